Background: an optimization exercise with open tools, aiming at small area, a short achievable clock period and few clock cycles per item. Do not read the settings as production practice. RTL that was checked went through simulation tests only; none was proved equivalent to the original. Runs are listed by start time; runs that overlapped did not see each other's results, and the first one shown may already differ from the original design. The series may have gaps, and a smaller design here may also do less where the tests do not look. No functional check of the RTL was part of runs 3 to 8. Power and IR drop assume default switching activity.

==> flow/design.v <==
module cordicp(
  x,
  clk,
  rst,
  en,
  lookup,
  y,
  valid);
input [31:0] x;
input clk;
input en;
input rst;
input [2047:0] lookup;
wire [63:0] tab [31:0];
output reg [63:0] y;
output reg valid;
reg [63:0] x_reg;
reg [4:0] counter;
reg [1:0] state;
  parameter E_IDLE  = 2'd0;
  parameter E_CALC  = 2'd1;
always @ (posedge clk) begin
  if (rst == 1'b1) begin
    x_reg <= {16'h00, x, 16'h00};
    y <= 64'h0000_0001_0000_0000;  
    counter <= 4'b0;
    valid <= 1'b0;
    state <= E_IDLE;
  end else begin
  case (state)
    E_IDLE: begin
      x_reg <= {16'h00, x, 16'h00};
      valid <= 1'b0;
      if (en == 1'b1) begin
        state <= E_CALC;
        y <= 64'h0000_0001_0000_0000;  
      end
    end
    E_CALC: begin
      counter <= counter+1;
      if (x_reg > tab[counter]) begin
        x_reg <= x_reg - tab[counter];
        if (counter < 5'd16)
          y <= y << (5'd16 - counter);
        else
          y <= y + (y >> (counter - 5'd15));
      end
      if (counter == 5'd31) begin
        state <= E_IDLE;
        valid <= 1'b1;
      end
    end
  endcase
  end
end
genvar i;
generate
  for (i=0; i<32; i=i+1) begin : U
    assign tab[31-i] = lookup[(i*64+63):i*64];
  end
endgenerate
endmodule
module cordicn(
  x,
  clk,
  rst,
  en,
  lookup,
  y,
  valid);
input [31:0] x;
input clk;
input en;
input rst;
input [2047:0] lookup;
wire [63:0] tab [31:0];
output reg [63:0] y;
output reg valid;
reg [63:0] x_reg;
reg [4:0] counter;
reg [1:0] state;
  parameter E_IDLE  = 2'd0;
  parameter E_CALC  = 2'd1;
always @ (posedge clk) begin
  if (rst == 1'b1) begin
    x_reg <= {16'h00, x, 16'h00};
    y <= 64'h0000_0001_0000_0000;  
    counter <= 4'b0;
    valid <= 1'b0;
    state <= E_IDLE;
  end else begin
  case (state)
    E_IDLE: begin
      x_reg <= {16'h00, x, 16'h00};
      valid <= 1'b0;
      if (en == 1'b1) begin
        state <= E_CALC;
        y <= 64'h0000_0001_0000_0000;  
      end
    end
    E_CALC: begin
      counter <= counter+1;
      if (x_reg > tab[counter]) begin
        x_reg <= x_reg - tab[counter];
        if (counter < 5'd16)
          y <= y >> (5'd16 - counter);
        else
          y <= y - (y >> (counter - 5'd14));
      end
      if (counter == 5'd31) begin
        state <= E_IDLE;
        valid <= 1'b1;
      end 
    end
  endcase
  end
end
genvar i;
generate
  for (i=0; i<32; i=i+1) begin : U
    assign tab[31-i] = lookup[(i*64+63):i*64];
  end
endgenerate
endmodule
module top
(
  clk,
  rst,
  x,
  en,
  epx,
  sinhx,
  coshx,
  valid
);
input             clk;
input             rst;
input      [31:0] x;
input             en;
output reg [31:0] epx;
       reg [31:0] enx;
output reg [31:0] sinhx;
output reg [31:0] coshx;
output reg        valid;
wire [2047:0] lookupp;
wire [2047:0] lookupn;
wire   [31:0] w_sinhx;
wire   [31:0] w_coshx;
wire   [63:0] w_epx;
wire   [63:0] w_enx;
wire          w_valid;
wire          validp;
wire          validn;
cordicp epos (
  .x      (x),
  .clk    (clk),
  .rst    (rst),
  .en     (en),
  .lookup (lookupp),
  .y      (w_epx),
  .valid  (validp)
);
cordicn eneg (
  .x      (x),
  .clk    (clk),
  .rst    (rst),
  .en     (en),
  .lookup (lookupn),
  .y      (w_enx),
  .valid  (validn)
);
always @ (posedge clk) begin
  if (rst == 1'b1) begin
    epx   <= 32'b0;
    enx   <= 32'b0;
    sinhx <= 32'b0;
    coshx <= 32'b0;
    valid <=  1'b0;
  end else begin
  if (validp == 1'b1)
    epx <= w_epx[47:16];
  if (validn == 1'b1)
    enx <= w_enx[47:16];
  sinhx <= w_sinhx;
  coshx <= w_coshx;
  valid <= w_valid;
  end
end
assign w_sinhx = (w_epx [47:16] - w_enx [47:16]) >> 1;
assign w_coshx = (w_epx [47:16] + w_enx [47:16]) >> 1;
assign w_valid = validn & validp;
assign lookupp = { 
  64'h0000_000B_1721_7F7D,    
  64'h0000_000A_65AF_6785,    
  64'h0000_0009_B43D_4F8D,    
  64'h0000_0009_02CB_3795,    
  64'h0000_0008_5159_1F9D,    
  64'h0000_0007_9FE7_07A6,    
  64'h0000_0006_EE74_EFAE,    
  64'h0000_0006_3D02_D7B6,    
  64'h0000_0005_8B90_BFBE,    
  64'h0000_0004_DA1E_A7C6,    
  64'h0000_0004_28AC_8FCE,    
  64'h0000_0003_773A_77D7,    
  64'h0000_0002_C5C8_5FDF,   
  64'h0000_0002_1456_47E7,   
  64'h0000_0001_62E4_2FEF,   
  64'h0000_0000_B172_17F7,   
  64'h0000_0000_67CC_8FB2,   
  64'h0000_0000_391F_EF8F,   
  64'h0000_0000_1E27_076E,  
  64'h0000_0000_0F85_1860, 
  64'h0000_0000_07E0_A6C3, 
  64'h0000_0000_03F8_1516, 
  64'h0000_0000_01FE_02A6, 
  64'h0000_0000_00FF_8055, 
  64'h0000_0000_007F_E00A,
  64'h0000_0000_003F_F801,
  64'h0000_0000_001F_FE00,
  64'h0000_0000_000F_FF80,
  64'h0000_0000_0007_FFE0,
  64'h0000_0000_0003_FFF8,
  64'h0000_0000_0001_FFFE,
  64'h0000_0000_0000_FFFF
  };
assign lookupn = {
    64'h0000_000B_1721_7F7D,      
    64'h0000_000A_65AF_6785,      
    64'h0000_0009_B43D_4F8D,      
    64'h0000_0009_02CB_3795,      
    64'h0000_0008_5159_1F9D,      
    64'h0000_0007_9FE7_07A6,      
    64'h0000_0006_EE74_EFAE,      
    64'h0000_0006_3D02_D7B6,      
    64'h0000_0005_8B90_BFBE,      
    64'h0000_0004_DA1E_A7C6,      
    64'h0000_0004_28AC_8FCE,      
    64'h0000_0003_773A_77D7,      
    64'h0000_0002_C5C8_5FDF,     
    64'h0000_0002_1456_47E7,     
    64'h0000_0001_62E4_2FEF,     
    64'h0000_0000_B172_17F7, 
    64'h0000_0000_49A5_8844, 
    64'h0000_0000_222F_1D04, 
    64'h0000_0000_1085_98B5, 
    64'h0000_0000_0820_AEC4, 
    64'h0000_0000_0408_1596,
    64'h0000_0000_0202_02AE,
    64'h0000_0000_0100_8055,
    64'h0000_0000_0080_200A,
    64'h0000_0000_0040_0801,
    64'h0000_0000_0020_0200,
    64'h0000_0000_0010_0080,
    64'h0000_0000_0008_0020,
    64'h0000_0000_0004_0008,
    64'h0000_0000_0002_0002,
    64'h0000_0000_0001_0000,
    64'h0000_0000_0000_8000
    };
endmodule
==> flow/run.sh <==
#!/bin/bash
# synth_recipe.tcl (not shown) runs the flow's synth.tcl, then flattens the netlist and writes it again
# the make line also repeats each setting of config.mk as NAME=value (left out here)
make -C /OpenROAD-flow-scripts/flow DESIGN_CONFIG=/design/flow/config.mk WORK_HOME=/design/flow/orfs CLKGATE_MAP_FILE= SYNTH_SCRIPT=/design/flow/synth_recipe.tcl finish
==> flow/config.mk <==
export PLATFORM = sky130hd
export DESIGN_NAME = top
export DESIGN_NICKNAME = top
export VERILOG_FILES = /design/flow/design.v
export SDC_FILE = /design/flow/constraint.sdc
export NUM_CORES = 4
export LEC_CHECK = 0
export CAP_MARGIN = 20
export CORE_MARGIN = 2
export CORE_UTILIZATION = 40
export PLACE_DENSITY = 0.6
export SLEW_MARGIN = 20
==> flow/constraint.sdc <==
create_clock -name core_clock -period 8.0 [get_ports {clk}]
set_input_delay 1.6000 -clock core_clock [delete_from_list [all_inputs] [get_ports {clk}]]
set_output_delay 1.6000 -clock core_clock [all_outputs]
set_load 0.01 [all_outputs]
==> results of run 1 <==
[worst max-delay path, stage by stage, from the launching register on]
cell,delay [ns]
dfxtp_4,0.36
buf_4,0.38
ha_1,0.72
buf_4,0.26
nor2_1,0.12
o31ai_1,0.58
o21ai_0,0.19
a311oi_1,0.54
ha_1,0.36
nand4_1,0.25
a2111oi_0,0.71
o311ai_0,0.24
buf_4,0.20
a2111oi_0,0.91
o211ai_1,0.45
nand2_1,0.58
xor2_1,0.18
o21ai_0,0.09
[power groups by stage]
stage | Combinational [W] | Clock (W) | Sequential [W]
5_1_grt | 0.00654 | 0.00255 | 0.00231
2_1_floorplan | 0.00406 | 0 | 0.00227
6_report | 0.00609 | 0.00245 | 0.00230
3_5_place_dp | 0.00589 | 0 | 0.00233
3_3_place_gp | 0.00591 | 0 | 0.00232
4_1_cts | 0.00593 | 0.00249 | 0.00229
[cells by family after synthesis]
group	after synthesis
buf+inv	592
flops	365
xor+xnor	263
mux	432
fa+ha+maj	284
simple gates	2138
compound gates	1952
other cells	1
[path summary, 6_finish.rpt]
kind                                 from                         end  slack [ns]  cells past startpoint
max          eneg.counter[1]$_SDFFE_PP0P_    eneg.x_reg[37]$_DFFE_PP_        0.57                     17
min            eneg.x_reg[5]$_SDFFE_PP0P_  eneg.x_reg[5]$_SDFFE_PP0P_        0.46                      2
max reg2reg  eneg.counter[1]$_SDFFE_PP0P_    eneg.x_reg[37]$_DFFE_PP_        0.57                     17
min reg2reg    eneg.x_reg[5]$_SDFFE_PP0P_  eneg.x_reg[5]$_SDFFE_PP0P_        0.46                      2
[layout by cell type, fill, tap and decap left out, types with 116 or more instances in the layout]
master             n
nand2_1          712
clkdlybuf4s50_1  128
nor2_1           798
inv_1            133
buf_4            116
dfxtp_1          294
ha_1             273
o21ai_0          510
a21oi_1          576
xnor2_1          161
a21o_1           154
mux2i_1          270
[cell type report]
type | instances | share of cell area [%]
antenna | 1 | 0.005218
clock buffer | 67 | 3.110
clock inverter | 22 | 0.6079
inverter | 140 | 1.096
multi-input combinational | 5071 | 70.23
sequential | 365 | 16.61
tap | 1414 | 3.689
timing repair buffer | 248 | 4.655
[through the flow]
| step | power (W) | area (um2) | std cells |
|---|---|---|---|
| detailed placement | 0.008218 | 46160 | 7238 |
| CTS | 0.01071 | 47950 | 7327 |
| finish | 0.01084 | 47950 | 7328 |
| floorplan | 0.006331 | 43590 | 6028 |
| global placement | 0.008231 | 46160 | 7238 |
| global route | 0.01140 | 47950 | 7328 |
[metal layers]
layer / routed length [um] / share of wire [%] / GRT usage, % / vias to the layer above
li1: - / - / - / 21780
met1: 78280 / 43 / 43.57 / 22320
met2: 77680 / 43 / 47.36 / 2583
met3: 18230 / 10 / 6.483 / 367
met4: 6527 / 3.6 / 9.718 / 0
met5: 0 / 0 / 0 / -
==> metrics.yaml, run 1 <==
rsz0062_at_grt: "false"
drv_cap: 0
p_clk_share_pct: 22.6
area_growth_pct: 10.07
core_area_um2: 108400
final_max_slew_viol_count: 0
synth_top_cell_area_share_pct: 13.83
antenna_found_initial: 2
multiInputGateArea_um2: 33680
hold_buffers: 0
grt_pass1_vias: 42860
numCtsBuffers: 50
fp.dieW_um: 334.0
crit_fanout: 38
synthTopCellsByArea: "dfxtp_1 14%, ha_1 8.0%, nor2_1 6.9%, a21oi_1 6.6%, mux2i_1 6.2%"
synth_seq_cells: 365
yosysUniqueCellTypes: 89
firstDrtPassIters: 8
grt_overflow: 0
p_leak_nw: 19.69
cts_tree: "yes"
worst_slew_pin_slew_ns: 1.283
area.sequential_um2: 7964
worst_ep_arrival_time_ns: 7.80
muxShareOfSynthArea_pct: 13.34
synth-edff-count: 64
hold_class: "flop to flop"
hpwl_um: 136400
status: "timing/DRC/antenna clean"
postLayoutCoreUtil_pct: 44.24
dp_slack_ns: 0.7794
via_count: 47050
grt_pass1_wl_um: 271700
critPathCaptureType: "flop"
layout.nets: 6195
port_buffers: 129
finalClockSkew_ns: 0.03738
fin_crit_sh_pct: 92.91
nFillCells: 11060
synth_top_area_cell: "dfxtp_1"
cts-root-buf: "clkbuf_16"
boundaryPins: 132
drt-total-wl_um: 180700
synth_commonest_cells: "798 x nor2_1, 715 x nand2_1, 578 x a21oi_1"
required_ns: 8.37
floorplan.initialDensity_pct: 40.19
worstSetupPathType: "flop to flop"
finalHoldViolCount: 0
fmaxAchievable_mhz: 134.5
drc: 0
grt_max_degree: 133
rows: 121
synth.most_common_cell: "nor2_1"
slew_headroom_pct: 13.58
drive_gt1_share_pct: 7.746
setup_viol: 0
clock_latency_ns: 0.66
postCtsSetupBuffers: 0
ir_drop_uv: 159.1
path_clk_slew_ns: 0.06
synth_warnings: 3
htree_levels: 2
place_congestion: 1.035
synth-xor-area-share_pct: 5.287
synth_compound_area_share_pct: 27.95
cellPowerDensity_nw_per_um2: 226.0
synth_top_family_by_area: "compound AO/OA/AOI/OAI gates"
ys.flop_type: "dfxtp_1"
synthCells: 6027
ys_seq_area_share_pct: 18.24
drtIter0Drc: 6281
p_sw_w: 0.005081
tns_ns: 0
fin_ws_ns: 0.5672
period_minus_slack_ns: 7.433
p_int_w: 0.005757
ys_async_sr_fraction_pct: 0
swShare_pct: 46.88
grt_usage_pct: 31.04
cts.sinks: 365
syn_avg_cell_area_um2: 7.229
pwr-share-comb_pct: 56.2
whs_ns: 0.4587
viasPerCell: 6.420
fp.dieArea_um2: 111600
routedWlPerCell_um: 24.66
yosys.area_share.simple_pct: 21.75
pwr-share-seq_pct: 21.2
synthAdderAreaFrac_pct: 8.259
cts_resized: 0
die_h_um: 334.0
cts_buffer_depth: 3
worst_setup_path_start_kind: "flop"
ant_nets: 0
syn_area_um2: 43570
Testbench counts, summed over its fixed seeds: cycles 69,640, items 2,048.
==> run 2, diff against run 1 <==
==> flow/design.v (replaced) <==
module cordicp (
  input             clk,
  input             ld,      
  input      [31:0] x,
  input             ph1,     
  input      [32:0] r0,
  input      [63:0] y0,
  input      [3:0]  cnt,     
  output reg [32:0] r,
  output reg [63:0] y
);
  reg [31:0] p;
  always @(*) begin
    case (cnt)
      4'd0: p = 32'h67CC8FB2;
      4'd1: p = 32'h391FEF8F;
      4'd2: p = 32'h1E27076E;
      4'd3: p = 32'hF851860;
      4'd4: p = 32'h7E0A6C3;
      4'd5: p = 32'h3F81516;
      4'd6: p = 32'h1FE02A6;
      4'd7: p = 32'hFF8055;
      4'd8: p = 32'h7FE00A;
      4'd9: p = 32'h3FF801;
      4'd10: p = 32'h1FFE00;
      4'd11: p = 32'hFFF80;
      4'd12: p = 32'h7FFE0;
      4'd13: p = 32'h3FFF8;
      4'd14: p = 32'h1FFFE;
      4'd15: p = 32'hFFFF;
    endcase
  end
  wire [32:0] diff = r - {1'b0, p};
  wire        d    = ~diff[32];
  wire [63:0] sh   = (y >> 1) >> cnt;
  always @(posedge clk) begin
    if (ld)       r <= {1'b0, x};
    else if (ph1) r <= r0;
    else if (d)   r <= diff;
    if (ph1)      y <= y0;
    else if (d)   y <= y + sh;
  end
endmodule
module cordicn (
  input             clk,
  input             ph1,
  input      [32:0] r0,
  input      [32:0] y0,
  input      [3:0]  cnt,
  output reg [32:0] y
);
  reg [32:0] r;
  reg [31:0] p;
  always @(*) begin
    case (cnt)
      4'd0: p = 32'h49A58844;
      4'd1: p = 32'h222F1D04;
      4'd2: p = 32'h108598B5;
      4'd3: p = 32'h820AEC4;
      4'd4: p = 32'h4081596;
      4'd5: p = 32'h20202AE;
      4'd6: p = 32'h1008055;
      4'd7: p = 32'h80200A;
      4'd8: p = 32'h400801;
      4'd9: p = 32'h200200;
      4'd10: p = 32'h100080;
      4'd11: p = 32'h80020;
      4'd12: p = 32'h40008;
      4'd13: p = 32'h20002;
      4'd14: p = 32'h10000;
      4'd15: p = 32'h8000;
    endcase
  end
  wire [32:0] diff = r - {1'b0, p};
  wire        d    = ~diff[32];
  wire [32:0] sh   = (y >> 2) >> cnt;
  always @(posedge clk) begin
    if (ph1)      r <= r0;
    else if (d)   r <= diff;
    if (ph1)      y <= y0;
    else if (d)   y <= y - sh;
  end
endmodule
module top (
  input             clk,
  input             rst,
  input      [31:0] x,
  input             en,
  output     [31:0] epx,
  output     [31:0] sinhx,
  output     [31:0] coshx,
  output reg        valid
);
  reg        ph1, busy;
  reg  [3:0] cnt;
  always @(posedge clk) begin
    if (rst) begin
      ph1   <= 1'b0;
      busy  <= 1'b0;
      valid <= 1'b0;
      cnt   <= 4'd0;
    end else begin
      ph1   <= en;
      valid <= busy & (cnt == 4'd15);
      if (ph1) begin
        busy <= 1'b1;
        cnt  <= 4'd0;
      end else if (busy) begin
        cnt <= cnt + 4'd1;
        if (cnt == 4'd15) busy <= 1'b0;
      end
    end
  end
  wire [32:0] xr;
  wire [31:0] xv = xr[31:0];
  wire [32:0] t;            
  assign t[0] = 1'b1;
  assign t[1] = xv[20:0] >= 21'hB173;
  assign t[2] = xv[20:0] >= 21'h162E5;
  assign t[3] = xv[20:0] >= 21'h21457;
  assign t[4] = xv[20:0] >= 21'h2C5C9;
  assign t[5] = xv[20:0] >= 21'h3773B;
  assign t[6] = xv[20:0] >= 21'h428AD;
  assign t[7] = xv[20:0] >= 21'h4DA1F;
  assign t[8] = xv[20:0] >= 21'h58B91;
  assign t[9] = xv[20:0] >= 21'h63D03;
  assign t[10] = xv[20:0] >= 21'h6EE75;
  assign t[11] = xv[20:0] >= 21'h79FE8;
  assign t[12] = xv[20:0] >= 21'h8515A;
  assign t[13] = xv[20:0] >= 21'h902CC;
  assign t[14] = xv[20:0] >= 21'h9B43E;
  assign t[15] = xv[20:0] >= 21'hA65B0;
  assign t[16] = xv[20:0] >= 21'hB1722;
  assign t[17] = xv[20:0] >= 21'hBC894;
  assign t[18] = xv[20:0] >= 21'hC7A06;
  assign t[19] = xv[20:0] >= 21'hD2B78;
  assign t[20] = xv[20:0] >= 21'hDDCEA;
  assign t[21] = xv[20:0] >= 21'hE8E5C;
  assign t[22] = xv[20:0] >= 21'hF3FCF;
  assign t[23] = xv[20:0] >= 21'hFF141;
  assign t[24] = xv[20:0] >= 21'h10A2B3;
  assign t[25] = xv[20:0] >= 21'h115425;
  assign t[26] = xv[20:0] >= 21'h120597;
  assign t[27] = xv[20:0] >= 21'h12B709;
  assign t[28] = xv[20:0] >= 21'h13687B;
  assign t[29] = xv[20:0] >= 21'h1419ED;
  assign t[30] = xv[20:0] >= 21'h14CB5F;
  assign t[31] = xv[20:0] >= 21'h157CD1;
  assign t[32] = xv[20:0] >= 21'h162E43;
  wire        z = (|xv[31:21]) | t[32];
  wire [31:0] hs;           
  genvar g;
  generate
    for (g = 0; g < 32; g = g + 1) begin : H
      assign hs[g] = t[g] & ~t[g+1] & ~z;
    end
  endgenerate
  reg [32:0] cs;            
  integer i;
  always @(*) begin
    cs = 33'd0;
    if (hs[0]) cs = cs | 33'h1;
    if (hs[1]) cs = cs | 33'hB17217F8;
    if (hs[2]) cs = cs | 33'h162E42FF0;
    if (hs[3]) cs = cs | 33'h145647E8;
    if (hs[4]) cs = cs | 33'hC5C85FE0;
    if (hs[5]) cs = cs | 33'h1773A77D8;
    if (hs[6]) cs = cs | 33'h28AC8FCF;
    if (hs[7]) cs = cs | 33'hDA1EA7C7;
    if (hs[8]) cs = cs | 33'h18B90BFBF;
    if (hs[9]) cs = cs | 33'h3D02D7B7;
    if (hs[10]) cs = cs | 33'hEE74EFAF;
    if (hs[11]) cs = cs | 33'h19FE707A7;
    if (hs[12]) cs = cs | 33'h51591F9E;
    if (hs[13]) cs = cs | 33'h102CB3796;
    if (hs[14]) cs = cs | 33'h1B43D4F8E;
    if (hs[15]) cs = cs | 33'h65AF6786;
    if (hs[16]) cs = cs | 33'h117217F7E;
    if (hs[17]) cs = cs | 33'h1C8939775;
    if (hs[18]) cs = cs | 33'h7A05AF6D;
    if (hs[19]) cs = cs | 33'h12B77C765;
    if (hs[20]) cs = cs | 33'h1DCE9DF5D;
    if (hs[21]) cs = cs | 33'h8E5BF755;
    if (hs[22]) cs = cs | 33'h13FCE0F4C;
    if (hs[23]) cs = cs | 33'h1F1402744;
    if (hs[24]) cs = cs | 33'hA2B23F3C;
    if (hs[25]) cs = cs | 33'h154245734;
    if (hs[26]) cs = cs | 33'h5966F2C;
    if (hs[27]) cs = cs | 33'hB7088724;
    if (hs[28]) cs = cs | 33'h1687A9F1B;
    if (hs[29]) cs = cs | 33'h19ECB713;
    if (hs[30]) cs = cs | 33'hCB5ECF0B;
    if (hs[31]) cs = cs | 33'h17CD0E703;
  end
  wire [32:0] r0  = {xv[16:0], 16'h0} - cs;
  wire [63:0] yp0 = {hs, 32'h0};
  wire [32:0] yn0;
  generate
    for (g = 0; g < 32; g = g + 1) begin : YN
      assign yn0[32-g] = hs[g];
    end
  endgenerate
  assign yn0[0] = 1'b0;
  wire [63:0] yp;
  wire [32:0] yn;
  cordicp epos (
    .clk (clk), .ld (en), .x (x), .ph1 (ph1), .r0 (r0), .y0 (yp0),
    .cnt (cnt), .r (xr), .y (yp)
  );
  cordicn eneg (
    .clk (clk), .ph1 (ph1), .r0 (r0), .y0 (yn0), .cnt (cnt), .y (yn)
  );
  wire [31:0] ep = yp[47:16];
  wire [31:0] en_ = {15'h0, yn[32:16]};
  wire [31:0] dif = ep - en_;
  wire [31:0] sum = ep + en_;
  assign epx   = ep;
  assign sinhx = {1'b0, dif[31:1]};
  assign coshx = {1'b0, sum[31:1]};
endmodule
==> run 2 against run 1 <==
  * Clock power fell by 44%
  * First-iteration DRC count fell by 56%
  * Cell area fell by 38%
  * Wire length fell by 47%
  * Cell count fell by 42%
  * Count of clock-buffer cells in the layout fell by 32
  * Core utilization rose by 0.13 points
  * Sequential share of layout area rose by 3.3 points
  * Worst hold slack improved by 0.0035 ns
  * Via count fell by 44%
  * Critical path type is now flop to output pin
  * Highest routed layer is now met5
==> metrics.yaml, run 2 <==
status: "timing/DRC/antenna clean"
synth_top_cell_area_share_pct: 14.42
syn_avg_cell_area_um2: 7.951
clock_latency_ns: 0.60
numCtsBuffers: 29
ys_seq_area_share_pct: 21.95
tns_ns: 0
grt_usage_pct: 26.71
syn_area_um2: 26860
final_max_slew_viol_count: 0
grt_overflow: 0
drv_cap: 0
worst_ep_arrival_time_ns: 5.64
drtIter0Drc: 2772
cts_resized: 0
slew_headroom_pct: 22.33
drive_gt1_share_pct: 8.075
boundaryPins: 132
hold_depth: 2
synth_seq_cells: 230
worstSetupPathType: "flop to output pin"
firstDrtPassIters: 6
hold_start: "epos.y[0]$_SDFFE_PP0P_"
cts.sinks: 230
hold_buffers: 0
floorplan.initialDensity_pct: 40.21
final_area_um2: 29640
ys.flop_type: "edfxtp_1"
ys_async_sr_fraction_pct: 0
antenna_found_initial: 1
finalClockSkew_ns: 0.01982
place_congestion: 1.013
grt_max_degree: 59
largest_register_ffs: 64
required_ns: 6.40
setup_viol: 0
final_common_cell: "nand2_1"
critPathCaptureType: "output pin"
period_minus_slack_ns: 7.237
ir_drop_uv: 255.3
synthTopCellsByArea: "edfxtp_1 14%, ha_1 10%, dfxtp_1 7.5%, mux4_2 5.7%, nand2_1 5.5%"
layout_common_cells: "396 x nand2_1, 253 x a21oi_1, 250 x nor2_1"
synth_commonest_cells: "396 x nand2_1, 253 x a21oi_1, 250 x nor2_1"
regMostFlops: "epos.y"
core_area_um2: 66800
drc: 0
drt-total-wl_um: 96010
fp.dieW_um: 263.1
hpwl_um: 73540
cts_buffer_depth: 3
reg2regPathDepth: 19
die_h_um: 263.1
area_growth_pct: 10.34
synthCells: 3378
via_count: 26340
yosysUniqueCellTypes: 100
path_clk_slew_ns: 0.06
postCtsSetupBuffers: 0
r2r_slack_ns: 1.19
routedWlPerCell_um: 22.49
cts-root-buf: "clkbuf_16"
synth_top_area_cell: "edfxtp_1"
cellPowerDensity_nw_per_um2: 459.5
cts_tree: "yes"
timing.rr.start: "cnt[0]$_SDFFE_PP0P_"
p_leak_nw: 12.42
fp.dieArea_um2: 69230
grt_pass1_vias: 24720
synth-edff-count: 129
fin_crit_sh_pct: 90.46
viasPerCell: 6.171
crit_fanout: 8
synth_warnings: 3
hold_class: "flop to flop"
rows: 95
htree_levels: 1
fmaxAchievable_mhz: 138.2
place_area_um2: 28660
layout.nets: 3628
synth.most_common_cell: "nand2_1"
hold_path_end: "epos.y[0]$_SDFFE_PP0P_"
rsz0062_at_grt: "false"
rr_endpoint: "epos.y[61]$_DFFE_PP_"
worst_setup_path_start_kind: "flop"
worst_slew_pin_slew_ns: 1.162
ant_nets: 0
grt_pass1_wl_um: 146500
port_buffers: 129
finalHoldViolCount: 0
==> run 2: cell count changes after synthesis, sizes merged, moves of 215 or more <==
cell    previous run  this run
nor2             801       251
mux2i            270        55
clkbuf           387       126
a21oi            578       253
nand2            715       396
o21ai            515       247
==> run 2: metal layers <==
| layer | track usage [%] | wire length [um] | vias to the layer above |
|---|---|---|---|
| met2 | 43.62 | 43970 | 1194 |
| met3 | 3.246 | 6626 | 244 |
| met5 | 0 | 9 | - |
| met4 | 11.80 | 4618 | 2 |
| li1 | - | - | 12420 |
| met1 | 35.46 | 40780 | 12480 |
==> run 2: cells by family (layout without fill, tap and decap cells) <==
group           after synthesis  count (layout)  synth area share [%]
simple gates               1172            1172                 21.56
compound gates              986             986                 23.53
buf+inv                     402             416                 6.433
flops                       230             230                 21.95
fa+ha+maj                   223             223                 10.56
xor+xnor                    204             204                 6.652
mux                         160             160                 9.303
other cells                   1               4               0.01396
==> run 2: layout make-up <==
class	instances	area (um2)
sequential	230	5912
inverter	176	660.6
multi-input combinational	2747	19280
timing repair buffer	186	1719
clock inverter	19	176.4
tap	873	1092
antenna	2	5.005
fill	6828	37170
clock buffer	35	790.8
==> run 2: worst max path at each step <==
stage                             from              endpoint  slack [ns]  cells after the start
2_1_floorplan      cnt[0]$_SDFFE_PP0P_  eneg.y[32]$_DFFE_PP_        1.72                     24
3_3_place_gp       cnt[0]$_SDFFE_PP0P_  epos.y[58]$_DFFE_PP_        1.33                     19
3_5_place_dp       cnt[0]$_SDFFE_PP0P_  epos.y[57]$_DFFE_PP_        1.35                     20
4_1_cts        epos.y[17]$_SDFFE_PP0P_             sinhx[27]        0.67                     18
5_1_grt        epos.y[17]$_SDFFE_PP0P_             sinhx[23]        0.18                     18
6_report       epos.y[17]$_SDFFE_PP0P_             sinhx[27]        0.76                     18
==> run 2: worst max-delay path: stages, from the launching register on <==
cell             delay [ns]
dfxtp_1                0.56
inv_1                  0.24
fa_1                   0.50
nor2b_1                0.14
o21ai_0                0.11
a21oi_1                0.22
o21ai_0                0.14
a21oi_1                0.24
o21ai_0                0.16
a21boi_0               0.28
o21ai_0                0.14
a21boi_0               0.26
o21ai_0                0.12
nand2b_1               0.16
a41oi_1                0.21
a31oi_1                0.68
nor4_1                 0.12
xor2_1                 0.20
clkdlybuf4s50_1        0.56
==> run 2: metrics by stage <==
stage / total power, W / utilization, % / std cells / hold slack [ns] / worst slack [ns]
6_report: 0.01362 / 44.36 / 4268 / 0.4622 / 0.7632
4_1_cts: 0.01351 / 44.35 / 4266 / 0.4722 / 0.6740
3_5_place_dp: 0.01208 / 42.90 / 4212 / 0.4641 / 1.347
2_1_floorplan: 0.009179 / - / 3379 / 0.4406 / 1.724
5_1_grt: 0.01462 / 44.36 / 4266 / 0.5015 / 0.1801
3_3_place_gp: 0.01207 / 42.90 / 4212 / 0.4551 / 1.333
==> run 2: report_power, final <==
| part | switching, W | internal (W) |
|---|---|---|
| Sequential | 0.000833 | 0.00198 |
| Combinational | 0.00536 | 0.00407 |
| Clock | 0.000592 | 0.000778 |
Testbench counts for the RTL of run 2, summed over its fixed seeds: cycles 36,872, items 2,048.
==> run 3, diff against run 2 <==
--- a/flow/design.v
+++ b/flow/design.v
@@ -4,4 +4,5 @@
   input      [31:0] x,
   input             ph1,     
+  input             run,     
   input      [32:0] r0,
   input      [63:0] y0,
@@ -31,18 +32,56 @@
     endcase
   end
-  wire [32:0] diff = r - {1'b0, p};
-  wire        d    = ~diff[32];
-  wire [63:0] sh   = (y >> 1) >> cnt;
-  always @(posedge clk) begin
-    if (ld)       r <= {1'b0, x};
-    else if (ph1) r <= r0;
-    else if (d)   r <= diff;
-    if (ph1)      y <= y0;
-    else if (d)   y <= y + sh;
-  end
+  wire [32:0] diff;
+  wire        dco;
+  padd #(.W(33)) sub (.a(r), .b({1'b1, ~p}), .ci(1'b1), .s(diff), .co(dco));
+  wire        d  = ~diff[32];
+  wire [63:0] sh = (y >> 1) >> cnt;
+  wire [63:0] sum;
+  wire        sco;
+  padd #(.W(64)) add (.a(y), .b(sh), .ci(1'b0), .s(sum), .co(sco));
+  always @(posedge clk) begin
+    if (ld)            r <= {1'b0, x};
+    else if (ph1)      r <= r0;
+    else if (d)        r <= diff;
+    if (ph1)           y <= y0;
+    else if (d & run)  y <= sum;
+  end
+endmodule
+module padd #(parameter integer W = 32) (
+  input  [W-1:0] a,
+  input  [W-1:0] b,
+  input          ci,
+  output [W-1:0] s,
+  output         co
+);
+  localparam integer L = $clog2(W);
+  wire [W-1:0] G [0:L];
+  wire [W-1:0] P [0:L];
+  wire [W-1:0] h = a ^ b;
+  assign G[0] = (a & b) | {{(W-1){1'b0}}, h[0] & ci};
+  assign P[0] = h;
+  genvar l, i;
+  generate
+    for (l = 0; l < L; l = l + 1) begin : A
+      for (i = 0; i < W; i = i + 1) begin : B
+        if ((i >> l) & 1) begin : C
+          localparam integer j = ((i >> l) << l) - 1;
+          assign G[l+1][i] = G[l][i] | (P[l][i] & G[l][j]);
+          assign P[l+1][i] = P[l][i] & P[l][j];
+        end else begin : D
+          assign G[l+1][i] = G[l][i];
+          assign P[l+1][i] = P[l][i];
+        end
+      end
+    end
+  endgenerate
+  wire [W:0] c = {G[L], ci};
+  assign s  = h ^ c[W-1:0];
+  assign co = c[W];
 endmodule
 module cordicn (
   input             clk,
   input             ph1,
+  input             run,
   input      [32:0] r0,
   input      [32:0] y0,
@@ -72,12 +111,17 @@
     endcase
   end
-  wire [32:0] diff = r - {1'b0, p};
-  wire        d    = ~diff[32];
-  wire [32:0] sh   = (y >> 2) >> cnt;
-  always @(posedge clk) begin
-    if (ph1)      r <= r0;
-    else if (d)   r <= diff;
-    if (ph1)      y <= y0;
-    else if (d)   y <= y - sh;
+  wire [32:0] diff;
+  wire        dco;
+  padd #(.W(33)) sub (.a(r), .b({1'b1, ~p}), .ci(1'b1), .s(diff), .co(dco));
+  wire        d  = ~diff[32];
+  wire [32:0] sh = (y >> 2) >> cnt;
+  wire [32:0] dif;
+  wire        yco;
+  padd #(.W(33)) sbt (.a(y), .b(~sh), .ci(1'b1), .s(dif), .co(yco));
+  always @(posedge clk) begin
+    if (ph1)           r <= r0;
+    else if (d)        r <= diff;
+    if (ph1)           y <= y0;
+    else if (d & run)  y <= dif;
   end
 endmodule
@@ -92,5 +136,5 @@
   output reg        valid
 );
-  reg        ph1, busy;
+  reg        ph1, busy, fin;
   reg  [3:0] cnt;
   always @(posedge clk) begin
@@ -98,9 +142,11 @@
       ph1   <= 1'b0;
       busy  <= 1'b0;
+      fin   <= 1'b0;
       valid <= 1'b0;
       cnt   <= 4'd0;
     end else begin
       ph1   <= en;
-      valid <= busy & (cnt == 4'd15);
+      fin   <= busy & (cnt == 4'd15);
+      valid <= fin;
       if (ph1) begin
         busy <= 1'b1;
@@ -157,5 +203,4 @@
   endgenerate
   reg [32:0] cs;            
-  integer i;
   always @(*) begin
     cs = 33'd0;
@@ -193,5 +238,7 @@
     if (hs[31]) cs = cs | 33'h17CD0E703;
   end
-  wire [32:0] r0  = {xv[16:0], 16'h0} - cs;
+  wire [32:0] r0;
+  wire        r0co;
+  padd #(.W(33)) sub0 (.a({xv[16:0], 16'h0}), .b(~cs), .ci(1'b1), .s(r0), .co(r0co));
   wire [63:0] yp0 = {hs, 32'h0};
   wire [32:0] yn0;
@@ -205,16 +252,23 @@
   wire [32:0] yn;
   cordicp epos (
-    .clk (clk), .ld (en), .x (x), .ph1 (ph1), .r0 (r0), .y0 (yp0),
+    .clk (clk), .ld (en), .x (x), .ph1 (ph1), .run (busy), .r0 (r0), .y0 (yp0),
     .cnt (cnt), .r (xr), .y (yp)
   );
   cordicn eneg (
-    .clk (clk), .ph1 (ph1), .r0 (r0), .y0 (yn0), .cnt (cnt), .y (yn)
+    .clk (clk), .ph1 (ph1), .run (busy), .r0 (r0), .y0 (yn0), .cnt (cnt), .y (yn)
   );
-  wire [31:0] ep = yp[47:16];
-  wire [31:0] en_ = {15'h0, yn[32:16]};
-  wire [31:0] dif = ep - en_;
-  wire [31:0] sum = ep + en_;
-  assign epx   = ep;
-  assign sinhx = {1'b0, dif[31:1]};
-  assign coshx = {1'b0, sum[31:1]};
-endmodule
+  wire [31:0] ep  = yp[47:16];
+  wire [16:0] en_ = yn[32:16];
+  wire [31:0] dif, sum;
+  wire        dco, sco;
+  padd #(.W(32)) osub (.a(ep), .b(~{15'h0, en_}), .ci(1'b1), .s(dif), .co(dco));
+  padd #(.W(32)) oadd (.a(ep), .b({15'h0, en_}), .ci(1'b0), .s(sum), .co(sco));
+  assign epx = ep;
+  reg  [30:0] sh_r, ch_r;
+  always @(posedge clk) begin
+    sh_r <= dif[31:1];
+    ch_r <= sum[31:1];
+  end
+  assign sinhx = {1'b0, sh_r};
+  assign coshx = {1'b0, ch_r};
+endmodule
--- a/flow/config.mk
+++ b/flow/config.mk
@@ -6,7 +6,9 @@
 export NUM_CORES = 4
 export LEC_CHECK = 0
+export ABC_AREA = 1
 export CAP_MARGIN = 20
 export CORE_MARGIN = 2
 export CORE_UTILIZATION = 40
 export PLACE_DENSITY = 0.6
+export SETUP_SLACK_MARGIN = 4.5
 export SLEW_MARGIN = 20
==> run 3 against run 2 <==
  * Sequential power fell by 17%
  * Maximum frequency rose by 53%
  * Register-to-register slack improved by 2.1 ns
  * Worst hold slack got worse by 0.0057 ns
  * Critical endpoint is now epos.r[31]$_DFFE_PP_
  * Largest cell class unchanged
  * Highest routed layer unchanged
==> metrics.yaml, run 3 <==
hold_start: "epos.y[0]$_SDFFE_PP0P_"
viasPerCell: 5.596
antenna_cells: 0
worst_setup_path_start_kind: "flop"
place_congestion: 1.019
grt_pass1_vias: 28960
finalHoldViolCount: 0
hold_buffers: 0
grt_pass1_wl_um: 172100
cts-root-buf: "clkbuf_16"
cellPowerDensity_nw_per_um2: 273.1
final_max_slew_viol_count: 0
ys.flop_type: "dfxtp_1"
stdcell_count: 5592
drtIter0Drc: 2997
hold_depth: 2
fmaxAchievable_mhz: 210.8
grt_overflow: 0
boundaryPins: 132
tns_ns: 0
rsz0062_at_grt: "true"
via_count: 31290
hpwl_um: 82610
path_clk_slew_ns: 0.06
regMostFlops: "epos.y"
htree_levels: 2
worst_slew_pin_slew_ns: 1.176
swShare_pct: 45.94
numCtsBuffers: 37
startpoint: "epos.r[18]$_DFFE_PP_"
synthCells: 4210
status: "timing/DRC/antenna clean"
worstSetupPathType: "flop to flop"
die_h_um: 268.5
drc: 0
crit_family: "simple AND/OR/NAND/NOR gates"
drive_gt1_share_pct: 27.05
core_area_um2: 68950
power.total_w: 0.01069
timing.rr.start: "epos.r[18]$_DFFE_PP_"
reg2regPathDepth: 27
synth-edff-count: 129
pwr-share-seq_pct: 21.8
fin_crit_sh_pct: 59.30
drt-total-wl_um: 121400
cts_tree: "yes"
p_leak_nw: 18.63
hold_path_end: "epos.y[0]$_SDFFE_PP0P_"
worst_ep_arrival_time_ns: 5.18
final_common_cell: "nand2_1"
finalClockSkew_ns: 0.02790
cts.sinks: 293
setup_viol: 0
floorplan.initialDensity_pct: 40.60
antenna_found_initial: 2
port_buffers: 129
largest_register_ffs: 64
yosysUniqueCellTypes: 66
ys_seq_area_share_pct: 25.57
dp.cells: 5117
ys_async_sr_fraction_pct: 0
pwr-share-comb_pct: 61.8
layout_common_cells: "944 x nand2_1, 456 x inv_1, 321 x nor2_1"
grt_usage_pct: 31.18
synth.most_common_cell: "nand2_1"
area_growth_pct: 39.89
critPathCaptureType: "flop"
slew_headroom_pct: 20.86
hold_class: "flop to flop"
grt_max_degree: 88
synth_top_cell_area_share_pct: 14.54
synth_commonest_cells: "1084 x nand2_1, 508 x inv_1, 401 x nor2_1"
syn_area_um2: 27990
synth_warnings: 6
p_sw_w: 0.004913
synth_seq_cells: 293
ant_nets: 0
drv_cap: 0
ir_drop_uv: 236.0
layout.nets: 4915
rows: 96
required_ns: 8.44
cts_buffer_depth: 3
routedWlPerCell_um: 21.70
firstDrtPassIters: 6
p_clk_share_pct: 16.4
crit_fanout: 4
r2r_slack_ns: 3.26
max_stage_delay_ns: 0.54
syn_avg_cell_area_um2: 6.649
clock_latency_ns: 0.58
fp.dieArea_um2: 72110
nFillCells: 6440
fp.dieW_um: 268.5
synthTopCellsByArea: "nand2_1 15%, edfxtp_1 14%, dfxtp_1 12%, ha_1 9.6%, inv_1 6.8%"
period_minus_slack_ns: 4.744
p_int_w: 0.005781
crit_slowest_cell: "edfxtp_1"
critical_path_buf_inv_count: 5
synth_top_area_cell: "nand2_1"
rr_endpoint: "epos.r[31]$_DFFE_PP_"
[run 3: cell families after synthesis]
group                      share of synthesized area (%)
and+or+nand+nor                                    32.33
DFF                                                25.57
muxes                                              1.967
buffers and inverters                              10.63
other                                            0.01340
AOI/OAI and AO/OA                                  14.50
adders and majority gates                          11.90
xor gates and xnor gates                           3.098
[run 3: final cells by class]
| class | count | area, um2 | share of cell area, % |
|---|---|---|---|
| multi-input combinational | 3206 | 21550 | 55.04 |
| timing repair buffer | 557 | 5846 | 14.93 |
| clock buffer | 53 | 1151 | 2.940 |
| inverter | 538 | 2161 | 5.518 |
| sequential | 293 | 7177 | 18.33 |
| tap | 931 | 1165 | 2.975 |
| clock inverter | 14 | 107.6 | 0.2748 |
[run 3: repair_timing]
item                       CTS  global route
setup buffers              241           137
cloned                      14            16
setup endpoints to repair  366           306
pin swaps                  193           192
gates resized for setup    660           446
[run 3: metal layers]
| layer | part of all wire [%] | track usage (%) | up-vias | routed length [um] |
|---|---|---|---|---|
| met5 | 0.0082 | 0 | - | 10 |
| met4 | 7.3 | 17.63 | 2 | 8918 |
| met3 | 7.1 | 4.521 | 453 | 8649 |
| met2 | 46 | 52.02 | 1491 | 56390 |
| met1 | 39 | 38.52 | 14570 | 47400 |
| li1 | - | - | 14770 | - |
[run 3: worst max-delay path by stage]
stage / endpoint / slack (ns) / cells past startpoint
2_1_floorplan: epos.y[33]$_DFFE_PP_ / 3.91 / 25
3_3_place_gp: epos.r[26]$_DFFE_PP_ / 2.25 / 23
3_5_place_dp: epos.r[26]$_DFFE_PP_ / 2.29 / 28
4_1_cts: epos.r[31]$_DFFE_PP_ / 3.46 / 30
5_1_grt: eneg.r[32]$_SDFFCE_PN0P_ / 3.14 / 23
6_report: epos.r[31]$_DFFE_PP_ / 3.26 / 27
[run 3: per-stage QoR]
step	hold slack (ns)	instance area, um2	util, %	worst slack, ns
after detailed placement	0.4464	30060	43.59	2.291
after CTS	0.4583	36030	52.26	3.457
after global routing	0.4710	39160	56.80	3.138
after global placement	0.4422	30060	43.59	2.249
final	0.4565	39160	56.80	3.256
after floorplan	0.3883	28490	-	3.909
[run 3: worst reg2reg max path: stages (launching register included)]
cell	delay, ns
edfxtp_1	0.54
buf_6	0.21
nor2_4	0.17
nand2_2	0.13
nor2_4	0.14
a21boi_1	0.17
and2_4	0.21
nor2_2	0.06
nand2_4	0.08
nand3_4	0.10
nor4_4	0.35
nand2_1	0.13
nor4b_2	0.25
ha_1	0.31
a21o_1	0.20
a21oi_2	0.15
inv_2	0.07
a21oi_2	0.13
inv_2	0.05
a21oi_2	0.15
inv_2	0.08
a21oi_4	0.14
inv_2	0.08
a211oi_4	0.31
nand2_1	0.08
nand2_1	0.08
nand3_2	0.09
a21oi_2	0.16
[run 3: power by group through the flow]
| stage | clock network, W | registers (W) | logic [W] |
|---|---|---|---|
| 2_1_floorplan | 0 | 0.00233 | 0.00317 |
| 3_3_place_gp | 0 | 0.00248 | 0.00441 |
| 3_5_place_dp | 0 | 0.00248 | 0.00440 |
| 4_1_cts | 0.00178 | 0.00232 | 0.00564 |
| 5_1_grt | 0.00184 | 0.00237 | 0.00714 |
| 6_report | 0.00176 | 0.00233 | 0.00660 |
==> run 4, diff against run 3 <==
--- a/flow/config.mk
+++ b/flow/config.mk
@@ -11,4 +11,3 @@
 export CORE_UTILIZATION = 40
 export PLACE_DENSITY = 0.6
-export SETUP_SLACK_MARGIN = 4.5
 export SLEW_MARGIN = 20
==> run 4 against run 3 <==
  * Via count decreased by 9.6%
  * Register-to-register slack got worse by 1.3 ns
  * Count of clock-buffer cells in the layout down 2
  * Critical path type unchanged
  * Non-clock buffer count fell by 400
  * Clock skew increased by 0.0025 ns
  * Combinational power fell by 33%
  * Still clean
  * Critical endpoint is now epos.r[26]$_DFFE_PP_
==> metrics.yaml, run 4 <==
status: "timing/DRC/antenna clean"
worst_setup_path_start_kind: "flop"
routedWlPerCell_um: 19.59
ant_nets: 0
antenna_found_initial: 1
synth_top_area_cell: "nand2_1"
port_buffers: 129
period_minus_slack_ns: 5.998
final_common_cell: "nand2_1"
synth-xor-area-share_pct: 3.098
timing.rr.start: "epos.r[20]$_DFFE_PP_"
syn_area_um2: 27990
antenna_cells: 0
crit_family: "simple AND/OR/NAND/NOR gates"
hold_start: "epos.y[0]$_SDFFE_PP0P_"
path_common_cell: "nor2_1"
area_growth_pct: 10.66
yosys.area_share.simple_pct: 32.33
muxShareOfSynthArea_pct: 1.967
regMostFlops: "epos.y"
drtIter0Drc: 2628
ir_drop_uv: 176.4
synth_compound_area_share_pct: 14.50
hpwl_um: 79930
place_area_um2: 29730
critical_path_buf_inv_count: 3
synth_seq_cells: 293
core_area_um2: 68950
tns_ns: 0
grt_overflow: 0
critPathCaptureType: "flop"
fin_ws_ns: 2.002
synth_commonest_cells: "1084 x nand2_1, 508 x inv_1, 401 x nor2_1"
slew_headroom_pct: 31.69
rows: 96
crit_fanout: 40
place_congestion: 1.026
yosysUniqueCellTypes: 66
largest_register_ffs: 64
synth_top_family_by_area: "simple AND/OR/NAND/NOR gates"
fp.dieW_um: 268.5
postCtsSetupBuffers: 0
layout.nets: 4507
numCtsBuffers: 37
crit_slowest_cell: "nor2_4"
synth.most_common_cell: "nand2_1"
htree_levels: 2
drive_gt1_share_pct: 5.784
viasPerCell: 5.456
synthTopCellsByArea: "nand2_1 15%, edfxtp_1 14%, dfxtp_1 12%, ha_1 9.6%, inv_1 6.8%"
worst_ep_arrival_time_ns: 6.32
synth_warnings: 6
final_max_slew_viol_count: 0
cellPowerDensity_nw_per_um2: 278.2
fmaxAchievable_mhz: 166.7
via_count: 28280
fp.dieArea_um2: 72110
floorplan.initialDensity_pct: 40.60
clock_latency_ns: 0.57
cts_tree: "yes"
drv_cap: 0
dp_slack_ns: 2.237
hold_buffers: 0
boundaryPins: 132
cts_buffer_depth: 3
synth-edff-count: 129
startpoint: "epos.r[20]$_DFFE_PP_"
worstSetupPathType: "flop to flop"
synth_top_cell_area_share_pct: 14.54
finalHoldViolCount: 0
drt-total-wl_um: 101500
p_leak_nw: 15.09
syn_avg_cell_area_um2: 6.649
grt_pass1_wl_um: 154600
whs_ns: 0.4569
synthCells: 4210
grt_usage_pct: 27.77
drc: 0
final_area_um2: 30970
max_stage_delay_ns: 0.74
required_ns: 8.32
ys.flop_type: "dfxtp_1"
fin_crit_sh_pct: 74.97
firstDrtPassIters: 7
die_h_um: 268.5
hold_class: "flop to flop"
cts.sinks: 293
cts-root-buf: "clkbuf_16"
synthAdderAreaFrac_pct: 11.90
rsz0062_at_grt: "false"
cts_resized: 0
ys_async_sr_fraction_pct: 0
grt_max_degree: 81
layout_common_cells: "1082 x nand2_1, 504 x inv_1, 399 x nor2_1"
finalClockSkew_ns: 0.03035
path_clk_slew_ns: 0.06
ys_seq_area_share_pct: 25.57
setup_viol: 0
grt_pass1_vias: 26460
worst_slew_pin_slew_ns: 1.022
## run 4: cell families after synthesis
group / after synthesis
buf+inv: 720
compound gates: 737
fa+ha+maj: 247
flops: 293
mux: 55
other cells: 1
xor+xnor: 99
simple gates: 2058
## run 4: through the flow
stage          cells  utilization, %  power [W]
2_1_floorplan   4211               -   0.005429
3_3_place_gp    5117           43.13   0.006816
3_5_place_dp    5117           43.13   0.006812
4_1_cts         5184           44.93   0.008604
5_1_grt         5184           44.93   0.009291
6_report        5184           44.93   0.008617
## run 4: tightest hold or removal path, cell delays in order, from the launching register on
cell,delay (ns)
dfxtp_1,0.31
nand2_1,0.06
nand2_1,0.04
## run 4: report_power, final
part | internal [W] | switching [W] | total (W) | leakage [nW]
Sequential | 0.00206 | 0.000394 | 0.00246 | 2.66
Clock | 0.00102 | 0.000728 | 0.00175 | 0.621
Combinational | 0.00157 | 0.00284 | 0.00441 | 11.8
Total | 0.00465 | 0.00397 | 0.00862 | 15.1
## run 4: per-layer routing
layer	track usage, %	wire [um]	vias to the layer above
met4	11.17	4488	0
met5	0	0	-
met1	35.48	42760	13030
met2	46.98	47620	1135
li1	-	-	13900
met3	4.027	6671	222
## run 4: cell type report
class | instances | area (um2)
clock buffers | 51 | 1086
clock inverters | 16 | 153.9
fillers | 7318 | 37970
inverters | 538 | 2023
multi-input cells | 3198 | 17880
flip-flops and latches | 293 | 7168
well taps | 931 | 1165
repair buffers | 157 | 1501
## run 4: path summary, 6_finish.rpt
path	endpoint	slack [ns]	cells after the start
worst min-delay path	epos.y[0]$_SDFFE_PP0P_	0.46	2
worst min register to register	epos.y[0]$_SDFFE_PP0P_	0.46	2
worst max register to register	epos.r[26]$_DFFE_PP_	2.00	27
worst max-delay path	epos.r[26]$_DFFE_PP_	2.00	27
==> run 5, diff against run 4 <==
--- a/flow/design.v
+++ b/flow/design.v
@@ -202,43 +202,46 @@
     end
   endgenerate
-  reg [32:0] cs;            
+  reg [15:0] rlo;
+  reg [16:0] rk;
   always @(*) begin
-    cs = 33'd0;
-    if (hs[0]) cs = cs | 33'h1;
-    if (hs[1]) cs = cs | 33'hB17217F8;
-    if (hs[2]) cs = cs | 33'h162E42FF0;
-    if (hs[3]) cs = cs | 33'h145647E8;
-    if (hs[4]) cs = cs | 33'hC5C85FE0;
-    if (hs[5]) cs = cs | 33'h1773A77D8;
-    if (hs[6]) cs = cs | 33'h28AC8FCF;
-    if (hs[7]) cs = cs | 33'hDA1EA7C7;
-    if (hs[8]) cs = cs | 33'h18B90BFBF;
-    if (hs[9]) cs = cs | 33'h3D02D7B7;
-    if (hs[10]) cs = cs | 33'hEE74EFAF;
-    if (hs[11]) cs = cs | 33'h19FE707A7;
-    if (hs[12]) cs = cs | 33'h51591F9E;
-    if (hs[13]) cs = cs | 33'h102CB3796;
-    if (hs[14]) cs = cs | 33'h1B43D4F8E;
-    if (hs[15]) cs = cs | 33'h65AF6786;
-    if (hs[16]) cs = cs | 33'h117217F7E;
-    if (hs[17]) cs = cs | 33'h1C8939775;
-    if (hs[18]) cs = cs | 33'h7A05AF6D;
-    if (hs[19]) cs = cs | 33'h12B77C765;
-    if (hs[20]) cs = cs | 33'h1DCE9DF5D;
-    if (hs[21]) cs = cs | 33'h8E5BF755;
-    if (hs[22]) cs = cs | 33'h13FCE0F4C;
-    if (hs[23]) cs = cs | 33'h1F1402744;
-    if (hs[24]) cs = cs | 33'hA2B23F3C;
-    if (hs[25]) cs = cs | 33'h154245734;
-    if (hs[26]) cs = cs | 33'h5966F2C;
-    if (hs[27]) cs = cs | 33'hB7088724;
-    if (hs[28]) cs = cs | 33'h1687A9F1B;
-    if (hs[29]) cs = cs | 33'h19ECB713;
-    if (hs[30]) cs = cs | 33'hCB5ECF0B;
-    if (hs[31]) cs = cs | 33'h17CD0E703;
-  end
-  wire [32:0] r0;
+    rlo = 16'd0;
+    rk  = 17'd0;
+    if (hs[0]) begin rlo = rlo | 16'hFFFF; rk = rk | 17'h1FFFF; end
+    if (hs[1]) begin rlo = rlo | 16'hE808; rk = rk | 17'h14E8D; end
+    if (hs[2]) begin rlo = rlo | 16'hD010; rk = rk | 17'h9D1B; end
+    if (hs[3]) begin rlo = rlo | 16'hB818; rk = rk | 17'h1EBA9; end
+    if (hs[4]) begin rlo = rlo | 16'hA020; rk = rk | 17'h13A37; end
+    if (hs[5]) begin rlo = rlo | 16'h8828; rk = rk | 17'h88C5; end
+    if (hs[6]) begin rlo = rlo | 16'h7031; rk = rk | 17'h1D753; end
+    if (hs[7]) begin rlo = rlo | 16'h5839; rk = rk | 17'h125E1; end
+    if (hs[8]) begin rlo = rlo | 16'h4041; rk = rk | 17'h746F; end
+    if (hs[9]) begin rlo = rlo | 16'h2849; rk = rk | 17'h1C2FD; end
+    if (hs[10]) begin rlo = rlo | 16'h1051; rk = rk | 17'h1118B; end
+    if (hs[11]) begin rlo = rlo | 16'hF859; rk = rk | 17'h6018; end
+    if (hs[12]) begin rlo = rlo | 16'hE062; rk = rk | 17'h1AEA6; end
+    if (hs[13]) begin rlo = rlo | 16'hC86A; rk = rk | 17'hFD34; end
+    if (hs[14]) begin rlo = rlo | 16'hB072; rk = rk | 17'h4BC2; end
+    if (hs[15]) begin rlo = rlo | 16'h987A; rk = rk | 17'h19A50; end
+    if (hs[16]) begin rlo = rlo | 16'h8082; rk = rk | 17'hE8DE; end
+    if (hs[17]) begin rlo = rlo | 16'h688B; rk = rk | 17'h376C; end
+    if (hs[18]) begin rlo = rlo | 16'h5093; rk = rk | 17'h185FA; end
+    if (hs[19]) begin rlo = rlo | 16'h389B; rk = rk | 17'hD488; end
+    if (hs[20]) begin rlo = rlo | 16'h20A3; rk = rk | 17'h2316; end
+    if (hs[21]) begin rlo = rlo | 16'h8AB; rk = rk | 17'h171A4; end
+    if (hs[22]) begin rlo = rlo | 16'hF0B4; rk = rk | 17'hC031; end
+    if (hs[23]) begin rlo = rlo | 16'hD8BC; rk = rk | 17'hEBF; end
+    if (hs[24]) begin rlo = rlo | 16'hC0C4; rk = rk | 17'h15D4D; end
+    if (hs[25]) begin rlo = rlo | 16'hA8CC; rk = rk | 17'hABDB; end
+    if (hs[26]) begin rlo = rlo | 16'h90D4; rk = rk | 17'h1FA69; end
+    if (hs[27]) begin rlo = rlo | 16'h78DC; rk = rk | 17'h148F7; end
+    if (hs[28]) begin rlo = rlo | 16'h60E5; rk = rk | 17'h9785; end
+    if (hs[29]) begin rlo = rlo | 16'h48ED; rk = rk | 17'h1E613; end
+    if (hs[30]) begin rlo = rlo | 16'h30F5; rk = rk | 17'h134A1; end
+    if (hs[31]) begin rlo = rlo | 16'h18FD; rk = rk | 17'h832F; end
+  end
+  wire [16:0] rhi;
   wire        r0co;
-  padd #(.W(33)) sub0 (.a({xv[16:0], 16'h0}), .b(~cs), .ci(1'b1), .s(r0), .co(r0co));
+  padd #(.W(17)) sub0 (.a(xv[16:0]), .b(rk), .ci(1'b0), .s(rhi), .co(r0co));
+  wire [32:0] r0 = {rhi, rlo};
   wire [63:0] yp0 = {hs, 32'h0};
   wire [32:0] yn0;
==> run 5 against run 4 <==
  * Setup slack better by 0.019 ns
  * Still clean
  * Sequential power down 6%
  * First-iteration DRC count up 0.68%
  * Cell area down 0.30%
  * Non-clock buffer count down 6
  * Maximum frequency up 0.32%
  * Core utilization down 0.058 points
  * Synthesized cell count up 0.95%
  * Highest routed layer unchanged
  * Clock skew up 0.0062 ns
  * Largest power group unchanged
==> metrics.yaml, run 5 <==
status: "timing/DRC/antenna clean"
antenna_cells: 0
grt_pass1_vias: 26300
finalHoldViolCount: 0
finalClockSkew_ns: 0.03655
cts_tree: "yes"
synth_warnings: 7
rows: 96
cts-root-buf: "clkbuf_16"
r2r_slack_ns: 2.02
area_growth_pct: 10.79
ys_async_sr_fraction_pct: 0
final_area_um2: 30880
worstSetupPathType: "flop to flop"
timing.rr.start: "cnt[0]$_SDFFE_PP0P_"
fp.dieArea_um2: 71810
layout_common_cells: "1127 x nand2_1, 541 x inv_1, 390 x nor2_1"
syn_area_um2: 27870
hold_depth: 2
final_max_slew_viol_count: 0
htree_levels: 2
hold_start: "fin$_SDFF_PP0_"
synth_top_cell_area_share_pct: 15.19
postCtsSetupBuffers: 0
rsz0062_at_grt: "false"
postLayoutCoreUtil_pct: 44.87
synth_seq_cells: 293
cts_resized: 0
grt_max_degree: 83
worst_setup_path_start_kind: "flop"
worst_slew_pin_slew_ns: 1.004
routedWlPerCell_um: 19.23
firstDrtPassIters: 8
synth_commonest_cells: "1128 x nand2_1, 544 x inv_1, 390 x nor2_1"
ys_seq_area_share_pct: 25.68
drv_cap: 0
ys.flop_type: "dfxtp_1"
synthTopCellsByArea: "nand2_1 15%, edfxtp_1 14%, dfxtp_1 12%, ha_1 9.4%, inv_1 7.3%"
ant_nets: 0
cts_buffer_depth: 3
cellPowerDensity_nw_per_um2: 252.0
place_congestion: 1.048
drtIter0Drc: 2646
fin_crit_sh_pct: 74.73
grt_pass1_wl_um: 153600
port_buffers: 129
synthCells: 4250
slew_headroom_pct: 32.97
boundaryPins: 132
viasPerCell: 5.373
path_clk_slew_ns: 0.06
hold_class: "flop to flop"
numCtsBuffers: 38
synth_top_area_cell: "nand2_1"
clock_latency_ns: 0.58
grt_usage_pct: 27.62
crit_fanout: 49
nFillCells: 7365
yosysUniqueCellTypes: 65
setup_viol: 0
grt_overflow: 0
cts.sinks: 293
p_leak_nw: 15.43
hold_buffers: 0
syn_avg_cell_area_um2: 6.559
die_h_um: 268.0
place_area_um2: 29630
core_area_um2: 68830
largest_register_ffs: 64
drt-total-wl_um: 100500
synth-edff-count: 129
period_minus_slack_ns: 5.978
rr_endpoint: "epos.y[33]$_DFFE_PP_"
worst_ep_arrival_time_ns: 6.28
floorplan.initialDensity_pct: 40.50
drc: 0
layout.nets: 4545
synth.most_common_cell: "nand2_1"
final_common_cell: "nand2_1"
fp.dieW_um: 268.0
fmaxAchievable_mhz: 167.3
hold_path_end: "valid$_SDFF_PP0_"
via_count: 28080
drive_gt1_share_pct: 4.751
critPathCaptureType: "flop"
antenna_found_initial: 1
regMostFlops: "epos.y"
tns_ns: 0
required_ns: 8.30
reg2regPathDepth: 19
ir_drop_uv: 180.7
hpwl_um: 78430
==> run 5: metrics by stage <==
stage	power (W)	cells	hold slack, ns	setup slack (ns)
3_5_place_dp	0.006009	5157	0.4170	2.131
5_1_grt	0.008378	5225	0.4425	1.613
2_1_floorplan	0.004861	4251	0.3883	3.642
6_report	0.007783	5225	0.4065	2.022
4_1_cts	0.007792	5225	0.4211	2.110
3_3_place_gp	0.006012	5157	0.4201	2.159
==> run 5: logic make-up (layout without fill, tap and decap cells) <==
kind of cell / Yosys count / after routing / share of synthesized area, %
other: 1 / 2 / 0.01345
buffers and inverters: 747 / 790 / 10.91
AND/OR/NAND/NOR: 2103 / 2103 / 32.55
adder cells (fa/ha/maj): 244 / 244 / 11.90
multiplexers: 59 / 59 / 2.119
XOR/XNOR: 85 / 85 / 2.671
AO/OA/AOI/OAI: 718 / 718 / 14.17
flip-flops: 293 / 293 / 25.68
==> run 5: final cells by class <==
type / count / area [um2] / area share (%)
Multi-Input combinational cell: 3211 / 17690 / 57.29
Inverter: 571 / 2145 / 6.945
Clock buffer: 55 / 1145 / 3.707
Sequential cell: 293 / 7168 / 23.21
Timing Repair Buffer: 151 / 1456 / 4.716
Tap cell: 931 / 1165 / 3.772
Clock inverter: 13 / 108.9 / 0.3525
==> run 5: worst max path at each step <==
| stage | startpoint | cells past startpoint | end |
|---|---|---|---|
| after floorplan | cnt[1]$_SDFFE_PP0P_ | 26 | epos.y[32]$_DFFE_PP_ |
| after CTS | cnt[0]$_SDFFE_PP0P_ | 19 | epos.y[33]$_DFFE_PP_ |
| after global routing | cnt[0]$_SDFFE_PP0P_ | 19 | epos.y[33]$_DFFE_PP_ |
| final | cnt[0]$_SDFFE_PP0P_ | 19 | epos.y[33]$_DFFE_PP_ |
| after global placement | cnt[0]$_SDFFE_PP0P_ | 19 | epos.y[33]$_DFFE_PP_ |
| after detailed placement | cnt[0]$_SDFFE_PP0P_ | 19 | epos.y[33]$_DFFE_PP_ |
==> run 5: routing by layer <==
metal	GRT usage (%)	vias to the layer above	wire, um	share of wire, %
met4	10.61	0	4024	4.0
met2	46.31	1053	46590	46
li1	-	13990	-	-
met3	3.784	185	6522	6.5
met1	35.98	12850	43350	43
met5	0	-	0	0
==> run 5: critical path: stages, from the launching register on <==
cell	delay, ns
dfxtp_4	0.66
inv_1	0.36
buf_4	0.33
nand2_1	0.08
o21ai_0	0.24
mux2i_1	0.22
inv_1	0.12
o21ai_0	0.57
o21ai_0	0.22
ha_1	0.25
a21o_1	0.17
a21oi_1	0.19
o21bai_1	0.14
a21oi_1	0.19
o21bai_1	0.11
a21oi_1	0.17
nand3_2	0.63
fa_1	0.71
xnor2_1	0.17
o21ai_0	0.14
==> run 5: power by group <==
group	total, W	internal [W]	switching [W]
sequential	0.00232	0.00200	0.000316
clock	0.00175	0.00103	0.000716
combinational	0.00372	0.00129	0.00242
==> run 6, diff against run 5 <==
--- a/flow/config.mk
+++ b/flow/config.mk
@@ -9,5 +9,6 @@
 export CAP_MARGIN = 20
 export CORE_MARGIN = 2
-export CORE_UTILIZATION = 40
-export PLACE_DENSITY = 0.6
+export CORE_UTILIZATION = 50
+export PLACE_DENSITY = 0.7
+export SETUP_SLACK_MARGIN = 3.5
 export SLEW_MARGIN = 20
==> run 6 against run 5 <==
  * Still clean on timing, DRC and antenna
  * Sequential power is 4% lower
  * First-iteration DRC count is 14% higher
  * Clock skew hardly changed
  * Total power is 9.0% higher
  * Clock power is 7% higher
  * Synthesized area stayed put
  * Setup slack better by 1.4 ns
  * Sequential share of layout area is 1.8 points lower
  * Global-route usage is 6.2 points higher
  * Cell area is 8.7% higher
  * Worst hold slack better by 0.0021 ns
  * Combinational power is 18% higher
  * Largest power group unchanged
==> metrics.yaml, run 6 <==
drt-total-wl_um: 101300
ys_seq_area_share_pct: 25.68
layout_common_cells: "1069 x nand2_1, 515 x inv_1, 335 x nor2_1"
crit_slowest_cell: "fa_2"
port_buffers: 129
routedWlPerCell_um: 19.49
final_common_cell: "nand2_1"
via_count: 29800
firstDrtPassIters: 7
grt_max_degree: 84
period_minus_slack_ns: 4.580
nFillCells: 5295
ys_async_sr_fraction_pct: 0
ir_drop_uv: 217.3
synthTopCellsByArea: "nand2_1 15%, edfxtp_1 14%, dfxtp_1 12%, ha_1 9.4%, inv_1 7.3%"
final_area_um2: 33560
drc: 0
p_leak_nw: 16.66
drive_gt1_share_pct: 13.37
status: "timing/DRC/antenna clean"
worst_slew_pin_slew_ns: 0.9763
grt_usage_pct: 33.79
boundaryPins: 132
hold_buffers: 0
cts_tree: "yes"
place_area_um2: 29390
syn_area_um2: 27870
antenna_found_initial: 0
worst_setup_path_start_kind: "flop"
final_max_slew_viol_count: 0
htree_levels: 2
path_common_cell: "nand2_2"
tns_ns: 0
grt_overflow: 0
antenna_cells: 0
synth.most_common_cell: "nand2_1"
crit_fanout: 5
fmaxAchievable_mhz: 218.3
drv_cap: 0
worst_ep_arrival_time_ns: 4.88
synth_top_area_cell: "nand2_1"
rsz0062_at_grt: "true"
fp.dieArea_um2: 57650
clock_latency_ns: 0.58
rows: 86
largest_register_ffs: 64
finalClockSkew_ns: 0.03645
floorplan.initialDensity_pct: 50.60
core_area_um2: 55090
layout.nets: 4699
regMostFlops: "epos.y"
fin_crit_sh_pct: 57.25
r2r_slack_ns: 3.42
ant_nets: 0
hpwl_um: 74530
area_growth_pct: 20.38
cts.sinks: 293
die_h_um: 240.1
yosysUniqueCellTypes: 65
slew_headroom_pct: 34.51
worstSetupPathType: "flop to flop"
critPathCaptureType: "flop"
numCtsBuffers: 38
synth_warnings: 7
synth-edff-count: 129
setup_viol: 0
grt_pass1_wl_um: 151900
power.total_w: 0.008482
cellPowerDensity_nw_per_um2: 252.8
syn_avg_cell_area_um2: 6.559
grt_pass1_vias: 27160
synth_seq_cells: 293
synth_commonest_cells: "1128 x nand2_1, 544 x inv_1, 390 x nor2_1"
viasPerCell: 5.734
max_stage_delay_ns: 0.52
cts-root-buf: "clkbuf_16"
synth_top_cell_area_share_pct: 15.19
cts_buffer_depth: 3
required_ns: 8.30
fp.dieW_um: 240.1
synthCells: 4250
ys.flop_type: "dfxtp_1"
finalHoldViolCount: 0
place_congestion: 1.096
hold_class: "flop to flop"
path_clk_slew_ns: 0.06
whs_ns: 0.4086
drtIter0Drc: 3023
-- run 6: what timing repair did --
action,in CTS,in global routing
setup buffers,75,72
resized for setup,158,266
pin swaps,25,89
endpoints found under the setup margin,103,103
gates cloned,3,5
-- run 6: path summary, 6_finish.rpt --
kind | end | startpoint | cells after the start
setup / recovery | epos.r[24]$_DFFE_PP_ | epos.r[16]$_DFFE_PP_ | 28
hold / removal | valid$_SDFF_PP0_ | fin$_SDFF_PP0_ | 2
setup reg to reg | epos.r[24]$_DFFE_PP_ | epos.r[16]$_DFFE_PP_ | 28
hold reg to reg | valid$_SDFF_PP0_ | fin$_SDFF_PP0_ | 2
-- run 6: per-layer routing --
| layer | vias up | wire (um) | global-route usage (%) |
|---|---|---|---|
| met5 | - | 0 | 0 |
| met4 | 0 | 6227 | 17.39 |
| met3 | 352 | 8104 | 4.971 |
| met2 | 1483 | 46460 | 56.03 |
| met1 | 13660 | 40510 | 42.68 |
| li1 | 14300 | - | - |
-- run 6: stage by stage --
step	util, %	std cells	worst slack (ns)
2_1_floorplan	-	4251	3.642
3_3_place_gp	53.34	4973	2.361
3_5_place_dp	53.34	4973	2.390
4_1_cts	58.05	5120	3.420
5_1_grt	60.91	5197	3.314
6_report	60.91	5197	3.420
-- run 6: kinds of logic after synthesis --
| group | after synthesis | synth area share [%] |
|---|---|---|
| flops | 293 | 25.68 |
| buf+inv | 747 | 10.91 |
| simple gates | 2103 | 32.55 |
| fa+ha+maj | 244 | 11.90 |
| mux | 59 | 2.119 |
| other cells | 1 | 0.01345 |
| compound gates | 718 | 14.17 |
| xor+xnor | 85 | 2.671 |
-- run 6: cell type report --
cell class | instances | area (um2) | area share, %
tap | 748 | 935.9 | 2.789
timing repair buffer | 298 | 2880 | 8.583
inverter | 571 | 2221 | 6.618
multi-input combinational | 3216 | 18960 | 56.50
sequential | 293 | 7171 | 21.37
clock inverter | 10 | 126.4 | 0.3766
timing repair inverter | 2 | 17.52 | 0.05220
clock buffer | 59 | 1245 | 3.710
-- run 6: where the power goes --
part / switching (W) / internal [W] / total, W
clock network: 0.000729 / 0.00114 / 0.00187
registers: 0.000229 / 0.00200 / 0.00223
logic: 0.00278 / 0.00161 / 0.00439
total: 0.00374 / 0.00474 / 0.00848
-- run 6: worst max-delay path, delay by kind of cell (launching register included) --
family / cells / cell delay (ns)
adders and majority gates: 3 / 1.07
buffers and inverters: 5 / 0.51
AOI/OAI and AO/OA: 1 / 0.06
and+or+nand+nor: 19 / 2.19
DFF: 1 / 0.48
==> run 7, diff against run 6 <==
==> flow/design.v (replaced) <==
module cordicp (
  input             clk,
  input             ph1,     
  input             run,     
  input      [32:0] r0,
  input      [63:0] y0,
  input      [3:0]  cnt,     
  input      [3:0]  sa,
  input      [3:0]  sb,
  output reg [63:0] y
);
  reg [32:0] r;
  reg [31:0] p;
  always @(*) begin
    case (cnt)
      4'd0: p = 32'h67CC8FB2;
      4'd1: p = 32'h391FEF8F;
      4'd2: p = 32'h1E27076E;
      4'd3: p = 32'hF851860;
      4'd4: p = 32'h7E0A6C3;
      4'd5: p = 32'h3F81516;
      4'd6: p = 32'h1FE02A6;
      4'd7: p = 32'hFF8055;
      4'd8: p = 32'h7FE00A;
      4'd9: p = 32'h3FF801;
      4'd10: p = 32'h1FFE00;
      4'd11: p = 32'hFFF80;
      4'd12: p = 32'h7FFE0;
      4'd13: p = 32'h3FFF8;
      4'd14: p = 32'h1FFFE;
      4'd15: p = 32'hFFFF;
    endcase
  end
  wire [32:0] diff;
  wire        dco;
  padd #(.W(33)) sub (.a(r), .b({1'b1, ~p}), .ci(1'b1), .s(diff), .co(dco));
  wire        d = ~diff[32];
  wire [63:0] v = y >> 1;
  wire [66:0] vx = {3'b0, v};
  wire [63:0] u;
  wire [75:0] ux = {12'b0, u};
  wire [63:0] sh;
  genvar i;
  generate
    for (i = 0; i < 64; i = i + 1) begin : SH
      assign u[i]  = (sa[0] & vx[i])   | (sa[1] & vx[i+1]) |
                     (sa[2] & vx[i+2]) | (sa[3] & vx[i+3]);
      assign sh[i] = (sb[0] & ux[i])   | (sb[1] & ux[i+4]) |
                     (sb[2] & ux[i+8]) | (sb[3] & ux[i+12]);
    end
  endgenerate
  wire [63:0] sum;
  wire        sco;
  padd #(.W(64)) add (.a(y), .b(sh), .ci(1'b0), .s(sum), .co(sco));
  always @(posedge clk) begin
    if (ph1)           r <= r0;
    else if (d)        r <= diff;
    if (ph1)           y <= y0;
    else if (d & run)  y <= sum;
  end
endmodule
module padd #(parameter integer W = 32) (
  input  [W-1:0] a,
  input  [W-1:0] b,
  input          ci,
  output [W-1:0] s,
  output         co
);
  localparam integer L = $clog2(W);
  wire [W-1:0] G [0:L];
  wire [W-1:0] P [0:L];
  wire [W-1:0] h = a ^ b;
  assign G[0] = (a & b) | {{(W-1){1'b0}}, h[0] & ci};
  assign P[0] = h;
  genvar l, i;
  generate
    for (l = 0; l < L; l = l + 1) begin : A
      for (i = 0; i < W; i = i + 1) begin : B
        if ((i >> l) & 1) begin : C
          localparam integer j = ((i >> l) << l) - 1;
          assign G[l+1][i] = G[l][i] | (P[l][i] & G[l][j]);
          assign P[l+1][i] = P[l][i] & P[l][j];
        end else begin : D
          assign G[l+1][i] = G[l][i];
          assign P[l+1][i] = P[l][i];
        end
      end
    end
  endgenerate
  wire [W:0] c = {G[L], ci};
  assign s  = h ^ c[W-1:0];
  assign co = c[W];
endmodule
module cordicn (
  input             clk,
  input             ph1,
  input             run,
  input      [32:0] r0,
  input      [32:0] y0,
  input      [3:0]  cnt,
  input      [3:0]  sa,
  input      [3:0]  sb,
  output reg [32:0] y
);
  reg [32:0] r;
  reg [31:0] p;
  always @(*) begin
    case (cnt)
      4'd0: p = 32'h49A58844;
      4'd1: p = 32'h222F1D04;
      4'd2: p = 32'h108598B5;
      4'd3: p = 32'h820AEC4;
      4'd4: p = 32'h4081596;
      4'd5: p = 32'h20202AE;
      4'd6: p = 32'h1008055;
      4'd7: p = 32'h80200A;
      4'd8: p = 32'h400801;
      4'd9: p = 32'h200200;
      4'd10: p = 32'h100080;
      4'd11: p = 32'h80020;
      4'd12: p = 32'h40008;
      4'd13: p = 32'h20002;
      4'd14: p = 32'h10000;
      4'd15: p = 32'h8000;
    endcase
  end
  wire [32:0] diff;
  wire        dco;
  padd #(.W(33)) sub (.a(r), .b({1'b1, ~p}), .ci(1'b1), .s(diff), .co(dco));
  wire        d = ~diff[32];
  wire [32:0] v = y >> 2;
  wire [35:0] vx = {3'b0, v};
  wire [32:0] u;
  wire [44:0] ux = {12'b0, u};
  wire [32:0] sh;
  genvar i;
  generate
    for (i = 0; i < 33; i = i + 1) begin : SH
      assign u[i]  = (sa[0] & vx[i])   | (sa[1] & vx[i+1]) |
                     (sa[2] & vx[i+2]) | (sa[3] & vx[i+3]);
      assign sh[i] = (sb[0] & ux[i])   | (sb[1] & ux[i+4]) |
                     (sb[2] & ux[i+8]) | (sb[3] & ux[i+12]);
    end
  endgenerate
  wire [32:0] dif;
  wire        yco;
  padd #(.W(33)) sbt (.a(y), .b(~sh), .ci(1'b1), .s(dif), .co(yco));
  always @(posedge clk) begin
    if (ph1)           r <= r0;
    else if (d)        r <= diff;
    if (ph1)           y <= y0;
    else if (d & run)  y <= dif;
  end
endmodule
module top (
  input             clk,
  input             rst,
  input      [31:0] x,
  input             en,
  output     [31:0] epx,
  output     [31:0] sinhx,
  output     [31:0] coshx,
  output reg        valid
);
  reg        ph1, busy, fin;
  reg  [3:0] cnt;
  reg  [3:0] sa, sb;        
  always @(posedge clk) begin
    if (rst) begin
      ph1   <= 1'b0;
      busy  <= 1'b0;
      fin   <= 1'b0;
      valid <= 1'b0;
    end else begin
      ph1   <= en;
      fin   <= busy & (cnt == 4'd15);
      valid <= fin;
      if (ph1)
        busy <= 1'b1;
      else if (cnt == 4'd15)
        busy <= 1'b0;
    end
    if (ph1) begin
      cnt <= 4'd0;
      sa  <= 4'b0001;
      sb  <= 4'b0001;
    end else begin
      cnt <= cnt + 4'd1;
      sa  <= {sa[2:0], sa[3]};
      if (sa[3]) sb <= {sb[2:0], sb[3]};
    end
  end
  wire [32:0] t;            
  assign t[0] = 1'b1;
  assign t[1] = x[20:0] >= 21'hB173;
  assign t[2] = x[20:0] >= 21'h162E5;
  assign t[3] = x[20:0] >= 21'h21457;
  assign t[4] = x[20:0] >= 21'h2C5C9;
  assign t[5] = x[20:0] >= 21'h3773B;
  assign t[6] = x[20:0] >= 21'h428AD;
  assign t[7] = x[20:0] >= 21'h4DA1F;
  assign t[8] = x[20:0] >= 21'h58B91;
  assign t[9] = x[20:0] >= 21'h63D03;
  assign t[10] = x[20:0] >= 21'h6EE75;
  assign t[11] = x[20:0] >= 21'h79FE8;
  assign t[12] = x[20:0] >= 21'h8515A;
  assign t[13] = x[20:0] >= 21'h902CC;
  assign t[14] = x[20:0] >= 21'h9B43E;
  assign t[15] = x[20:0] >= 21'hA65B0;
  assign t[16] = x[20:0] >= 21'hB1722;
  assign t[17] = x[20:0] >= 21'hBC894;
  assign t[18] = x[20:0] >= 21'hC7A06;
  assign t[19] = x[20:0] >= 21'hD2B78;
  assign t[20] = x[20:0] >= 21'hDDCEA;
  assign t[21] = x[20:0] >= 21'hE8E5C;
  assign t[22] = x[20:0] >= 21'hF3FCF;
  assign t[23] = x[20:0] >= 21'hFF141;
  assign t[24] = x[20:0] >= 21'h10A2B3;
  assign t[25] = x[20:0] >= 21'h115425;
  assign t[26] = x[20:0] >= 21'h120597;
  assign t[27] = x[20:0] >= 21'h12B709;
  assign t[28] = x[20:0] >= 21'h13687B;
  assign t[29] = x[20:0] >= 21'h1419ED;
  assign t[30] = x[20:0] >= 21'h14CB5F;
  assign t[31] = x[20:0] >= 21'h157CD1;
  assign t[32] = x[20:0] >= 21'h162E43;
  reg  [4:0]  s;
  integer j;
  always @(*) begin
    s = 5'd0;
    for (j = 1; j < 32; j = j + 1)
      if (t[j]) s = j;
  end
  reg  [4:0]  sr;
  reg         zr;           
  reg  [16:0] xr;
  always @(posedge clk) begin
    sr <= s;
    zr <= (|x[31:21]) | t[32];
    xr <= x[16:0];
  end
  reg [15:0] rlo;
  reg [16:0] rk;
  always @(*) begin
    case (sr)
      5'd0: begin rlo = 16'hFFFF; rk = 17'h1FFFF; end
      5'd1: begin rlo = 16'hE808; rk = 17'h14E8D; end
      5'd2: begin rlo = 16'hD010; rk = 17'h9D1B; end
      5'd3: begin rlo = 16'hB818; rk = 17'h1EBA9; end
      5'd4: begin rlo = 16'hA020; rk = 17'h13A37; end
      5'd5: begin rlo = 16'h8828; rk = 17'h88C5; end
      5'd6: begin rlo = 16'h7031; rk = 17'h1D753; end
      5'd7: begin rlo = 16'h5839; rk = 17'h125E1; end
      5'd8: begin rlo = 16'h4041; rk = 17'h746F; end
      5'd9: begin rlo = 16'h2849; rk = 17'h1C2FD; end
      5'd10: begin rlo = 16'h1051; rk = 17'h1118B; end
      5'd11: begin rlo = 16'hF859; rk = 17'h6018; end
      5'd12: begin rlo = 16'hE062; rk = 17'h1AEA6; end
      5'd13: begin rlo = 16'hC86A; rk = 17'hFD34; end
      5'd14: begin rlo = 16'hB072; rk = 17'h4BC2; end
      5'd15: begin rlo = 16'h987A; rk = 17'h19A50; end
      5'd16: begin rlo = 16'h8082; rk = 17'hE8DE; end
      5'd17: begin rlo = 16'h688B; rk = 17'h376C; end
      5'd18: begin rlo = 16'h5093; rk = 17'h185FA; end
      5'd19: begin rlo = 16'h389B; rk = 17'hD488; end
      5'd20: begin rlo = 16'h20A3; rk = 17'h2316; end
      5'd21: begin rlo = 16'h8AB; rk = 17'h171A4; end
      5'd22: begin rlo = 16'hF0B4; rk = 17'hC031; end
      5'd23: begin rlo = 16'hD8BC; rk = 17'hEBF; end
      5'd24: begin rlo = 16'hC0C4; rk = 17'h15D4D; end
      5'd25: begin rlo = 16'hA8CC; rk = 17'hABDB; end
      5'd26: begin rlo = 16'h90D4; rk = 17'h1FA69; end
      5'd27: begin rlo = 16'h78DC; rk = 17'h148F7; end
      5'd28: begin rlo = 16'h60E5; rk = 17'h9785; end
      5'd29: begin rlo = 16'h48ED; rk = 17'h1E613; end
      5'd30: begin rlo = 16'h30F5; rk = 17'h134A1; end
      5'd31: begin rlo = 16'h18FD; rk = 17'h832F; end
    endcase
  end
  wire [16:0] rhi;
  wire        r0co;
  padd #(.W(17)) sub0 (.a(xr), .b(rk), .ci(1'b0), .s(rhi), .co(r0co));
  wire [32:0] r0 = {rhi, rlo};
  wire [31:0] hs = zr ? 32'd0 : (32'd1 << sr);    
  wire [63:0] yp0 = {hs, 32'h0};
  wire [32:0] yn0;
  genvar g;
  generate
    for (g = 0; g < 32; g = g + 1) begin : YN
      assign yn0[32-g] = hs[g];
    end
  endgenerate
  assign yn0[0] = 1'b0;
  wire [63:0] yp;
  wire [32:0] yn;
  cordicp epos (
    .clk (clk), .ph1 (ph1), .run (busy), .r0 (r0), .y0 (yp0),
    .cnt (cnt), .sa (sa), .sb (sb), .y (yp)
  );
  cordicn eneg (
    .clk (clk), .ph1 (ph1), .run (busy), .r0 (r0), .y0 (yn0),
    .cnt (cnt), .sa (sa), .sb (sb), .y (yn)
  );
  wire [31:0] ep  = yp[47:16];
  wire [16:0] en_ = yn[32:16];
  wire [31:0] dif, sum;
  wire        dco, sco;
  padd #(.W(32)) osub (.a(ep), .b(~{15'h0, en_}), .ci(1'b1), .s(dif), .co(dco));
  padd #(.W(32)) oadd (.a(ep), .b({15'h0, en_}), .ci(1'b0), .s(sum), .co(sco));
  reg  [30:0] shr, chr;
  always @(posedge clk) begin
    shr <= dif[31:1];
    chr <= sum[31:1];
  end
  assign epx   = ep;
  assign sinhx = {1'b0, shr};
  assign coshx = {1'b0, chr};
endmodule
--- a/flow/config.mk
+++ b/flow/config.mk
@@ -11,4 +11,4 @@
 export CORE_UTILIZATION = 50
 export PLACE_DENSITY = 0.7
-export SETUP_SLACK_MARGIN = 3.5
+export SETUP_SLACK_MARGIN = 4.5
 export SLEW_MARGIN = 20
==> run 7 against run 6 <==
  * Non-clock buffer count grew 201
  * Synthesized cell count shrank 16%
  * Highest routed layer is now met5
  * Global-route usage grew 1.2 points
  * Register-to-register slack lost 0.32 ns
  * Largest power group unchanged
==> metrics.yaml, run 7 <==
largest_register_ffs: 64
met3_usage_pct: 8.415
postLayoutCoreUtil_pct: 69.41
synthCells: 3549
r2r_slack_ns: 3.10
setup_viol: 0
ys.flop_type: "dfxtp_1"
cts.sinks: 324
synth_commonest_cells: "626 x nand2_1, 530 x inv_1, 414 x nor2_1"
grt_max_degree: 62
die_h_um: 231.5
core_area_um2: 51200
area_growth_pct: 37.32
clock_latency_ns: 0.61
cts-root-buf: "clkbuf_16"
fmaxAchievable_mhz: 204.2
rr_endpoint: "epos.y[50]$_DFFE_PP_"
drive_gt1_share_pct: 26.00
grt_overflow: 0
worst_ep_arrival_time_ns: 5.26
drt-total-wl_um: 104400
final_common_cell: "nand2_1"
grt_pass1_wl_um: 147000
dp_slack_ns: 2.733
slew_headroom_pct: 17.24
antenna_found_initial: 3
syn_avg_cell_area_um2: 7.291
cts_tree: "yes"
period_minus_slack_ns: 4.898
cellPowerDensity_nw_per_um2: 400.6
floorplan.initialDensity_pct: 50.54
use_met1_pct: 42.84
fin_ws_ns: 3.102
multiInputGateArea_um2: 18060
drc: 0
htree_levels: 2
hold_path_end: "valid$_SDFF_PP0_"
rsz0062_at_grt: "true"
port_buffers: 129
place_area_um2: 27730
busiest_layer: "met2"
firstDrtPassIters: 13
synthTopCellsByArea: "edfxtp_1 15%, dfxtp_1 15%, ha_1 10%, nand2_1 9.1%, inv_1 7.7%"
synth_top_cell_area_share_pct: 15.09
timing.rr.start: "sa[0]$_SDFF_PP1_"
fp.dieArea_um2: 53590
rows: 83
hold_buffers: 0
hold_start: "fin$_SDFF_PP0_"
ir_drop_uv: 291.7
grt_usage_pct: 34.99
viasPerCell: 6.207
hold_class: "flop to flop"
nFillCells: 3911
regMostFlops: "epos.y"
crit_fanout: 11
grt_pass1_vias: 26550
fp.dieW_um: 231.5
place_congestion: 1.028
finalHoldViolCount: 0
worstSetupPathType: "flop to flop"
ys_async_sr_fraction_pct: 0
worst_slew_pin_slew_ns: 1.241
finalClockSkew_ns: 0.04143
layout.nets: 4241
boundaryPins: 132
whs_ns: 0.4087
required_ns: 8.36
synth_top_area_cell: "edfxtp_1"
synth-edff-count: 130
drv_cap: 0
yosysUniqueCellTypes: 74
hpwl_um: 60160
fin_crit_sh_pct: 61.23
area.sequential_um2: 7818
tns_ns: 0
syn_area_um2: 25880
layout_common_cells: "536 x nand2_1, 484 x inv_1, 354 x nor2_1"
via_count: 28990
critPathCaptureType: "flop"
p_leak_nw: 16.20
routedWlPerCell_um: 22.35
cts_buffer_depth: 3
ant_nets: 0
use_met2_pct: 54.87
worst_setup_path_start_kind: "flop"
final_area_um2: 35530
synth_warnings: 7
final_max_slew_viol_count: 0
reg2regPathDepth: 24
ys_seq_area_share_pct: 30.10
synth_seq_cells: 324
hold_depth: 2
path_clk_slew_ns: 0.07
synth.most_common_cell: "nand2_1"
drtIter0Drc: 4305
status: "timing/DRC/antenna clean"
numCtsBuffers: 40
-- run 7: cell count changes in the layout (fill, tap and decap cells not counted), sizes merged, moves of 59 or more --
cell   before  now
buf       168  379
mux2i      59    0
nand2    1147  673
nand3     351  158
o21ai     383  171
o22ai       2  185
-- run 7: kinds of logic after synthesis --
| kind of cell | after synthesis | synth area share (%) |
|---|---|---|
| AND/OR/NAND/NOR | 1343 | 22.09 |
| AO/OA/AOI/OAI | 834 | 20.59 |
| buffers and inverters | 704 | 11.01 |
| flip-flops | 324 | 30.10 |
| adder cells (fa/ha/maj) | 247 | 12.96 |
| XOR/XNOR | 96 | 3.249 |
| other | 1 | 0.01449 |
-- run 7: worst max-delay path by stage --
stage	start	slack (ns)	endpoint
after CTS	epos.y[40]$_DFFE_PP_	3.76	epos.y[33]$_DFFE_PP_
after global routing	sa[0]$_SDFF_PP1_	2.98	epos.y[38]$_DFFE_PP_
final	sa[0]$_SDFF_PP1_	3.10	epos.y[50]$_DFFE_PP_
after global placement	sa[3]$_SDFF_PP0_	2.81	epos.y[48]$_DFFE_PP_
after floorplan	sa[0]$_SDFF_PP1_	3.75	epos.y[32]$_DFFE_PP_
after detailed placement	sa[3]$_SDFF_PP0_	2.73	epos.y[48]$_DFFE_PP_
-- run 7: timing repair --
action                                  4_1_cts  5_1_grt
gates cloned                                 34       11
endpoints found under the setup margin      290      292
pin swaps                                   153      143
setup buffers                               220      109
gates resized for setup                     545      335
-- run 7: routing by layer --
| metal | up-vias | wire length [um] |
|---|---|---|
| met2 | 2163 | 45490 |
| li1 | 12920 | - |
| met1 | 13180 | 37000 |
| met3 | 725 | 13130 |
| met4 | 2 | 8743 |
| met5 | - | 9 |
-- run 7: worst max-delay path, stage by stage, from the launching register on --
cell,delay [ns]
dfxtp_4,0.37
buf_12,0.17
inv_8,0.18
o22ai_1,0.12
a221oi_2,0.41
nor2_1,0.08
a21oi_1,0.59
o221ai_1,0.34
ha_1,0.43
a21oi_1,0.09
a21boi_2,0.18
o21bai_2,0.21
a21oi_4,0.09
o21ai_2,0.16
nand2_2,0.08
nand2_4,0.13
nand3_4,0.12
buf_12,0.19
buf_8,0.12
nand3_4,0.16
nand3_2,0.11
nand2_1,0.08
nand2_1,0.05
nand3_1,0.07
nand2_1,0.07
-- run 7: cell type report --
type	instances	area share (%)
diodes	1	0.007042
clock buffers	52	3.176
clock inverters	20	0.6373
inverters	543	6.000
multi-input cells	2536	50.82
flip-flops and latches	324	22.00
well taps	680	2.394
repair buffers	499	14.36
repair inverters	15	0.6056
-- run 7: metrics by stage --
step / instances / power, W
after floorplan: 3550 / 0.007893
after global placement: 4223 / 0.009454
after detailed placement: 4223 / 0.009566
after CTS: 4549 / 0.01277
after global routing: 4669 / 0.01510
final: 4670 / 0.01424
-- run 7: where the power goes --
group / leakage [nW] / internal (W) / switching, W
Combinational: 12.6 / 0.00388 / 0.00542
Sequential: 2.94 / 0.00257 / 0.000478
Clock: 0.659 / 0.00105 / 0.000827
==> run 8, diff against run 7 <==
--- a/flow/config.mk
+++ b/flow/config.mk
@@ -11,4 +11,4 @@
 export CORE_UTILIZATION = 50
 export PLACE_DENSITY = 0.7
-export SETUP_SLACK_MARGIN = 4.5
+export SETUP_SLACK_MARGIN = 4.0
 export SLEW_MARGIN = 20
==> run 8 against run 7 <==
  * Count of clock-buffer cells in the layout is 7 higher
  * Synthesized area stayed put
  * Register-to-register slack better by 0.45 ns
  * Still clean
  * Sequential cell count stayed put
  * Combinational power is 16% lower
  * First-iteration DRC count is 29% lower
  * Global-route usage is 3.6 points lower
  * Die area stayed put
  * Highest routed layer is now met4
  * Core utilization is 5.6 points lower
==> metrics.yaml, run 8 <==
critPathCaptureType: "flop"
layout.nets: 4081
firstDrtPassIters: 9
yosysUniqueCellTypes: 74
area_growth_pct: 26.29
synthCells: 3549
layout_common_cells: "578 x nand2_1, 499 x inv_1, 372 x nor2_1"
boundaryPins: 132
syn_area_um2: 25880
grt_max_degree: 64
fin_crit_sh_pct: 55.60
muxShareOfSynthArea_pct: 0
p_leak_nw: 15.01
hold_class: "flop to flop"
drt-total-wl_um: 89810
fmaxAchievable_mhz: 224.8
port_buffers: 129
synth_top_cell_area_share_pct: 15.09
ant_nets: 0
ys_seq_area_share_pct: 30.10
slew_headroom_pct: 35.78
finalClockSkew_ns: 0.03581
place_congestion: 0.9574
finalHoldViolCount: 0
numCtsBuffers: 40
regMostFlops: "epos.y"
cts_tree: "yes"
antenna_cells: 0
worst_slew_pin_slew_ns: 0.9597
period_minus_slack_ns: 4.448
core_area_um2: 51200
synthAdderAreaFrac_pct: 12.96
rows: 83
setup_viol: 0
viasPerCell: 6.027
drc: 0
final_common_cell: "nand2_1"
synth-edff-count: 130
cts_buffer_depth: 3
drtIter0Drc: 3067
clock_latency_ns: 0.60
pwr-share-seq_pct: 23.6
final_area_um2: 32680
grt_pass1_vias: 24710
final_max_slew_viol_count: 0
place_area_um2: 27460
ir_drop_uv: 281.0
status: "timing/DRC/antenna clean"
synth.most_common_cell: "nand2_1"
cts.sinks: 324
die_h_um: 231.5
worstSetupPathType: "flop to flop"
via_count: 27190
worst_ep_arrival_time_ns: 4.78
worst_setup_path_start_kind: "flop"
synth-xor-area-share_pct: 3.249
synth_warnings: 7
cellPowerDensity_nw_per_um2: 392.5
yosys.area_share.simple_pct: 22.09
nFillCells: 4394
fp.dieW_um: 231.5
floorplan.initialDensity_pct: 50.54
antenna_found_initial: 0
syn_avg_cell_area_um2: 7.291
synth_top_area_cell: "edfxtp_1"
crit_fanout: 8
p_sw_w: 0.005879
grt_usage_pct: 31.38
swShare_pct: 45.83
synth_top_family_by_area: "simple AND/OR/NAND/NOR gates"
whs_ns: 0.4041
drv_cap: 0
largest_register_ffs: 64
synth_commonest_cells: "626 x nand2_1, 530 x inv_1, 414 x nor2_1"
grt_overflow: 0
synthTopCellsByArea: "edfxtp_1 15%, dfxtp_1 15%, ha_1 10%, nand2_1 9.1%, inv_1 7.7%"
grt_pass1_wl_um: 133600
postLayoutCoreUtil_pct: 63.83
drive_gt1_share_pct: 19.50
ys_async_sr_fraction_pct: 0
ys.flop_type: "dfxtp_1"
hpwl_um: 59260
htree_levels: 2
synth_seq_cells: 324
path_clk_slew_ns: 0.06
routedWlPerCell_um: 19.91
p_int_w: 0.006947
synth_compound_area_share_pct: 20.59
tns_ns: 0
p_clk_share_pct: 15.2
fp.dieArea_um2: 53590
required_ns: 8.33
cts-root-buf: "clkbuf_16"
pwr-share-comb_pct: 61.1
rsz0062_at_grt: "true"
## run 8: cell counts after synthesis
No cell type changed its count.
## run 8: metal layers
layer  part of all wire [%]  global-route usage [%]
met1                     38                   39.09
met4                    6.8                   17.44
met5                      0                       0
met2                     45                   51.29
met3                     10                   5.672
## run 8: cell families after synthesis
logic type | count (synthesis)
AO/OA/AOI/OAI | 834
buffers and inverters | 704
other | 1
adder cells (fa/ha/maj) | 247
flip-flops | 324
AND/OR/NAND/NOR | 1343
XOR/XNOR | 96
## run 8: worst max-delay path, stage by stage, from the launching register on
cell	delay (ns)
dfxtp_4	0.45
clkinv_8	0.12
buf_4	0.17
o22ai_1	0.10
a221oi_1	0.65
o221ai_1	0.24
ha_1	0.45
nand2_1	0.10
nor3_1	0.16
inv_1	0.10
o21ai_1	0.38
nand2_2	0.29
nand3_4	0.21
buf_12	0.16
inv_4	0.03
fa_2	0.51
o21ai_1	0.05
## run 8: per-stage QoR
| stage | power (W) | setup WS, ns | instances |
|---|---|---|---|
| floorplan | 0.007813 | 3.738 | 3550 |
| global placement | 0.009362 | 2.814 | 4223 |
| detailed placement | 0.009465 | 2.715 | 4223 |
| CTS | 0.01195 | 3.806 | 4392 |
| global route | 0.01379 | 3.362 | 4511 |
| finish | 0.01283 | 3.552 | 4511 |
## run 8: what timing repair did
item | 4_1_cts | 5_1_grt
gates resized for setup | 248 | 291
buffers inserted | 83 | 113
cloned | 12 | 6
setup endpoints to repair | 212 | 250
pin swaps | 61 | 132
hold buffers | 0 | 0
hold endpoints to repair | 0 | 0
## run 8: final cells by class
type | instances | area (um2) | share of cell area (%)
multi-input cells | 2525 | 16970 | 51.91
flip-flops and latches | 324 | 7820 | 23.93
repair buffers | 355 | 3348 | 10.25
inverters | 543 | 2120 | 6.486
clock buffers | 59 | 1220 | 3.733
well taps | 680 | 850.8 | 2.604
clock inverters | 15 | 217.7 | 0.6662
repair inverters | 10 | 137.6 | 0.4212
## run 8: path summary, 6_finish.rpt
| kind | startpoint | to | slack [ns] | cells past startpoint |
|---|---|---|---|---|
| hold / removal | fin$_SDFF_PP0_ | valid$_SDFF_PP0_ | 0.40 | 2 |
| setup reg to reg | sa[0]$_SDFF_PP1_ | epos.y[32]$_DFFE_PP_ | 3.55 | 16 |
| hold reg to reg | fin$_SDFF_PP0_ | valid$_SDFF_PP0_ | 0.40 | 2 |
| setup / recovery | sa[0]$_SDFF_PP1_ | epos.y[32]$_DFFE_PP_ | 3.55 | 16 |
## run 8: power by group through the flow
stage	registers, W	clock network, W	logic (W)
global route	0.00309	0.00204	0.00866
detailed placement	0.00304	0	0.00642
finish	0.00303	0.00195	0.00784
global placement	0.00303	0	0.00633
CTS	0.00302	0.00199	0.00695
floorplan	0.00294	0	0.00487

-- what the ideal ports hide --
Ports are ideal in the flow. The routed layouts listed here were re-timed in OpenROAD.
Step 1: set_driving_cell puts a clkbuf_16 on clk and a buf_2 on each other input, an assumption about the parent block.
Step 2 times the ports against the registers' clock, not the clock port: input delays grow and output delays shrink by t, the midpoint of the rising clock arrivals with the driver on.
Slacks: ideal ports / drivers / drivers and shift; pairs: ideal ports / drivers.
run	t (ns)	setup WS [ns]	clock arrival spread, ns	worst register clock-pin slew, ns	cell pins on the clock port's net
run 1	0.715	0.567 / 0.567 / 0.567	0.038 / 0.038	0.07 / 0.07	1
run 2	0.658	0.763 / 0.697 / 1.191	0.020 / 0.020	0.07 / 0.07	1
run 3	0.630	3.256 / 3.256 / 3.256	0.027 / 0.028	0.07 / 0.07	1
run 4	0.617	2.002 / 2.002 / 2.002	0.030 / 0.030	0.07 / 0.07	1
run 5	0.619	2.022 / 2.022 / 2.022	0.036 / 0.036	0.07 / 0.07	1
run 6	0.627	3.420 / 3.420 / 3.321	0.036 / 0.036	0.07 / 0.07	1
run 7	0.647	3.102 / 3.102 / 3.102	0.043 / 0.043	0.07 / 0.07	1
run 8	0.645	3.552 / 3.552 / 3.552	0.037 / 0.037	0.06 / 0.06	1
After both steps every run listed still meets setup and hold. For run 6, which loses most, drivers alone change the setup slack by 0.000 ns; drivers and shift together by -0.099 ns.
